Context: an optimization exercise on an open-source flow, tuned for small area and a short achievable clock period. The choices shown serve that exercise and are no tape-out recipe.
RTL that was checked went through simulation tests only; none was proved equivalent to the original.
Runs are listed by start time; runs that overlapped did not see each other's results, and the first one shown may already differ from the original design.
Not every run is shown, and edits may drop behaviour that the tests do not exercise.
For runs 3 and 4, only the layout was checked, not whether the RTL still works.
No activity file was given, so power comes from the tool's default toggle rates.

==> design/flow/design.v <==
    module fullHashDES(
        input clk,
        input M_valid,
        input rst_n,
        input [63 : 0] C_in, 
        input [7 : 0] M,
        output reg hash_ready,
        output reg [31 : 0] digest_out
    );
    localparam h0_value = 4'h4;
    localparam h1_value = 4'hB;
    localparam h2_value = 4'h7;
    localparam h3_value = 4'h1;
    localparam h4_value = 4'hD;
    localparam h5_value = 4'hF;
    localparam h6_value = 4'h0;
    localparam h7_value = 4'h3;
    reg [15 : 0] counter;
    reg [15 : 0] C;
    reg state;
    reg [7 : 0] M_r;
    wire [7 : 0] [3 : 0] H_main_w_o;
    reg [7 : 0] [3 : 0]  H_main;
    wire [31 : 0] digest;
    reg M_valid_r;
    wire compute_state, init_state, final_state;
    assign compute_state = counter > 0 && state == 1;
    assign init_state = state == 0 && M_valid;
    assign final_state = state == 1 && counter == 0;  
    mainHashIteration main(
        .M(M_r), 
        .h(H_main),
        .h_out(H_main_w_o)
    );
    hashRound_final hashRound_f(
        .C ({48'd0, C}), 
        .h(H_main), 
        .digest(digest)
    );
    always @(posedge clk or negedge rst_n) begin
        if (!rst_n) begin  
            hash_ready <= 0;
            state <= 0;
        end else if(init_state) begin  
            state <= 1;
            hash_ready <= 0;
        end else if(final_state) begin  
            hash_ready <= 1; 
            state <= 0;
        end
    end
    always @(posedge clk) begin
        if (rst_n) begin
            if(init_state) begin  
                counter <= C_in[15 : 0];
                C <= C_in[15 : 0];
                M_r <= M;
                M_valid_r <= M_valid;
                H_main[0] <= h0_value;
                H_main[1] <= h1_value;
                H_main[2] <= h2_value;
                H_main[3] <= h3_value;
                H_main[4] <= h4_value;
                H_main[5] <= h5_value;
                H_main[6] <= h6_value;
                H_main[7] <= h7_value;
            end else if(compute_state) begin 
                if(M_valid_r == 1)begin  
                    counter <= counter - 1; 
                    H_main <= H_main_w_o;
                end
                M_r <= M;  
                M_valid_r <= M_valid;
            end else if(final_state) begin  
                digest_out <= digest;
            end
        end
    end
endmodule
module Sbox (
    input [5 : 0] in,
    output reg [3 : 0] out
);
    reg [1 : 0] row ;
    reg [3 : 0] colum;
    always @(*) begin
        row = {in[5], in[0]};
        colum = in[4 : 1];
        case (colum)
            4'b0000 : case (row)
                        2'b00 :  out = 4'b0010; 
                        2'b01 :  out = 4'b1110;
                        2'b10 :  out = 4'b0100;
                        2'b11 :  out = 4'b1011;
                    endcase
            4'b0001 : case (row)
                        2'b00 :  out = 4'b1100; 
                        2'b01 :  out = 4'b1011;
                        2'b10 :  out = 4'b0010;
                        2'b11 :  out = 4'b1000;
                    endcase
            4'b0010 : case (row)
                        2'b00 :  out = 4'b0100; 
                        2'b01 :  out = 4'b0010;
                        2'b10 :  out = 4'b0001;
                        2'b11 :  out = 4'b1100;
                    endcase
            4'b0011 : case (row)
                        2'b00 :  out = 4'b0001; 
                        2'b01 :  out = 4'b1100;
                        2'b10 :  out = 4'b1011;
                        2'b11 :  out = 4'b0111;
                    endcase
            4'b0100 : case (row)
                        2'b00 :  out = 4'b0111;
                        2'b01 :  out = 4'b0100;
                        2'b10 :  out = 4'b1100;
                        2'b11 :  out = 4'b0001;
                    endcase
            4'b0101 : case (row)
                        2'b00 :  out = 4'b1010; 
                        2'b01 :  out = 4'b0111;
                        2'b10 :  out = 4'b1101;
                        2'b11 :  out = 4'b1110;
                    endcase
            4'b0110 : case (row)
                        2'b00 :  out = 4'b1011;
                        2'b01 :  out = 4'b1101;
                        2'b10 :  out = 4'b0111;
                        2'b11 :  out = 4'b0010;
                    endcase
            4'b0111 : case (row)
                        2'b00 :  out = 4'b0110;
                        2'b01 :  out = 4'b0001;
                        2'b10 :  out = 4'b1000;
                        2'b11 :  out = 4'b1101;
                    endcase
            4'b1000 : case (row)
                        2'b00 :  out = 4'b1000; 
                        2'b01 :  out = 4'b0101;
                        2'b10 :  out = 4'b1111;
                        2'b11 :  out = 4'b0110;
                    endcase
            4'b1001 : case (row)
                        2'b00 :  out = 4'b0101;
                        2'b01 :  out = 4'b0000;
                        2'b10 :  out = 4'b1001;
                        2'b11 :  out = 4'b1111;
                    endcase
            4'b1010 : case (row)
                        2'b00 :  out = 4'b0011;
                        2'b01 :  out = 4'b1111;
                        2'b10 :  out = 4'b1100;
                        2'b11 :  out = 4'b0000;
                    endcase
            4'b1011 : case (row)
                        2'b00 :  out = 4'b1111; 
                        2'b01 :  out = 4'b1100;
                        2'b10 :  out = 4'b0101;
                        2'b11 :  out = 4'b1001;
                    endcase
            4'b1100 :  case (row)
                        2'b00 :  out = 4'b1101;
                        2'b01 :  out = 4'b0011;
                        2'b10 :  out = 4'b0110;
                        2'b11 :  out = 4'b1100;
                    endcase
            4'b1101 :  case (row)
                        2'b00 :  out = 4'b0000; 
                        2'b01 :  out = 4'b1001;
                        2'b10 :  out = 4'b0011;
                        2'b11 :  out = 4'b0100;
                    endcase
            4'b1110 : case (row)
                        2'b00 :  out = 4'b1110; 
                        2'b01 :  out = 4'b1000;
                        2'b10 :  out = 4'b0000;
                        2'b11 :  out = 4'b0101;
                    endcase
            4'b1111 : case (row)
                        2'b00 :  out = 4'b1001;
                        2'b01 :  out = 4'b0110;
                        2'b10 :  out = 4'b1110;
                        2'b11 :  out = 4'b0011;
                    endcase 
        endcase
    end
endmodule
module hashRound (
    input [3 : 0] s_value,  
    input [7 : 0] [3 : 0] h,  
    output reg [7 : 0] [3 : 0]  h_out  
);
reg [3 : 0] tmp; 
    always @(*) begin
        tmp = h[1] ^ s_value;
        h_out[0] = tmp;
        tmp = h[2] ^ s_value;
        h_out[1] = tmp;
        tmp = h[3] ^ s_value;
        h_out[2] = (tmp << 1) | (tmp >> 3);
        tmp = h[4] ^ s_value;
        h_out[3] = (tmp << 1) | (tmp >> 3);
        tmp = h[5] ^ s_value;
        h_out[4] = (tmp << 2) | (tmp >> 2);
        tmp = h[6] ^ s_value;
        h_out[5] = (tmp << 2) | (tmp >> 2);
        tmp = h[7] ^ s_value;
        h_out[6] = (tmp << 3) | (tmp >> 1);
        tmp = h[0] ^ s_value;
        h_out[7] = (tmp << 3) | (tmp >> 1);
    end
endmodule
module hashRound_final (
    input [63 : 0] C,  
    input [7 : 0] [3 : 0] h,  
    output reg [31 : 0] digest  
);
reg [7 : 0] [3 : 0]  s_value;
reg [7 : 0] Ci;
reg [7 : 0] [5 : 0] idx ;
reg [3 : 0] tmp;
reg [7 : 0] [3 : 0] h_out;
Sbox sbox1 (
    .in (idx[0]),
    .out(s_value[0])
);
Sbox sbox2 (
    .in (idx[1]),
    .out(s_value[1])
);
Sbox sbox3 (
    .in (idx[2]),
    .out(s_value[2])
);
Sbox sbox4 (
    .in (idx[3]),
    .out(s_value[3])
);
Sbox sbox5 (
    .in (idx[4]),
    .out(s_value[4])
);
Sbox sbox6 (
    .in (idx[5]),
    .out(s_value[5])
);
Sbox sbox7 (
    .in (idx[6]),
    .out(s_value[6])
);
Sbox sbox8 (
    .in (idx[7]),
    .out(s_value[7])
);
    always @(*) begin
        Ci = C[63 : 56];
        idx[0] = {Ci[7] ^ Ci[1], Ci[3], Ci[2], Ci[5] ^ Ci[0], Ci[4], Ci[6]};
        tmp = h[1] ^ s_value[0];
        h_out[0] = tmp;
        Ci = C[55 : 48];
        idx[1] = {Ci[7] ^ Ci[1], Ci[3], Ci[2], Ci[5] ^ Ci[0], Ci[4], Ci[6]};
        tmp = h[2] ^ s_value[1];
        h_out[1] = tmp;
        Ci = C[47 : 40];
        idx[2] = {Ci[7] ^ Ci[1], Ci[3], Ci[2], Ci[5] ^ Ci[0], Ci[4], Ci[6]};
        tmp = h[3] ^ s_value[2];
        h_out[2] = (tmp << 1) | (tmp >> 3);
        Ci = C[39 : 32];
        idx[3] = {Ci[7] ^ Ci[1], Ci[3], Ci[2], Ci[5] ^ Ci[0], Ci[4], Ci[6]};
        tmp = h[4] ^ s_value[3];
        h_out[3] = (tmp << 1) | (tmp >> 3);
        Ci = C[31 : 24];
        idx[4] = {Ci[7] ^ Ci[1], Ci[3], Ci[2], Ci[5] ^ Ci[0], Ci[4], Ci[6]};
        tmp = h[5] ^ s_value[4];
        h_out[4] = (tmp << 2) | (tmp >> 2);
        Ci = C[23 : 16];
        idx[5] = {Ci[7] ^ Ci[1], Ci[3], Ci[2], Ci[5] ^ Ci[0], Ci[4], Ci[6]};
        tmp = h[6] ^ s_value[5];
        h_out[5] = (tmp << 2) | (tmp >> 2);
        Ci = C[15 : 8];
        idx[6] = {Ci[7] ^ Ci[1], Ci[3], Ci[2], Ci[5] ^ Ci[0], Ci[4], Ci[6]};
        tmp = h[7] ^ s_value[6];
        h_out[6] = (tmp << 3) | (tmp >> 1);
        Ci = C[7 : 0];
        idx[7] = {Ci[7] ^ Ci[1], Ci[3], Ci[2], Ci[5] ^ Ci[0], Ci[4], Ci[6]};     
        tmp = h[0] ^ s_value[7];
        h_out[7] = (tmp << 3) | (tmp >> 1);
        digest = {h_out[0], h_out[1], h_out[2], h_out[3], h_out[4], h_out[5], h_out[6], h_out[7]};
    end
endmodule
module mainHashIteration (
    input [7 : 0] M,
    input [7 : 0] [3 : 0] h,
    output [7 : 0] [3 : 0] h_out
);
reg [3 : 0] s_value;
wire [5 : 0] M6;
assign M6 = {M[3] ^ M[2], M[1], M[0], M[7], M[6], M[5] ^ M[4]};
Sbox sbox(
    .in (M6),
    .out (s_value)
);
wire [7 : 0] [3 : 0] h1_out;
hashRound round1 (
    .s_value(s_value),
    .h(h),
    .h_out(h1_out)
);
wire [7 : 0] [3 : 0] h2_out;
hashRound round2 (
    .s_value(s_value),
    .h(h1_out),
    .h_out(h2_out)
);
wire [7 : 0] [3 : 0] h3_out;
hashRound round3 (
    .s_value(s_value),
    .h(h2_out),
    .h_out(h3_out)
);
hashRound round4 (
    .s_value(s_value),
    .h(h3_out),
    .h_out(h_out)
);
endmodule
==> design/flow/run.sh <==
#!/bin/bash
# synth_recipe.tcl (not shown) runs the flow's synth.tcl, then flattens the netlist and writes it again
# the make line also repeats each setting of config.mk as NAME=value (left out here)
make -C /OpenROAD-flow-scripts/flow DESIGN_CONFIG=/design/flow/config.mk WORK_HOME=/design/flow/orfs CLKGATE_MAP_FILE= SYNTH_SCRIPT=/design/flow/synth_recipe.tcl finish
==> design/flow/config.mk <==
export PLATFORM = sky130hd
export DESIGN_NAME = fullHashDES
export DESIGN_NICKNAME = fullHashDES
export VERILOG_FILES = /design/flow/design.v
export SDC_FILE = /design/flow/constraint.sdc
export NUM_CORES = 4
export LEC_CHECK = 0
export CAP_MARGIN = 20
export CORE_MARGIN = 2
export CORE_UTILIZATION = 40
export SLEW_MARGIN = 20
==> design/flow/constraint.sdc <==
create_clock -name core_clock -period 3.3 [get_ports {clk}]
set_input_delay 0.6600 -clock core_clock [delete_from_list [all_inputs] [get_ports {clk}]]
set_output_delay 0.6600 -clock core_clock [all_outputs]
set_load 0.01 [all_outputs]
==> flow_metrics.env, run 1 <==
export IMPL_max_clock_freq_mhz=324
export IMPL_synthArstFlopShare_pct=1.87
export IMPL_slowest_delay_ns=0.48
export IMPL_seqPwrFrac_pct=48.6
export IMPL_clock_sinks=107
export IMPL_period_minus_slack_ns=3.09
export IMPL_postRouteAntennaNets=0
export IMPL_synth_area_leaders="edfxtp_1 46%, xnor2_1 4.2%, ha_1 4.2%"
export IMPL_cp_start_kind="flop"
export IMPL_core_area_um2=16600
export IMPL_rows=47
export IMPL_worstPathMaxFanout=8
export IMPL_num_antenna_cells=0
export IMPL_dp_slack_ns=0.153
export IMPL_dp_final_hpwl_um=10700
export IMPL_fin_ws_ns=0.212
export IMPL_status="timing/DRC/antenna clean"
export IMPL_synthCells=643
export IMPL_die_area_um2=18100
export IMPL_p_int_uw=2610
export IMPL_start_util_pct=40.9
export IMPL_cts_tree="built"
export IMPL_combPwrFrac_pct=20.2
export IMPL_synth_ff_type="edfxtp_1"
export IMPL_yosys_area_top_type_share_pct=46.3
export IMPL_rsz0062_at_grt="false"
export IMPL_end_kind="flop"
export IMPL_first_pass_iters=5
export IMPL_wl_per_cell_um=16.3
export IMPL_powerDensity_nw_per_um2=429
export IMPL_slew_headroom_pct=33.8
export IMPL_peakVddDrop_uv=304
export IMPL_die_h_um=134
export IMPL_grt_pass1_vias=4892
export IMPL_clk_pin_slew_ns=0.07
export IMPL_grt_max_degree=49
export IMPL_wl_um=15100
export IMPL_avgSynthCellArea_um2=10.6
export IMPL_critPathKind="reg -> reg"
export IMPL_antenna_found_initial=0
export IMPL_drc=0
export IMPL_finalSetupViolCount=0
export IMPL_chipWidth_um=134
export IMPL_cts_buffer_depth=2
export IMPL_drv_cap=0
export IMPL_ys_warn_count=4
export IMPL_fin_skew_ns=0.00939
export IMPL_swShare_pct=24.5
export IMPL_postCtsSetupBuffers=0
export IMPL_viasPerCell=5.48
export IMPL_hold_buffers=0
export IMPL_grt_pass1_wl_um=24500
export IMPL_min_period_over_period_pct=93.6
export IMPL_nNetsFinal=799
export IMPL_gp_congestion=0.889
export IMPL_tns_ns=0
export IMPL_yosysMostFrequentCell="edfxtp_1"
export IMPL_hold_viol_final=0
export IMPL_port_buffers=59
export IMPL_worst_slew_pin_slew_ns=0.993
export IMPL_numCtsBuffers=9
export IMPL_grt_overflow=0
export IMPL_path_cells="xor2_2, ha_1, inv_1, mux4_2, a211oi_2, a31oi_4, xnor2_4, xnor2_1, nand2_1"
export IMPL_synth_cell_type_count=74
export IMPL_final_layout_size_suffix_gt1_share_pct=9.07
export IMPL_root_buffer="clkbuf_16"
export IMPL_synth_edf_count=105
export IMPL_required_ns=3.40
export IMPL_finalMaxSlewViolations=0
export IMPL_layout_area_overhead_vs_synth_pct=18.4
export IMPL_total_leakage_power_uw=0.00293
export IMPL_crit_slowest_cell="mux4_2"
export IMPL_holdPathStages=0
export IMPL_htreeDepth=3
export IMPL_synth_largest_area_cell="edfxtp_1"
export IMPL_drt_initial_drc_count=384
export IMPL_reg2reg_depth=9
export IMPL_pwr_share_clk_pct=31.2
export IMPL_switchingPower_uw=848
export IMPL_synth_common_cells="105 x edfxtp_1, 64 x nand2_1, 50 x nor2_1"
export IMPL_synth_area_um2=6810
export IMPL_ios=108
export IMPL_seq_area_frac_synth_pct=47.0
export IMPL_syn_num_nets=741
export IMPL_insertion_delay_ns=0.35
export IMPL_ys_ff_latch=107
export IMPL_grtUsageTotal_pct=16.9
export IMPL_vias=5074
export IMPL_hold_class="reg -> reg"
export IMPL_cp_arrival_ns=3.19
-- layout make-up --
| type | instances | area [µm²] |
|---|---|---|
| fill | 1513 | 8580 |
| multi-input combinational | 467 | 3310 |
| sequential | 107 | 3200 |
| timing repair buffer | 92 | 888 |
| tap | 220 | 275 |
| clock buffer | 10 | 229 |
| inverter | 24 | 92.6 |
| clock inverter | 6 | 63.8 |
-- placed cells by master (no fill, tap or decap), drive strengths merged, types with 5 or more instances in the layout --
cell           Yosys  layout
o21ai             46      46
nor2              50      50
a21oi             26      26
a31oi             11      11
xnor3              9       9
nor2b             14      14
xnor2             35      35
xor2              20      20
edfxtp           105     105
ha                23      23
a32oi              7       7
a211oi             5       5
and2              10      10
mux2i             20      20
buf               17      33
clkdlybuf4s50      0      59
o22ai              6       6
nor3              17      17
nand2             64      64
clkbuf            28      10
nand3             15      15
nand2b            14      14
inv               24      26
-- kinds of logic after synthesis --
| group | Yosys count | synth area share, % |
|---|---|---|
| buffers and inverters | 69 | 4.65 |
| and+or+nand+nor | 211 | 15.0 |
| xor gates and xnor gates | 64 | 10.6 |
| adders and majority gates | 23 | 4.23 |
| DFF | 107 | 47.0 |
| AOI/OAI and AO/OA | 145 | 14.5 |
| muxes | 24 | 3.99 |
-- critical path: cells and delay by family (launching register included) --
family	cells	cell delay, ns
mux	1	0.48
xor+xnor	3	0.80
flops	1	0.43
fa+ha+maj	1	0.46
buf+inv	1	0.09
compound gates	2	0.50
simple gates	1	0.07
-- power groups by stage --
stage	sequential, µW	clock [µW]	combinational (µW)
after global routing	1690	1150	767
after detailed placement	1710	0	702
after floorplan	1690	0	516
after global placement	1710	0	680
after CTS	1680	1110	706
final	1680	1080	699
-- registers in the layout (all words and copies together), names as in the netlist --
signal,cells
M_r,8
digest_out,32
M_valid_r,1
C,16
state,1
H_main,32
hash_ready,1
counter,16
-- worst paths after layout --
path / from / to / slack, ns
worst max-delay path: M_r[2]$_DFFE_PP_ / H_main[21]$_SDFFCE_PP1P_ / 0.21
worst min-delay path: H_main[10]$_SDFFCE_PP1P_ / digest_out[26]$_DFFE_PP_ / 0.47
worst max register to register: M_r[2]$_DFFE_PP_ / H_main[21]$_SDFFCE_PP1P_ / 0.21
worst min register to register: H_main[10]$_SDFFCE_PP1P_ / digest_out[26]$_DFFE_PP_ / 0.47
max in group asynchronous: rst_n / hash_ready$_DFFE_PN0P_ / 2.62
min in group asynchronous: rst_n / state$_DFFE_PN0P_ / 0.51
-- metrics by stage --
| step | util, % | instances | hold WS [ns] | total power [µW] | cell area [µm²] |
|---|---|---|---|---|---|
| global placement | 46.6 | 910 | 0.436 | 2390 | 7760 |
| floorplan | - | 643 | 0.364 | 2200 | 6810 |
| detailed placement | 46.6 | 910 | 0.445 | 2410 | 7760 |
| CTS | 48.4 | 926 | 0.470 | 3500 | 8050 |
| global route | 48.4 | 926 | 0.480 | 3610 | 8060 |
| finish | 48.4 | 926 | 0.466 | 3460 | 8060 |
-- metal layers --
metal	track usage [%]	up-vias	routed length (µm)
met1	22.7	2433	6920
li1	-	2460	-
met3	2.67	27	736
met2	27.5	154	7090
met4	6.78	0	354
met5	0	-	0
-- what timing repair did --
| action | 4_1_cts | 5_1_grt |
|---|---|---|
| resized for setup | 0 | 1 |
| setup endpoints to repair | 0 | 9 |
| hold endpoints to repair | 0 | 0 |
==> run 2, diff against run 1 <==
==> design/flow/design.v (replaced) <==
module fullHashDES(
    input clk,
    input M_valid,
    input rst_n,
    input [63 : 0] C_in,
    input [7 : 0] M,
    output reg hash_ready,
    output [31 : 0] digest_out
);
    localparam [31:0] H_INIT = {4'h3, 4'h0, 4'hF, 4'hD, 4'h1, 4'h7, 4'hB, 4'h4};
    function automatic [3:0] sbox(input [5:0] i);
        case (i)
            6'd0: sbox = 4'd2;
            6'd1: sbox = 4'd14;
            6'd2: sbox = 4'd12;
            6'd3: sbox = 4'd11;
            6'd4: sbox = 4'd4;
            6'd5: sbox = 4'd2;
            6'd6: sbox = 4'd1;
            6'd7: sbox = 4'd12;
            6'd8: sbox = 4'd7;
            6'd9: sbox = 4'd4;
            6'd10: sbox = 4'd10;
            6'd11: sbox = 4'd7;
            6'd12: sbox = 4'd11;
            6'd13: sbox = 4'd13;
            6'd14: sbox = 4'd6;
            6'd15: sbox = 4'd1;
            6'd16: sbox = 4'd8;
            6'd17: sbox = 4'd5;
            6'd18: sbox = 4'd5;
            6'd19: sbox = 4'd0;
            6'd20: sbox = 4'd3;
            6'd21: sbox = 4'd15;
            6'd22: sbox = 4'd15;
            6'd23: sbox = 4'd12;
            6'd24: sbox = 4'd13;
            6'd25: sbox = 4'd3;
            6'd26: sbox = 4'd0;
            6'd27: sbox = 4'd9;
            6'd28: sbox = 4'd14;
            6'd29: sbox = 4'd8;
            6'd30: sbox = 4'd9;
            6'd31: sbox = 4'd6;
            6'd32: sbox = 4'd4;
            6'd33: sbox = 4'd11;
            6'd34: sbox = 4'd2;
            6'd35: sbox = 4'd8;
            6'd36: sbox = 4'd1;
            6'd37: sbox = 4'd12;
            6'd38: sbox = 4'd11;
            6'd39: sbox = 4'd7;
            6'd40: sbox = 4'd12;
            6'd41: sbox = 4'd1;
            6'd42: sbox = 4'd13;
            6'd43: sbox = 4'd14;
            6'd44: sbox = 4'd7;
            6'd45: sbox = 4'd2;
            6'd46: sbox = 4'd8;
            6'd47: sbox = 4'd13;
            6'd48: sbox = 4'd15;
            6'd49: sbox = 4'd6;
            6'd50: sbox = 4'd9;
            6'd51: sbox = 4'd15;
            6'd52: sbox = 4'd12;
            6'd53: sbox = 4'd0;
            6'd54: sbox = 4'd5;
            6'd55: sbox = 4'd9;
            6'd56: sbox = 4'd6;
            6'd57: sbox = 4'd12;
            6'd58: sbox = 4'd3;
            6'd59: sbox = 4'd4;
            6'd60: sbox = 4'd0;
            6'd61: sbox = 4'd5;
            6'd62: sbox = 4'd14;
            6'd63: sbox = 4'd3;
            default: sbox = 4'd0;
        endcase
    endfunction
    function automatic [3:0] rotl(input [3:0] x, input integer r);
        rotl = (r == 0) ? x : ((x << r) | (x >> (4 - r)));
    endfunction
    function automatic [31:0] perm(input [31:0] h);
        integer i;
        for (i = 0; i < 8; i = i + 1)
            perm[4*i +: 4] = rotl(h[4*((i+1)%8) +: 4], i/2);
    endfunction
    function automatic [31:0] perm2(input [31:0] h);
        perm2 = perm(perm(h));
    endfunction
    function automatic [31:0] perm3(input [31:0] h);
        perm3 = perm(perm2(h));
    endfunction
    function automatic [31:0] perm4(input [31:0] h);
        perm4 = perm2(perm2(h));
    endfunction
    function automatic [31:0] perm7(input [31:0] h);
        perm7 = perm3(perm4(h));
    endfunction
    function automatic [31:0] tmap(input [3:0] u);
        tmap = {rotl(u, 2), rotl(u, 1), u, rotl(u, 2), rotl(u, 2), rotl(u, 3), u, u};
    endfunction
    function automatic [3:0] ubits(input [3:0] s);
        ubits = {s[1]^s[2], s[0]^s[1], s[0]^s[3], s[2]^s[3]};
    endfunction
    function automatic [31:0] absorb(input [31:0] h, input [3:0] u);
        absorb = perm4(h) ^ tmap(u);
    endfunction
    function automatic [31:0] kfin(input [15:0] l);
        reg [3:0] s6, s7;
        begin
            s6 = sbox({l[15]^l[9], l[11], l[10], l[13]^l[8], l[12], l[14]});
            s7 = sbox({l[7]^l[1], l[3], l[2], l[5]^l[0], l[4], l[6]});
            kfin = {rotl(s7, 3), rotl(s6, 3), rotl(4'd2, 2), rotl(4'd2, 2),
                    rotl(4'd2, 1), rotl(4'd2, 1), 4'd2, 4'd2};
        end
    endfunction
    reg busy;
    reg pend;
    reg [15:0] q;
    reg [31:0] g;
    wire [15:0] L = C_in[15:0];
    wire lz = (L == 16'd0);
    wire start = !busy && M_valid;
    wire q_gt1 = |q[15:1];
    wire recv = busy && M_valid && q_gt1;
    wire done = busy && !q_gt1 && !pend;
    wire [3:0] u_m = ubits(sbox({M[3]^M[2], M[1], M[0], M[7], M[6], M[5]^M[4]}));
    wire [31:0] g_base = H_INIT ^ (L[0] ? perm3(kfin(L)) : perm7(kfin(L)));
    wire [31:0] g_start = lz ? (H_INIT ^ perm7(kfin(16'd0))) : absorb(g_base, u_m);
    always @(posedge clk or negedge rst_n) begin
        if (!rst_n) begin
            busy <= 1'b0;
            hash_ready <= 1'b0;
        end else if (start) begin
            busy <= 1'b1;
            hash_ready <= 1'b0;
        end else if (done) begin
            busy <= 1'b0;
            hash_ready <= 1'b1;
        end
    end
    always @(posedge clk) begin
        if (!busy) begin
            q <= L;
            pend <= !lz;
        end else begin
            if (recv) q <= q - 16'd1;
            pend <= recv;
        end
        if (start) g <= g_start;
        else if (recv) g <= absorb(g, u_m);
    end
    wire [31:0] dg = perm(g);
    assign digest_out = {dg[3:0], dg[7:4], dg[11:8], dg[15:12],
                         dg[19:16], dg[23:20], dg[27:24], dg[31:28]};
endmodule
==> run 2 against run 1 <==
  * Still clean on timing, DRC and antenna
  * Global-route usage is 2.1 points higher
  * Critical path depth grew 3
  * Total power fell by 6.8%
  * Sequential power is 34% lower
  * Register-to-register slack improved by 0.62 ns
  * Utilization up 3.2 points
  * First-iteration DRC count decreased by 14%
  * Sequential share of layout area down 15 points
  * Area after synthesis down 27%
  * Clock skew fell by 0.00087 ns
  * Clock power shrank 52%
  * Largest power group is now combinational logic
  * Highest routed layer unchanged
==> flow_metrics.env, run 2 <==
export IMPL_status="timing/DRC/antenna clean"
export IMPL_yosys_area_top_type_share_pct=28.9
export IMPL_largest_reg_flops=32
export IMPL_seq_area_frac_synth_pct=30.3
export IMPL_combPwrFrac_pct=49.5
export IMPL_fin_skew_ns=0.00852
export IMPL_synth_edf_count=48
export IMPL_viasPerCell=5.41
export IMPL_synth_cell_type_count=65
export IMPL_top_register="g"
export IMPL_synthArstFlopShare_pct=3.92
export IMPL_num_antenna_cells=0
export IMPL_hold_buffers=0
export IMPL_total_leakage_power_uw=0.00237
export IMPL_die_h_um=116
export IMPL_layout_area_overhead_vs_synth_pct=25.0
export IMPL_synthCells=552
export IMPL_wl_per_cell_um=15.8
export IMPL_peakVddDrop_uv=241
export IMPL_core_area_um2=12100
export IMPL_clock_sinks=51
export IMPL_period_minus_slack_ns=3.16
export IMPL_finalSetupViolCount=0
export IMPL_insertion_delay_ns=0.30
export IMPL_cp_start_kind="input pin"
export IMPL_max_clock_freq_mhz=317
export IMPL_drc=0
export IMPL_worst_slew_pin_slew_ns=0.747
export IMPL_grt_overflow=0
export IMPL_tns_ns=0
export IMPL_synth_ff_type="edfxtp_1"
export IMPL_synth_area_leaders="edfxtp_1 29%, xor2_1 6.5%, xnor2_1 6.0%"
export IMPL_nNetsFinal=730
export IMPL_hold_viol_final=0
export IMPL_reg_top3="g x32, q x16"
export IMPL_grtUsageTotal_pct=19.0
export IMPL_postCtsSetupBuffers=0
export IMPL_drv_cap=0
export IMPL_grt_pass1_wl_um=20800
export IMPL_syn_num_nets=648
export IMPL_rows=40
export IMPL_final_layout_size_suffix_gt1_share_pct=14.3
export IMPL_ys_warn_count=1
export IMPL_reg2reg_depth=6
export IMPL_drt_initial_drc_count=329
export IMPL_seqPwrFrac_pct=34.4
export IMPL_hold_class="reg -> reg"
export IMPL_hold_start="pend$_DFF_P_"
export IMPL_worstPathMaxFanout=14
export IMPL_numCtsBuffers=5
export IMPL_critPathKind="in -> reg"
export IMPL_swShare_pct=34.3
export IMPL_synth_common_cells="60 x nor2_1, 48 x edfxtp_1, 42 x a21oi_1"
export IMPL_r2r_start="q[2]$_DFFE_PP_"
export IMPL_p_int_uw=2120
export IMPL_whs_ns=0.485
export IMPL_p_total_uw=3220
export IMPL_dp_slack_ns=-0.409
export IMPL_rr_endpoint="q[14]$_DFFE_PP_"
export IMPL_required_ns=3.34
export IMPL_powerDensity_nw_per_um2=518
export IMPL_ys_ff_latch=51
export IMPL_cts_tree="built"
export IMPL_end_kind="flop"
export IMPL_root_buffer="clkbuf_16"
export IMPL_clk_pin_slew_ns=0.07
export IMPL_grt_pass1_vias=4202
export IMPL_yosysMostFrequentCell="nor2_1"
export IMPL_finalMaxSlewViolations=0
export IMPL_vias=4345
export IMPL_min_to="busy$_DFFE_PN0P_"
export IMPL_switchingPower_uw=1100
export IMPL_fin_ws_ns=0.145
export IMPL_dp_final_hpwl_um=9440
export IMPL_slew_headroom_pct=50.1
export IMPL_postRouteAntennaNets=0
export IMPL_rrSetupSlack_ns=0.83
export IMPL_cts_buffer_depth=2
export IMPL_first_pass_iters=5
export IMPL_fill_cells=1144
export IMPL_holdPathStages=2
export IMPL_crit_start="M[4]"
export IMPL_htreeDepth=2
export IMPL_port_buffers=59
export IMPL_mostFrequentLayoutCells="60 x nor2_1, 56 x clkdlybuf4s50_1, 48 x edfxtp_1"
export IMPL_avgSynthCellArea_um2=9.02
export IMPL_gp_congestion=0.901
export IMPL_wl_um=12700
export IMPL_chipWidth_um=116
export IMPL_final_common_cell="nor2_1"
export IMPL_pwr_share_clk_pct=16.1
export IMPL_synth_largest_area_cell="edfxtp_1"
export IMPL_rsz0062_at_grt="false"
export IMPL_utilization_pct=51.6
export IMPL_grt_max_degree=33
export IMPL_cp_arrival_ns=3.19
export IMPL_ios=108
export IMPL_min_period_over_period_pct=95.6
export IMPL_antenna_found_initial=0
export IMPL_synth_area_um2=4980
export IMPL_die_area_um2=13400
export IMPL_start_util_pct=41.3
run 2: cell count changes in the layout (fill, tap and decap cells not counted), moves of 16 or more:
cell | before | now
a21oi_1 | 26 | 42
buf_4 | 29 | 47
edfxtp_1 | 105 | 48
nand2_1 | 64 | 41
o21ai_0 | 46 | 25
xor2_1 | 19 | 37
run 2: cell families (layout without fill, tap and decap cells):
logic type / count (synthesis) / in the layout / share of synthesized area [%]
flops: 51 / 51 / 30.3
xor+xnor: 72 / 72 / 12.8
mux: 34 / 34 / 11.0
fa+ha+maj: 21 / 21 / 5.28
simple gates: 176 / 176 / 16.7
buf+inv: 59 / 142 / 5.98
compound gates: 139 / 139 / 17.9
run 2: per-layer routing:
metal | GRT usage (%) | routed length (µm)
met2 | 31.3 | 5940
met1 | 26.7 | 6130
met3 | 1.73 | 417
met5 | 0 | 0
met4 | 5.54 | 187
run 2: area by class of cell:
cell class                 instances  area (µm²)  area share, %
clock inverter                     3        20.0          0.321
tap                              168         210           3.38
inverter                          21        81.3           1.31
sequential                        51        1510           24.3
clock buffer                       5         125           2.01
multi-input combinational        442        3200           51.3
timing repair buffer             113        1080           17.4
run 2: worst max path at each step:
stage | end | slack (ns) | cells past startpoint
floorplan | g[0]$_DFFE_PP_ | 0.03 | 11
global placement | g[11]$_DFFE_PP_ | -0.31 | 12
detailed placement | g[1]$_DFFE_PP_ | -0.41 | 12
CTS | g[30]$_DFFE_PP_ | 0.07 | 12
global route | g[30]$_DFFE_PP_ | 0.01 | 12
finish | g[1]$_DFFE_PP_ | 0.14 | 12
run 2: what timing repair did:
item / 4_1_cts / 5_1_grt
setup endpoints to repair: 21 / 22
gates resized for setup: 2 / 4
cloned: 0 / 0
run 2: power groups by stage:
stage / clock (µW) / combinational (µW) / sequential, µW
finish: 518 / 1600 / 1110
global route: 544 / 1750 / 1130
CTS: 525 / 1600 / 1110
detailed placement: 0 / 1590 / 1120
global placement: 0 / 1560 / 1120
floorplan: 0 / 906 / 1170
run 2: worst max-delay path, stage by stage:
cell and delay [ns]:
dlygate4sd2_1 0.28, xnor2_4 0.17, inv_1 0.09, ha_1 0.31
inv_1 0.06, mux2_4 0.26, mux4_2 0.52, xor2_1 0.19
mux2i_4 0.17, buf_12 0.17, xor2_1 0.19, a22oi_1 0.11
run 2: metrics by stage:
stage          std cells  cell area, µm²
6_report             803            6230
5_1_grt              803            6230
4_1_cts              803            6210
3_5_place_dp         795            6070
3_3_place_gp         795            6070
2_1_floorplan        552            4990
==> run 3, diff against run 2 <==
--- a/design/flow/design.v
+++ b/design/flow/design.v
@@ -128,4 +128,7 @@
     wire [3:0] u_m = ubits(sbox({M[3]^M[2], M[1], M[0], M[7], M[6], M[5]^M[4]}));
-    wire [31:0] g_base = H_INIT ^ (L[0] ? perm3(kfin(L)) : perm7(kfin(L)));
-    wire [31:0] g_start = lz ? (H_INIT ^ perm7(kfin(16'd0))) : absorb(g_base, u_m);
+    wire [31:0] g_base = lz ? perm4(H_INIT ^ perm7(kfin(16'd0)))
+                            : (H_INIT ^ (L[0] ? perm3(kfin(L)) : perm7(kfin(L))));
+    wire [31:0] g_src = start ? g_base : g;
+    wire [3:0] u_g = (start && lz) ? 4'd0 : u_m;
+    wire [31:0] g_next = absorb(g_src, u_g);
     always @(posedge clk or negedge rst_n) begin
@@ -150,4 +153,3 @@
         end
-        if (start) g <= g_start;
-        else if (recv) g <= absorb(g, u_m);
+        if (start || recv) g <= g_next;
     end
==> run 3 against run 2 <==
  * Critical endpoint is now g[7]$_DFFE_PP_
  * Largest power group unchanged
  * Sequential share of layout area grew 0.12 points
  * Combinational power shrank 4%
  * Final cell count shrank 1.6%
  * Largest cell class unchanged
  * Critical path type unchanged
==> flow_metrics.env, run 3 <==
export IMPL_status="timing/DRC/antenna clean"
export IMPL_cts_tree="built"
export IMPL_slowest_delay_ns=0.54
export IMPL_clock_sinks=51
export IMPL_route_met3_wl_um=597
export IMPL_yosys_area_top_type_share_pct=30.0
export IMPL_holdPathStages=1
export IMPL_root_buffer="clkbuf_16"
export IMPL_numCtsBuffers=5
export IMPL_chipWidth_um=114
export IMPL_antenna_found_initial=0
export IMPL_synth_common_cells="59 x nor2_1, 50 x nand2_1, 49 x a21oi_1"
export IMPL_grt_pass1_wl_um=22100
export IMPL_rows=40
export IMPL_nNetsFinal=742
export IMPL_drt_initial_drc_count=387
export IMPL_dp_final_hpwl_um=10100
export IMPL_grt_max_degree=38
export IMPL_ios=108
export IMPL_rsz0062_at_grt="false"
export IMPL_synth_edf_count=48
export IMPL_p_int_uw=2120
export IMPL_yosysMostFrequentCell="nor2_1"
export IMPL_fin_skew_ns=0.00865
export IMPL_path_depth=10
export IMPL_finalMaxSlewViolations=0
export IMPL_start_util_pct=40.5
export IMPL_swShare_pct=33.7
export IMPL_whs_ns=0.490
export IMPL_crit_slowest_cell="mux4_2"
export IMPL_postRouteAntennaNets=0
export IMPL_hold_viol_final=0
export IMPL_seqPwrFrac_pct=34.5
export IMPL_design_area_um2=6200
export IMPL_synth_area_leaders="edfxtp_1 30%, ha_1 6.5%, xnor2_1 5.7%"
export IMPL_syn_num_nets=640
export IMPL_utilization_pct=52.2
export IMPL_seq_area_frac_synth_pct=31.5
export IMPL_vias=4507
export IMPL_cts_buffer_depth=2
export IMPL_mostFrequentLayoutCells="73 x buf_4, 59 x nor2_1, 57 x clkdlybuf4s50_1"
export IMPL_hold_class="reg -> reg"
export IMPL_viasPerCell=5.71
export IMPL_required_ns=3.34
export IMPL_htreeDepth=2
export IMPL_reg2reg_depth=7
export IMPL_synthArstFlopShare_pct=3.92
export IMPL_min_period_over_period_pct=96.9
export IMPL_grtUsageTotal_pct=21.1
export IMPL_switchingPower_uw=1080
export IMPL_drv_cap=0
export IMPL_crit_start="M[6]"
export IMPL_combPwrFrac_pct=48.4
export IMPL_fill_cells=1126
export IMPL_synthCells=540
export IMPL_grt_pass1_vias=4476
export IMPL_worstPathMaxFanout=6
export IMPL_period_minus_slack_ns=3.20
export IMPL_cp_top_family="multiplexers"
export IMPL_powerDensity_nw_per_um2=515
export IMPL_grt_overflow=0
export IMPL_clk_pin_slew_ns=0.08
export IMPL_end_kind="flop"
export IMPL_drc=0
export IMPL_insertion_delay_ns=0.29
export IMPL_peakVddDrop_uv=353
export IMPL_ys_ff_latch=51
export IMPL_worst_slew_pin_slew_ns=0.738
export IMPL_postCtsSetupBuffers=0
export IMPL_r2r_start="busy$_DFFE_PN0P_"
export IMPL_layout_area_overhead_vs_synth_pct=29.1
export IMPL_met2_length_um=6510
export IMPL_synth_ff_type="edfxtp_1"
export IMPL_wl_met1_um=6110
export IMPL_total_leakage_power_uw=0.00244
export IMPL_synth_largest_area_cell="edfxtp_1"
export IMPL_critPathKind="in -> reg"
export IMPL_highest_layer="met4"
export IMPL_final_common_cell="buf_4"
export IMPL_wl_um=13400
export IMPL_cp_arrival_ns=3.24
export IMPL_port_buffers=59
export IMPL_avgSynthCellArea_um2=8.89
export IMPL_reg_top3="g x32, q x16"
export IMPL_final_layout_size_suffix_gt1_share_pct=17.9
export IMPL_first_pass_iters=5
export IMPL_critPathBufInv=2
export IMPL_max_clock_freq_mhz=313
export IMPL_path_cells="clkdlybuf4s50_1, inv_2, ha_4, nor2b_1, o21bai_1, mux4_2, xnor2_2, nor2_1, a211o_2, mux2_2"
export IMPL_pwr_share_clk_pct=17.2
export IMPL_die_h_um=114
export IMPL_dp_slack_ns=-0.530
export IMPL_synth_area_um2=4800
export IMPL_gp_congestion=0.914
export IMPL_synth_cell_type_count=71
export IMPL_cp_start_kind="input pin"
export IMPL_core_area_um2=11900
export IMPL_die_area_um2=12900
export IMPL_largest_reg_flops=32
export IMPL_wl_per_cell_um=16.9
export IMPL_finalSetupViolCount=0
export IMPL_slew_headroom_pct=50.7
export IMPL_hold_start="hash_ready$_DFFE_PN0P_"
export IMPL_num_antenna_cells=0
export IMPL_fin_ws_ns=0.102
export IMPL_top_register="g"
export IMPL_ys_warn_count=1
export IMPL_post_dp_cell_area_um2=6000
run 3: final cells by class:
class	count	area, µm²	share of cell area [%]
clock inverters	2	16.3	0.263
multi-input cells	430	3110	50.2
inverters	21	78.8	1.27
clock buffers	6	139	2.24
well taps	147	184	2.97
flip-flops and latches	51	1510	24.4
repair buffers	133	1160	18.7
run 3: routing by layer:
metal,up-vias,GRT usage (%)
li1,2190,-
met1,2184,28.7
met2,121,35.8
met3,12,3.40
met4,0,4.39
met5,-,0
run 3: cells by family after synthesis:
family                     after synthesis  synth area share, %
and+or+nand+nor                        180                 17.3
adders and majority gates               25                 6.52
buffers and inverters                   59                 5.19
xor gates and xnor gates                54                 10.6
muxes                                   29                 9.12
DFF                                     51                 31.5
AOI/OAI and AO/OA                      142                 19.8
run 3: worst paths after layout:
| kind | end | slack [ns] |
|---|---|---|
| max in group asynchronous | busy$_DFFE_PN0P_ | 2.66 |
| min reg2reg | hash_ready$_DFFE_PN0P_ | 0.49 |
| min in group asynchronous | hash_ready$_DFFE_PN0P_ | 0.52 |
| max reg2reg | g[7]$_DFFE_PP_ | 1.10 |
| min | hash_ready$_DFFE_PN0P_ | 0.49 |
| max | g[7]$_DFFE_PP_ | 0.10 |
run 3: through the flow:
stage          total power (µW)  setup TNS [ns]  instances
3_5_place_dp               2630          -13.60        782
3_3_place_gp               2610          -13.59        782
5_1_grt                    3390               0        790
4_1_cts                    3210               0        790
6_report                   3190               0        790
2_1_floorplan              1970               0        540
run 3: power by group through the flow:
| stage | Clock [µW] | Sequential (µW) | Combinational, µW |
|---|---|---|---|
| floorplan | 0 | 1160 | 809 |
| global placement | 0 | 1110 | 1500 |
| detailed placement | 0 | 1110 | 1520 |
| CTS | 564 | 1100 | 1540 |
| global route | 583 | 1120 | 1690 |
| finish | 548 | 1100 | 1540 |
run 3: timing repair:
action                     4_1_cts  5_1_grt
pin swaps                        1        1
setup endpoints to repair       29        9
hold buffers                     0        0
gates resized for setup          7        4
==> run 4, diff against run 3 <==
--- a/design/flow/config.mk
+++ b/design/flow/config.mk
@@ -10,2 +10,3 @@
 export CORE_UTILIZATION = 40
+export SETUP_SLACK_MARGIN = 1.5
 export SLEW_MARGIN = 20
==> run 4 against run 3 <==
  * Synthesized cell count unchanged
  * Critical path depth unchanged
  * Area after synthesis unchanged
  * Hold slack got worse by 0.0035 ns
  * First-iteration DRC count increased by 1.8%
  * Via count increased by 4.7%
  * Sequential power about the same
  * Global-route usage increased by 1.1 points
  * Sequential share of layout area decreased by 2.3 points
  * Final cell count increased by 3.9%
  * Clock power increased by 8.9%
==> flow_metrics.env, run 4 <==
export IMPL_status="timing/DRC/antenna clean"
export IMPL_die_h_um=114
export IMPL_rows=40
export IMPL_holdPathStages=1
export IMPL_p_total_uw=3390
export IMPL_synth_ff_type="edfxtp_1"
export IMPL_peakVddDrop_uv=358
export IMPL_die_area_um2=12900
export IMPL_path_cells="buf_8, xnor2_4, inv_2, ha_4, inv_2, mux4_2, mux4_2, xnor2_2, or2_4, xor2_1"
export IMPL_worstPathMaxFanout=6
export IMPL_fin_ws_ns=0.341
export IMPL_clock_sinks=51
export IMPL_syn_num_nets=640
export IMPL_hold_start="hash_ready$_DFFE_PN0P_"
export IMPL_largest_reg_flops=32
export IMPL_vias=4720
export IMPL_nNetsFinal=773
export IMPL_hold_class="reg -> reg"
export IMPL_wl_um=15200
export IMPL_dp_final_hpwl_um=10500
export IMPL_critPathBufInv=3
export IMPL_insertion_delay_ns=0.30
export IMPL_top_register="g"
export IMPL_hold_buffers=0
export IMPL_viasPerCell=5.75
export IMPL_min_to="hash_ready$_DFFE_PN0P_"
export IMPL_fin_skew_ns=0.00608
export IMPL_grt_overflow=0
export IMPL_synth_edf_count=48
export IMPL_synth_cell_type_count=71
export IMPL_avgSynthCellArea_um2=8.89
export IMPL_clk_pin_slew_ns=0.07
export IMPL_antenna_found_initial=0
export IMPL_postRouteAntennaNets=0
export IMPL_worst_slew_pin_slew_ns=0.612
export IMPL_port_buffers=59
export IMPL_required_ns=3.34
export IMPL_grt_max_degree=38
export IMPL_synthArstFlopShare_pct=3.92
export IMPL_num_antenna_cells=0
export IMPL_mostFrequentLayoutCells="83 x buf_4, 55 x nor2_1, 48 x edfxtp_1"
export IMPL_finalMaxSlewViolations=0
export IMPL_core_area_um2=11900
export IMPL_dp_slack_ns=-0.620
export IMPL_reg2reg_depth=8
export IMPL_ys_warn_count=1
export IMPL_rsz0062_at_grt="true"
export IMPL_slew_headroom_pct=59.1
export IMPL_tns_ns=0
export IMPL_final_common_cell="buf_4"
export IMPL_grtUsageTotal_pct=22.2
export IMPL_synth_common_cells="59 x nor2_1, 50 x nand2_1, 49 x a21oi_1"
export IMPL_root_buffer="clkbuf_16"
export IMPL_ys_ff_latch=51
export IMPL_finalSetupViolCount=0
export IMPL_drt_initial_drc_count=394
export IMPL_hold_viol_final=0
export IMPL_synth_area_um2=4800
export IMPL_end_kind="flop"
export IMPL_gp_congestion=0.896
export IMPL_yosysMostFrequentCell="nor2_1"
export IMPL_rrSetupSlack_ns=1.23
export IMPL_min_period_over_period_pct=89.7
export IMPL_whs_ns=0.486
export IMPL_final_layout_size_suffix_gt1_share_pct=29.8
export IMPL_cp_arrival_ns=3.00
export IMPL_cp_start_kind="input pin"
export IMPL_period_minus_slack_ns=2.96
export IMPL_synthCells=540
export IMPL_rr_endpoint="g[29]$_DFFE_PP_"
export IMPL_cts_tree="built"
export IMPL_critPathKind="in -> reg"
export IMPL_first_pass_iters=5
export IMPL_powerDensity_nw_per_um2=495
export IMPL_drc=0
export IMPL_synth_area_leaders="edfxtp_1 30%, ha_1 6.5%, xnor2_1 5.7%"
export IMPL_grt_pass1_wl_um=23200
export IMPL_cp_top_family="multiplexers"
export IMPL_max_clock_freq_mhz=338
export IMPL_ios=108
export IMPL_chipWidth_um=114
export IMPL_synth_largest_area_cell="edfxtp_1"
export IMPL_grt_pass1_vias=4606
export IMPL_total_leakage_power_uw=0.00280
export IMPL_slowest_delay_ns=0.53
export IMPL_layout_area_overhead_vs_synth_pct=42.8
export IMPL_crit_slowest_cell="mux4_2"
export IMPL_yosys_area_top_type_share_pct=30.0
export IMPL_start_util_pct=40.5
export IMPL_htreeDepth=2
export IMPL_drv_cap=0
export IMPL_cts_buffer_depth=2
export IMPL_reg_top3="g x32, q x16"
export IMPL_numCtsBuffers=5
export IMPL_r2r_start="busy$_DFFE_PN0P_"
export IMPL_seq_area_frac_synth_pct=31.5
export IMPL_wl_per_cell_um=18.5
## run 4: cell counts after synthesis
Identical to the previous run, type by type.
## run 4: kinds of logic (layout without fill, tap and decap cells)
kind of cell | Yosys count | in the layout | share of synthesized area [%]
xor+xnor | 54 | 54 | 10.6
buf+inv | 59 | 190 | 5.19
fa+ha+maj | 25 | 25 | 6.52
flops | 51 | 51 | 31.5
mux | 29 | 29 | 9.12
compound gates | 142 | 142 | 19.8
simple gates | 180 | 183 | 17.3
## run 4: cell type report
cell class	instances	area, µm²
tap	147	184
inverter	21	78.8
timing repair buffer	161	1440
clock buffer	6	129
sequential	51	1510
multi-input combinational	433	3470
clock inverter	2	37.5
fill	1060	5010
## run 4: power by group
group          switching [µW]  total (µW)  internal [µW]  leakage, µW
Sequential                125        1100            980     0.000501
Combinational             813        1690            877      0.00222
Clock                     238         597            359    0.0000771
Total                    1180        3390           2220      0.00280
## run 4: worst register-to-register path: cells and delay by family (launching register included)
family | cells | cell delay (ns)
flip-flops | 1 | 0.32
AND/OR/NAND/NOR | 3 | 0.55
XOR/XNOR | 1 | 0.14
buffers and inverters | 2 | 0.43
AO/OA/AOI/OAI | 2 | 0.37
## run 4: per-stage QoR
stage                     std cells  area, µm²  utilization [%]
after floorplan                 540       4860                -
after global placement          787       6090             51.3
after detailed placement        787       6090             51.3
after CTS                       807       6600             55.7
after global routing            821       6850             57.8
final                           821       6850             57.8
## run 4: repair_timing
item                                    4_1_cts  5_1_grt
resized for setup                           105       42
endpoints found under the setup margin      123       88
pin swaps                                    20       15
setup buffers                                11       11
cloned                                        1        3
## run 4: worst max-delay path by stage
stage	start	end	slack, ns	cells after the start
floorplan	M[5]	g[0]$_DFFE_PP_	0.08	10
global placement	M[5]	g[16]$_DFFE_PP_	-0.57	11
detailed placement	M[5]	g[2]$_DFFE_PP_	-0.62	11
CTS	M[4]	g[0]$_DFFE_PP_	0.36	10
global route	M[4]	g[26]$_DFFE_PP_	0.29	13
finish	M[4]	g[25]$_DFFE_PP_	0.34	10
## run 4: layer usage
| metal | up-vias | track usage, % | part of all wire [%] |
|---|---|---|---|
| met5 | - | 0 | 0 |
| met4 | 0 | 4.31 | 1.5 |
| met3 | 20 | 4.14 | 5.7 |
| met2 | 147 | 38.4 | 50 |
| met1 | 2305 | 29.3 | 43 |
| li1 | 2248 | - | - |
==> run 5, diff against run 4 <==
--- a/design/flow/design.v
+++ b/design/flow/design.v
@@ -105,2 +105,71 @@
     endfunction
+    function automatic [3:0] ubox(input [5:0] i);
+        case (i)
+            6'd0: ubox = 4'd12;
+            6'd1: ubox = 4'd6;
+            6'd2: ubox = 4'd10;
+            6'd3: ubox = 4'd9;
+            6'd4: ubox = 4'd9;
+            6'd5: ubox = 4'd12;
+            6'd6: ubox = 4'd6;
+            6'd7: ubox = 4'd10;
+            6'd8: ubox = 4'd3;
+            6'd9: ubox = 4'd9;
+            6'd10: ubox = 4'd15;
+            6'd11: ubox = 4'd3;
+            6'd12: ubox = 4'd9;
+            6'd13: ubox = 4'd12;
+            6'd14: ubox = 4'd5;
+            6'd15: ubox = 4'd6;
+            6'd16: ubox = 4'd3;
+            6'd17: ubox = 4'd15;
+            6'd18: ubox = 4'd15;
+            6'd19: ubox = 4'd0;
+            6'd20: ubox = 4'd10;
+            6'd21: ubox = 4'd0;
+            6'd22: ubox = 4'd0;
+            6'd23: ubox = 4'd10;
+            6'd24: ubox = 4'd12;
+            6'd25: ubox = 4'd10;
+            6'd26: ubox = 4'd0;
+            6'd27: ubox = 4'd5;
+            6'd28: ubox = 4'd6;
+            6'd29: ubox = 4'd3;
+            6'd30: ubox = 4'd5;
+            6'd31: ubox = 4'd5;
+            6'd32: ubox = 4'd9;
+            6'd33: ubox = 4'd9;
+            6'd34: ubox = 4'd12;
+            6'd35: ubox = 4'd3;
+            6'd36: ubox = 4'd6;
+            6'd37: ubox = 4'd10;
+            6'd38: ubox = 4'd9;
+            6'd39: ubox = 4'd3;
+            6'd40: ubox = 4'd10;
+            6'd41: ubox = 4'd6;
+            6'd42: ubox = 4'd12;
+            6'd43: ubox = 4'd6;
+            6'd44: ubox = 4'd3;
+            6'd45: ubox = 4'd12;
+            6'd46: ubox = 4'd3;
+            6'd47: ubox = 4'd12;
+            6'd48: ubox = 4'd0;
+            6'd49: ubox = 4'd5;
+            6'd50: ubox = 4'd5;
+            6'd51: ubox = 4'd0;
+            6'd52: ubox = 4'd10;
+            6'd53: ubox = 4'd0;
+            6'd54: ubox = 4'd15;
+            6'd55: ubox = 4'd5;
+            6'd56: ubox = 4'd5;
+            6'd57: ubox = 4'd10;
+            6'd58: ubox = 4'd10;
+            6'd59: ubox = 4'd9;
+            6'd60: ubox = 4'd0;
+            6'd61: ubox = 4'd15;
+            6'd62: ubox = 4'd6;
+            6'd63: ubox = 4'd10;
+            default: ubox = 4'd0;
+        endcase
+    endfunction
     function automatic [31:0] absorb(input [31:0] h, input [3:0] u);
@@ -119,2 +188,3 @@
     reg pend;
+    reg [3:0] u_r;
     reg [15:0] q;
@@ -122,3 +192,2 @@
     wire [15:0] L = C_in[15:0];
-    wire lz = (L == 16'd0);
     wire start = !busy && M_valid;
@@ -127,8 +196,3 @@
     wire done = busy && !q_gt1 && !pend;
-    wire [3:0] u_m = ubits(sbox({M[3]^M[2], M[1], M[0], M[7], M[6], M[5]^M[4]}));
-    wire [31:0] g_base = lz ? perm4(H_INIT ^ perm7(kfin(16'd0)))
-                            : (H_INIT ^ (L[0] ? perm3(kfin(L)) : perm7(kfin(L))));
-    wire [31:0] g_src = start ? g_base : g;
-    wire [3:0] u_g = (start && lz) ? 4'd0 : u_m;
-    wire [31:0] g_next = absorb(g_src, u_g);
+    wire [31:0] g_base = H_INIT ^ (L[0] ? perm3(kfin(L)) : perm7(kfin(L)));
     always @(posedge clk or negedge rst_n) begin
@@ -146,5 +210,6 @@
     always @(posedge clk) begin
+        u_r <= ubox({M[3]^M[2], M[1], M[0], M[7], M[6], M[5]^M[4]});
         if (!busy) begin
             q <= L;
-            pend <= !lz;
+            pend <= M_valid && (L != 16'd0);
         end else begin
@@ -153,3 +218,4 @@
         end
-        if (start || recv) g <= g_next;
+        if (start) g <= g_base;
+        else if (pend) g <= absorb(g, u_r);
     end
--- a/design/flow/config.mk
+++ b/design/flow/config.mk
@@ -10,3 +10,2 @@
 export CORE_UTILIZATION = 40
-export SETUP_SLACK_MARGIN = 1.5
 export SLEW_MARGIN = 20
==> run 5 against run 4 <==
  * Worst setup slack gained 0.13 ns
  * Via count down 17%
  * Synthesized cell count down 8.7%
  * Critical path depth is 1 lower
  * Total power fell by 24%
  * Clock-buffer cell count fell by 1
  * Combinational power down 43%
  * Area after synthesis is 6.2% lower
  * Largest power group is now sequential cells
  * Still clean
  * Global-route usage shrank 3.1 points
  * First-iteration DRC count is 12% higher
  * Fmax rose by 4.7%
  * Sequential share of layout area up 6.8 points
==> flow_metrics.env, run 5 <==
export IMPL_ys_warn_count=1
export IMPL_hold_viol_final=0
export IMPL_num_antenna_cells=0
export IMPL_cp_start_kind="input pin"
export IMPL_seq_area_frac_synth_pct=35.3
export IMPL_die_h_um=110
export IMPL_largest_reg_flops=32
export IMPL_period_minus_slack_ns=2.83
export IMPL_required_ns=3.42
export IMPL_pwr_share_clk_pct=21.5
export IMPL_clk_pin_slew_ns=0.08
export IMPL_hold_class="in -> async"
export IMPL_dp_final_hpwl_um=8440
export IMPL_vias=3918
export IMPL_r2r_start="q[5]$_DFFE_PP_"
export IMPL_status="timing/DRC/antenna clean"
export IMPL_wl_um=11400
export IMPL_final_layout_size_suffix_gt1_share_pct=10.3
export IMPL_placed_cells=688
export IMPL_core_area_um2=10900
export IMPL_rsz0062_at_grt="false"
export IMPL_cts_tree="built"
export IMPL_slew_headroom_pct=43.3
export IMPL_p_total_uw=2590
export IMPL_top_register="g"
export IMPL_synth_ff_type="edfxtp_1"
export IMPL_yosys_area_top_type_share_pct=32.0
export IMPL_worstPathMaxFanout=5
export IMPL_final_common_cell="clkdlybuf4s50_1"
export IMPL_grt_max_degree=33
export IMPL_hold_buffers=0
export IMPL_peakVddDrop_uv=252
export IMPL_drv_cap=0
export IMPL_drc=0
export IMPL_reg2reg_depth=5
export IMPL_seqPwrFrac_pct=41.4
export IMPL_ios=108
export IMPL_grt_pass1_wl_um=18400
export IMPL_end_kind="flop"
export IMPL_numCtsBuffers=5
export IMPL_synth_largest_area_cell="edfxtp_1"
export IMPL_clock_sinks=55
export IMPL_combPwrFrac_pct=37.1
export IMPL_switchingPower_uw=829
export IMPL_die_area_um2=12100
export IMPL_htreeDepth=2
export IMPL_swShare_pct=32.1
export IMPL_ys_ff_latch=55
export IMPL_viasPerCell=5.63
export IMPL_finalSetupViolCount=0
export IMPL_avgSynthCellArea_um2=9.14
export IMPL_synth_cell_type_count=61
export IMPL_start_util_pct=41.2
export IMPL_postCtsSetupBuffers=0
export IMPL_finalMaxSlewViolations=0
export IMPL_grtUsageTotal_pct=19.1
export IMPL_synth_area_leaders="edfxtp_1 32%, xnor2_1 7.4%, ha_1 7.2%"
export IMPL_dp_slack_ns=0.185
export IMPL_post_cts_resized=0
export IMPL_reg_top3="g x32, q x16, u_r x4"
export IMPL_synthArstFlopShare_pct=3.64
export IMPL_critPathKind="in -> reg"
export IMPL_powerDensity_nw_per_um2=469
export IMPL_mostFrequentLayoutCells="59 x clkdlybuf4s50_1, 52 x nand2_1, 48 x nor2_1, 48 x edfxtp_1, 38 x xnor2_1"
export IMPL_fin_skew_ns=0.00938
export IMPL_drt_initial_drc_count=440
export IMPL_rows=38
export IMPL_worst_slew_pin_slew_ns=0.845
export IMPL_gp_congestion=0.913
export IMPL_p_int_uw=1760
export IMPL_root_buffer="clkbuf_16"
export IMPL_rrSetupSlack_ns=0.94
export IMPL_layout_area_overhead_vs_synth_pct=22.3
export IMPL_grt_overflow=0
export IMPL_grt_pass1_vias=3736
export IMPL_cts_buffer_depth=2
export IMPL_chipWidth_um=110
export IMPL_max_clock_freq_mhz=354
export IMPL_rr_endpoint="q[15]$_DFFE_PP_"
export IMPL_postRouteAntennaNets=0
export IMPL_synth_common_cells="52 x nand2_1, 48 x edfxtp_1, 48 x nor2_1"
export IMPL_antenna_found_initial=0
export IMPL_first_pass_iters=5
export IMPL_cp_arrival_ns=2.94
export IMPL_tns_ns=0
export IMPL_syn_num_nets=594
export IMPL_fill_cells=1036
export IMPL_port_buffers=59
export IMPL_total_leakage_power_uw=0.00210
export IMPL_synth_edf_count=48
export IMPL_min_period_over_period_pct=85.7
export IMPL_fin_ws_ns=0.473
export IMPL_nNetsFinal=656
export IMPL_insertion_delay_ns=0.30
export IMPL_synth_area_um2=4500
export IMPL_yosysMostFrequentCell="nand2_1"
export IMPL_fin_cells=696
export IMPL_synthCells=493
export IMPL_wl_per_cell_um=16.4
==> run 5: cell type report <==
class | instances | area, µm² | area share, %
sequential | 55 | 1590 | 28.9
multi-input combinational | 388 | 2720 | 49.3
timing repair buffer | 88 | 808 | 14.7
clock buffer | 5 | 125 | 2.27
clock inverter | 3 | 27.5 | 0.500
inverter | 17 | 63.8 | 1.16
tap | 140 | 175 | 3.18
==> run 5: kinds of logic (layout without fill, tap and decap cells) <==
kind of cell | count (synthesis) | count (layout) | share of synthesized area [%]
flops | 55 | 55 | 35.3
mux | 19 | 19 | 6.25
buf+inv | 50 | 113 | 4.31
xor+xnor | 56 | 56 | 11.7
compound gates | 125 | 125 | 18.5
fa+ha+maj | 26 | 26 | 7.22
simple gates | 162 | 162 | 16.6
==> run 5: power groups by stage <==
stage          sequential, µW  clock, µW  combinational (µW)
6_report                 1070        557                 958
4_1_cts                  1070        564                 961
3_5_place_dp             1090          0                 954
2_1_floorplan            1080          0                 557
3_3_place_gp             1080          0                 941
5_1_grt                  1090        594                1050
==> run 5: critical path: stages <==
cell	delay, ns
clkdlybuf4s50_1	0.47
inv_1	0.11
ha_1	0.38
xor3_1	0.45
nor2_1	0.05
a311oi_1	0.22
o21ai_1	0.10
o21a_1	0.24
o31ai_1	0.24
==> run 5: metal layers <==
layer / up-vias / wire length [µm] / global-route usage (%)
met5: - / 0 / 0
met4: 0 / 127 / 5.00
met3: 9 / 443 / 1.88
met2: 112 / 5580 / 33.3
met1: 1874 / 5230 / 25.3
li1: 1923 / - / -
==> run 5: worst max path at each step <==
stage / startpoint / end / slack [ns] / cells past startpoint
floorplan: M[4] / u_r[2]$_DFF_P_ / 0.85 / 6
global placement: C_in[5] / g[3]$_DFFE_PP_ / 0.18 / 7
detailed placement: C_in[12] / g[30]$_DFFE_PP_ / 0.18 / 9
CTS: C_in[12] / g[30]$_DFFE_PP_ / 0.49 / 9
global route: C_in[5] / g[3]$_DFFE_PP_ / 0.28 / 7
finish: C_in[12] / g[30]$_DFFE_PP_ / 0.47 / 9
==> run 5: stage by stage <==
| stage | utilization (%) | hold WS [ns] | cell area (µm²) |
|---|---|---|---|
| finish | 50.4 | 0.541 | 5510 |
| global placement | 49.0 | 0.537 | 5360 |
| detailed placement | 49.0 | 0.538 | 5360 |
| CTS | 50.4 | 0.532 | 5510 |
| floorplan | - | 0.364 | 4500 |
| global route | 50.4 | 0.533 | 5510 |
==> run 6, diff against run 5 <==
--- a/design/flow/design.v
+++ b/design/flow/design.v
@@ -187,2 +187,3 @@
     reg busy;
+    reg take;        
     reg pend;
@@ -193,5 +194,4 @@
     wire start = !busy && M_valid;
-    wire q_gt1 = |q[15:1];
-    wire recv = busy && M_valid && q_gt1;
-    wire done = busy && !q_gt1 && !pend;
+    wire recv = take && M_valid;
+    wire done = busy && !take && !pend;
     wire [31:0] g_base = H_INIT ^ (L[0] ? perm3(kfin(L)) : perm7(kfin(L)));
@@ -208,2 +208,6 @@
         end
+    end
+    always @(posedge clk) begin
+        if (!busy) take <= M_valid && (|L[15:1]);
+        else if (recv) take <= (|q[15:2]) || (q[1] && q[0]);
     end
==> design/flow/flow/run.sh (new file) <==
#!/bin/bash
# Own layout flow: the standard ORFS flow (standard.sh), with two changes:
#  - synthesis: ORFS's synth.tcl with the extract_fa step skipped and
#    flow/abc.script as ABC's mapping script (registers are mapped exactly as
#    in the standard synthesis: same dfflibmap, names and cell types);
#  - port buffers: buf_1 cells (BUFFER_PORTS_ARGS) in place of ORFS's default.
# Every tool's output goes to a log file in this folder (and ORFS's own logs).
set -euo pipefail
W=$PWD
F=$W/flow

# synthesis script: a patched copy of ORFS's synth.tcl
python3 - "$FLOW_HOME/scripts/synth.tcl" "$W/own_synth.tcl" "$F/abc.script" > "$W/own_synth_patch.log" 2>&1 <<'PY'
import sys
src, dst, abc = sys.argv[1:4]
s = open(src).read()
pre = "source $::env(SCRIPTS_DIR)/synth_preamble.tcl"
fa = "  extract_fa {*}[dont_use_extract_fa_args]"
assert s.count(pre) == 1 and s.count(fa) == 1
s = s.replace(pre, pre + "\nset abc_args [lreplace $abc_args 1 1 {%s}]" % abc)
s = s.replace(fa, "  # extract_fa skipped")
open(dst, "w").write(s)
print("patched", src, "->", dst)
PY
sed "s#source \$::env(SCRIPTS_DIR)/synth.tcl#source $W/own_synth.tcl#" synth_recipe.tcl > "$W/own_synth_recipe.tcl"
grep -q "source $W/own_synth.tcl" "$W/own_synth_recipe.tcl"

bash standard.sh SYNTH_SCRIPT="$W/own_synth_recipe.tcl" \
  "BUFFER_PORTS_ARGS=-buffer_cell sky130_fd_sc_hd__buf_1" finish > "$W/own_flow_make.log" 2>&1
test -s out/final.def
==> design/flow/flow/abc.script (new file) <==
strash
&get -n
&fraig -x
&put
scorr
dc2
strash
&get -n
&dch -f
&nf -R 1000
&put
==> design/flow/standard.sh (new file) <==
#!/bin/bash
# synth_recipe.tcl (not shown) runs the flow's synth.tcl, then flattens the netlist and writes it again
# the make line also repeats each setting of config.mk as NAME=value (left out here)
make -C /OpenROAD-flow-scripts/flow DESIGN_CONFIG=/design/flow/config.mk WORK_HOME=/design/flow/orfs CLKGATE_MAP_FILE= SYNTH_SCRIPT=/design/flow/synth_recipe.tcl "${@:-finish}"
--- a/design/flow/config.mk
+++ b/design/flow/config.mk
@@ -10,2 +10,3 @@
 export CORE_UTILIZATION = 40
+export SETUP_SLACK_MARGIN = 1.0
 export SLEW_MARGIN = 20
removed: design/flow/run.sh
==> run 6 against run 5 <==
  * Still clean
  * Combinational power grew 39%
  * Worst setup slack gained 0.68 ns
  * Die area shrank 17%
  * Via count shrank 8.0%
  * Clock power shrank 27%
  * Final cell count shrank 10%
  * Largest cell class unchanged
==> flow_metrics.env, run 6 <==
export IMPL_cp_arrival_ns=2.19
export IMPL_worstPathMaxFanout=10
export IMPL_rsz0062_at_grt="true"
export IMPL_wl_per_cell_um=15.7
export IMPL_placed_cells=618
export IMPL_numCtsBuffers=5
export IMPL_first_pass_iters=5
export IMPL_start_util_pct=40.7
export IMPL_drc=0
export IMPL_cts_tree="built"
export IMPL_min_period_over_period_pct=65.2
export IMPL_die_h_um=100
export IMPL_port_buffers=59
export IMPL_path_cells="buf_2, xor2_1, buf_4, nor2_2, nor2_1, nor3_1, a31oi_1, a21oi_1, a22oi_1"
export IMPL_drt_initial_drc_count=286
export IMPL_synth_area_um2=3720
export IMPL_critPathKind="in -> reg"
export IMPL_htreeDepth=2
export IMPL_vias=3605
export IMPL_num_antenna_cells=0
export IMPL_synth_ff_type="edfxtp_1"
export IMPL_fin_ws_ns=1.15
export IMPL_finalMaxSlewViolations=0
export IMPL_dp_final_hpwl_um=7170
export IMPL_synth_edf_count=49
export IMPL_dp_slack_ns=0.612
export IMPL_hold_class="in -> async"
export IMPL_slew_headroom_pct=45.8
export IMPL_insertion_delay_ns=0.32
export IMPL_largest_reg_flops=32
export IMPL_ios=108
export IMPL_reg2reg_depth=6
export IMPL_slowest_delay_ns=0.27
export IMPL_grt_pass1_wl_um=16400
export IMPL_reg_top3="g x32, q x16, u_r x4"
export IMPL_final_layout_size_suffix_gt1_share_pct=6.60
export IMPL_synth_cell_type_count=41
export IMPL_wl_um=9810
export IMPL_yosys_area_top_type_share_pct=39.5
export IMPL_hold_viol_final=0
export IMPL_layout_area_overhead_vs_synth_pct=15.8
export IMPL_synthArstFlopShare_pct=3.57
export IMPL_powerDensity_nw_per_um2=787
export IMPL_peakVddDrop_uv=320
export IMPL_syn_num_nets=513
export IMPL_status="timing/DRC/antenna clean"
export IMPL_rrSetupSlack_ns=1.15
export IMPL_required_ns=3.34
export IMPL_clock_sinks=56
export IMPL_rows=35
export IMPL_synth_area_leaders="edfxtp_1 40%, a21oi_1 7.4%, nand2_1 6.7%"
export IMPL_drv_cap=0
export IMPL_rr_endpoint="q[15]$_DFFE_PP_"
export IMPL_cts_buffer_depth=2
export IMPL_antenna_found_initial=0
export IMPL_cp_start_kind="input pin"
export IMPL_end_kind="flop"
export IMPL_fin_skew_ns=0.0137
export IMPL_finalSetupViolCount=0
export IMPL_core_area_um2=9150
export IMPL_tns_ns=0
export IMPL_seq_area_frac_synth_pct=43.6
export IMPL_chipWidth_um=100
export IMPL_worst_slew_pin_slew_ns=0.814
export IMPL_clk_pin_slew_ns=0.10
export IMPL_viasPerCell=5.76
export IMPL_hold_buffers=0
export IMPL_total_leakage_power_uw=0.00150
export IMPL_yosysMostFrequentCell="nand2_1"
export IMPL_max_clock_freq_mhz=465
export IMPL_period_minus_slack_ns=2.15
export IMPL_whs_ns=0.109
export IMPL_root_buffer="clkbuf_8"
export IMPL_grtUsageTotal_pct=19.9
export IMPL_ys_warn_count=1
export IMPL_r2r_start="q[5]$_DFFE_PP_"
export IMPL_top_register="g"
export IMPL_grt_pass1_vias=3277
export IMPL_postRouteAntennaNets=0
export IMPL_p_total_uw=3390
export IMPL_fin_cells=626
export IMPL_final_common_cell="nand2_1"
export IMPL_die_area_um2=10100
export IMPL_avgSynthCellArea_um2=8.50
export IMPL_synthCells=438
export IMPL_grt_overflow=0
export IMPL_ys_ff_latch=56
export IMPL_synth_largest_area_cell="edfxtp_1"
export IMPL_nNetsFinal=589
export IMPL_synth_common_cells="66 x nand2_1, 58 x nor2_1, 55 x a21oi_1"
export IMPL_gp_congestion=0.931
export IMPL_postCtsSetupBuffers=0
export IMPL_crit_slowest_cell="a21oi_1"
export IMPL_grt_max_degree=40
export IMPL_mostFrequentLayoutCells="66 x nand2_1, 57 x nor2_1, 55 x a21oi_1"
-- run 6: cell types whose count changed after synthesis, moves of 11 or more --
cell	previous run	this run
a31oi_1	5	16
o21ai_0	19	43
a21oi_1	37	55
inv_1	17	0
ha_1	26	0
clkbuf_1	25	0
nand2_1	52	66
-- run 6: stage by stage --
| step | util (%) | instance area (µm²) |
|---|---|---|
| after floorplan | - | 3730 |
| after global placement | 45.5 | 4160 |
| after detailed placement | 45.5 | 4160 |
| after CTS | 46.7 | 4280 |
| after global routing | 47.1 | 4310 |
| final | 47.1 | 4310 |
-- run 6: worst max-delay path, delay by kind of cell --
kind / cells / cell delay, ns
AO/OA/AOI/OAI: 3 / 0.48
XOR/XNOR: 1 / 0.18
buffers and inverters: 2 / 0.36
AND/OR/NAND/NOR: 3 / 0.50
-- run 6: layout make-up --
type / instances / area, µm²
clock buffer: 5 / 68.8
clock inverter: 3 / 27.5
fill: 918 / 4840
inverter: 2 / 7.51
multi-input combinational: 380 / 2140
sequential: 56 / 1620
tap: 111 / 139
timing repair buffer: 69 / 305
-- run 6: worst max path at each step --
stage | startpoint | endpoint | slack [ns] | cells after the start
global route | C_in[4] | g[2]$_DFFE_PP_ | 0.98 | 10
finish | C_in[0] | g[2]$_DFFE_PP_ | 1.15 | 9
floorplan | C_in[8] | g[14]$_DFFE_PP_ | 1.02 | 7
global placement | C_in[0] | g[19]$_DFFE_PP_ | 0.59 | 9
detailed placement | C_in[0] | g[2]$_DFFE_PP_ | 0.61 | 8
CTS | C_in[8] | g[30]$_DFFE_PP_ | 1.02 | 9
-- run 6: repair_timing --
action | CTS | global route
gates resized for setup | 4 | 13
setup endpoints to repair | 6 | 16
endpoints found under the hold margin | 0 | 0
-- run 6: cells by family after synthesis --
group | count (synthesis) | share of synthesized area (%)
and+or+nand+nor | 179 | 21.0
muxes | 1 | 0.269
DFF | 56 | 43.6
xor gates and xnor gates | 36 | 8.47
AOI/OAI and AO/OA | 164 | 26.5
buffers and inverters | 2 | 0.202
-- run 6: per-layer routing --
layer | vias to the layer above | routed length (µm) | share of wire (%) | global-route usage [%]
met1 | 1656 | 4540 | 46 | 28.6
li1 | 1814 | - | - | -
met5 | - | 0 | 0 | 0
met2 | 124 | 4650 | 47 | 32.7
met4 | 0 | 147 | 1.5 | 4.32
met3 | 11 | 479 | 4.9 | 2.08
-- run 6: power by group --
part | total, µW | switching (µW) | internal (µW)
combinational | 1330 | 798 | 535
clock | 405 | 248 | 157
sequential | 1650 | 320 | 1340
==> run 7, diff against run 6 <==
==> design/flow/flow/abc.script (replaced) <==
strash
dch
map
topo
buffer
upsize
dnsize
--- a/design/flow/config.mk
+++ b/design/flow/config.mk
@@ -10,3 +10,3 @@
 export CORE_UTILIZATION = 40
-export SETUP_SLACK_MARGIN = 1.0
+export SETUP_SLACK_MARGIN = 1.6
 export SLEW_MARGIN = 20
==> run 7 against run 6 <==
  * Clock-buffer cell count unchanged
  * Critical path depth unchanged
  * Area after synthesis increased by 11%
==> flow_metrics.env, run 7 <==
export IMPL_worst_slew_pin_slew_ns=0.600
export IMPL_cts_tree="built"
export IMPL_mostFrequentLayoutCells="75 x nand3_1, 70 x nand2_1, 59 x nor2_1"
export IMPL_antenna_found_initial=0
export IMPL_hold_viol_final=0
export IMPL_die_h_um=106
export IMPL_whs_ns=0.0879
export IMPL_finalSetupViolCount=0
export IMPL_ios=108
export IMPL_final_common_cell="nand3_1"
export IMPL_slew_headroom_pct=59.8
export IMPL_synth_largest_area_cell="edfxtp_1"
export IMPL_ys_warn_count=1
export IMPL_postRouteAntennaNets=0
export IMPL_fin_skew_ns=0.0111
export IMPL_yosysMostFrequentCell="nand2_1"
export IMPL_clock_sinks=56
export IMPL_avgSynthCellArea_um2=7.51
export IMPL_synthArstFlopShare_pct=3.57
export IMPL_syn_num_nets=627
export IMPL_grtUsageTotal_pct=20.6
export IMPL_htreeDepth=2
export IMPL_grt_pass1_wl_um=18800
export IMPL_tns_ns=0
export IMPL_synth_area_um2=4150
export IMPL_wl_per_cell_um=15.6
export IMPL_largest_reg_flops=32
export IMPL_final_layout_size_suffix_gt1_share_pct=19.9
export IMPL_dp_final_hpwl_um=8130
export IMPL_grt_max_degree=34
export IMPL_nNetsFinal=697
export IMPL_reg_top3="g x32, q x16, u_r x4"
export IMPL_critPathKind="in -> reg"
export IMPL_yosys_area_top_type_share_pct=35.5
export IMPL_cts_buffer_depth=2
export IMPL_grt_overflow=0
export IMPL_worstPathMaxFanout=16
export IMPL_gp_congestion=0.895
export IMPL_wl_um=11800
export IMPL_status="timing/DRC/antenna clean"
export IMPL_drc=0
export IMPL_core_area_um2=10200
export IMPL_top_register="g"
export IMPL_max_clock_freq_mhz=599
export IMPL_ys_ff_latch=56
export IMPL_drt_initial_drc_count=366
export IMPL_end_kind="flop"
export IMPL_start_util_pct=40.7
export IMPL_crit_start="C_in[10]"
export IMPL_powerDensity_nw_per_um2=418
export IMPL_numCtsBuffers=5
export IMPL_fill_cells=1005
export IMPL_drv_cap=0
export IMPL_rows=37
export IMPL_layout_area_overhead_vs_synth_pct=23.8
export IMPL_rsz0062_at_grt="true"
export IMPL_required_ns=3.40
export IMPL_synth_area_leaders="edfxtp_1 35%, nand3_1 9.7%, nand2_1 8.2%"
export IMPL_synth_ff_type="edfxtp_1"
export IMPL_seq_area_frac_synth_pct=39.1
export IMPL_port_buffers=59
export IMPL_cp_start_kind="input pin"
export IMPL_clk_pin_slew_ns=0.12
export IMPL_period_minus_slack_ns=1.67
export IMPL_reg2reg_depth=8
export IMPL_total_leakage_power_uw=0.00201
export IMPL_synthCells=552
export IMPL_hold_class="in -> async"
export IMPL_synth_edf_count=49
export IMPL_hold_buffers=0
export IMPL_num_antenna_cells=0
export IMPL_chipWidth_um=106
export IMPL_r2r_start="q[2]$_DFFE_PP_"
export IMPL_insertion_delay_ns=0.33
export IMPL_synth_common_cells="91 x nand2_1, 80 x nand3_1, 72 x nor2_1"
export IMPL_first_pass_iters=5
export IMPL_grt_pass1_vias=3873
export IMPL_finalMaxSlewViolations=0
export IMPL_vias=4369
export IMPL_viasPerCell=5.76
export IMPL_synth_cell_type_count=49
export IMPL_min_period_over_period_pct=50.6
export IMPL_root_buffer="clkbuf_8"
export IMPL_cp_arrival_ns=1.77
export IMPL_die_area_um2=11200
export IMPL_peakVddDrop_uv=193
==> run 7: cell types whose count changed after synthesis, moves of 13 or more <==
cell / previous run / this run
a21oi_1: 55 / 32
clkbuf_1: 0 / 14
inv_1: 0 / 34
nand2_1: 66 / 91
nand3_1: 13 / 80
nor2_1: 58 / 72
o21ai_0: 43 / 28
xnor2_1: 28 / 15
==> run 7: final cells by class <==
cell class	count	area [µm²]	share of cell area (%)
multi-input combinational	435	2590	50.4
sequential	56	1620	31.6
timing repair buffer	83	478	9.32
inverter	41	176	3.44
tap	136	170	3.32
clock buffer	5	68.8	1.34
clock inverter	3	27.5	0.537
==> run 7: power breakdown <==
part	internal, µW	switching [µW]
combinational	283	414
clock	157	259
sequential	925	108
==> run 7: critical path, cell delays in order <==
cell and delay (ns):
buf_4 0.18, clkinvlp_4 0.16, buf_6 0.14, nand3_1 0.07
o2bb2ai_1 0.14, nand2_1 0.08, nand4_1 0.08, o21ai_1 0.10
o2bb2ai_1 0.14
==> run 7: metal layers <==
metal / track usage, % / up-vias / wire length (µm)
met5: 0 / - / 0
met4: 5.45 / 0 / 247
met3: 1.98 / 25 / 759
met2: 34.3 / 206 / 5740
li1: - / 2127 / -
met1: 28.6 / 2011 / 5080
==> run 7: per-stage QoR <==
stage,setup slack [ns],total power (µW),cell area (µm²),std cells,utilization [%]
after floorplan,1.52,1470,4210,552,-
after global placement,0.788,1650,4500,727,44.2
after detailed placement,0.770,1660,4500,727,44.2
after CTS,1.50,2100,4800,749,47.1
after global routing,1.56,2260,5130,759,50.4
final,1.63,2150,5130,759,50.4
==> run 7: cells by family after synthesis <==
family	synth area share, %
xor gates and xnor gates	4.86
AOI/OAI and AO/OA	20.4
buffers and inverters	6.28
DFF	39.1
and+or+nand+nor	29.3
==> run 7: final timing paths <==
check	end	slack, ns
min in group core_clock	hash_ready$_DFFE_PN0P_	0.54
max	g[30]$_DFFE_PP_	1.63
max in group asynchronous	hash_ready$_DFFE_PN0P_	3.07
max reg2reg	q[14]$_DFFE_PP_	1.65
min	busy$_DFFE_PN0P_	0.09
min reg2reg	hash_ready$_DFFE_PN0P_	0.54
==> run 7: repair_timing <==
item	in CTS	in global routing
endpoints found under the hold margin	0	0
pin swaps	7	16
resized for setup	37	74
buffers inserted	11	10
gates cloned	3	0
endpoints found under the setup margin	63	88
==> run 8, diff against run 7 <==
--- a/design/flow/design.v
+++ b/design/flow/design.v
@@ -105,69 +105,69 @@
     endfunction
-    function automatic [3:0] ubox(input [5:0] i);
+    function automatic [2:0] ubox3(input [5:0] i);
         case (i)
-            6'd0: ubox = 4'd12;
-            6'd1: ubox = 4'd6;
-            6'd2: ubox = 4'd10;
-            6'd3: ubox = 4'd9;
-            6'd4: ubox = 4'd9;
-            6'd5: ubox = 4'd12;
-            6'd6: ubox = 4'd6;
-            6'd7: ubox = 4'd10;
-            6'd8: ubox = 4'd3;
-            6'd9: ubox = 4'd9;
-            6'd10: ubox = 4'd15;
-            6'd11: ubox = 4'd3;
-            6'd12: ubox = 4'd9;
-            6'd13: ubox = 4'd12;
-            6'd14: ubox = 4'd5;
-            6'd15: ubox = 4'd6;
-            6'd16: ubox = 4'd3;
-            6'd17: ubox = 4'd15;
-            6'd18: ubox = 4'd15;
-            6'd19: ubox = 4'd0;
-            6'd20: ubox = 4'd10;
-            6'd21: ubox = 4'd0;
-            6'd22: ubox = 4'd0;
-            6'd23: ubox = 4'd10;
-            6'd24: ubox = 4'd12;
-            6'd25: ubox = 4'd10;
-            6'd26: ubox = 4'd0;
-            6'd27: ubox = 4'd5;
-            6'd28: ubox = 4'd6;
-            6'd29: ubox = 4'd3;
-            6'd30: ubox = 4'd5;
-            6'd31: ubox = 4'd5;
-            6'd32: ubox = 4'd9;
-            6'd33: ubox = 4'd9;
-            6'd34: ubox = 4'd12;
-            6'd35: ubox = 4'd3;
-            6'd36: ubox = 4'd6;
-            6'd37: ubox = 4'd10;
-            6'd38: ubox = 4'd9;
-            6'd39: ubox = 4'd3;
-            6'd40: ubox = 4'd10;
-            6'd41: ubox = 4'd6;
-            6'd42: ubox = 4'd12;
-            6'd43: ubox = 4'd6;
-            6'd44: ubox = 4'd3;
-            6'd45: ubox = 4'd12;
-            6'd46: ubox = 4'd3;
-            6'd47: ubox = 4'd12;
-            6'd48: ubox = 4'd0;
-            6'd49: ubox = 4'd5;
-            6'd50: ubox = 4'd5;
-            6'd51: ubox = 4'd0;
-            6'd52: ubox = 4'd10;
-            6'd53: ubox = 4'd0;
-            6'd54: ubox = 4'd15;
-            6'd55: ubox = 4'd5;
-            6'd56: ubox = 4'd5;
-            6'd57: ubox = 4'd10;
-            6'd58: ubox = 4'd10;
-            6'd59: ubox = 4'd9;
-            6'd60: ubox = 4'd0;
-            6'd61: ubox = 4'd15;
-            6'd62: ubox = 4'd6;
-            6'd63: ubox = 4'd10;
-            default: ubox = 4'd0;
+            6'd0: ubox3 = 3'd4;
+            6'd1: ubox3 = 3'd6;
+            6'd2: ubox3 = 3'd2;
+            6'd3: ubox3 = 3'd1;
+            6'd4: ubox3 = 3'd1;
+            6'd5: ubox3 = 3'd4;
+            6'd6: ubox3 = 3'd6;
+            6'd7: ubox3 = 3'd2;
+            6'd8: ubox3 = 3'd3;
+            6'd9: ubox3 = 3'd1;
+            6'd10: ubox3 = 3'd7;
+            6'd11: ubox3 = 3'd3;
+            6'd12: ubox3 = 3'd1;
+            6'd13: ubox3 = 3'd4;
+            6'd14: ubox3 = 3'd5;
+            6'd15: ubox3 = 3'd6;
+            6'd16: ubox3 = 3'd3;
+            6'd17: ubox3 = 3'd7;
+            6'd18: ubox3 = 3'd7;
+            6'd19: ubox3 = 3'd0;
+            6'd20: ubox3 = 3'd2;
+            6'd21: ubox3 = 3'd0;
+            6'd22: ubox3 = 3'd0;
+            6'd23: ubox3 = 3'd2;
+            6'd24: ubox3 = 3'd4;
+            6'd25: ubox3 = 3'd2;
+            6'd26: ubox3 = 3'd0;
+            6'd27: ubox3 = 3'd5;
+            6'd28: ubox3 = 3'd6;
+            6'd29: ubox3 = 3'd3;
+            6'd30: ubox3 = 3'd5;
+            6'd31: ubox3 = 3'd5;
+            6'd32: ubox3 = 3'd1;
+            6'd33: ubox3 = 3'd1;
+            6'd34: ubox3 = 3'd4;
+            6'd35: ubox3 = 3'd3;
+            6'd36: ubox3 = 3'd6;
+            6'd37: ubox3 = 3'd2;
+            6'd38: ubox3 = 3'd1;
+            6'd39: ubox3 = 3'd3;
+            6'd40: ubox3 = 3'd2;
+            6'd41: ubox3 = 3'd6;
+            6'd42: ubox3 = 3'd4;
+            6'd43: ubox3 = 3'd6;
+            6'd44: ubox3 = 3'd3;
+            6'd45: ubox3 = 3'd4;
+            6'd46: ubox3 = 3'd3;
+            6'd47: ubox3 = 3'd4;
+            6'd48: ubox3 = 3'd0;
+            6'd49: ubox3 = 3'd5;
+            6'd50: ubox3 = 3'd5;
+            6'd51: ubox3 = 3'd0;
+            6'd52: ubox3 = 3'd2;
+            6'd53: ubox3 = 3'd0;
+            6'd54: ubox3 = 3'd7;
+            6'd55: ubox3 = 3'd5;
+            6'd56: ubox3 = 3'd5;
+            6'd57: ubox3 = 3'd2;
+            6'd58: ubox3 = 3'd2;
+            6'd59: ubox3 = 3'd1;
+            6'd60: ubox3 = 3'd0;
+            6'd61: ubox3 = 3'd7;
+            6'd62: ubox3 = 3'd6;
+            6'd63: ubox3 = 3'd2;
+            default: ubox3 = 3'd0;
         endcase
@@ -189,3 +189,3 @@
     reg pend;
-    reg [3:0] u_r;
+    reg [2:0] u_r;
     reg [15:0] q;
@@ -214,3 +214,3 @@
     always @(posedge clk) begin
-        u_r <= ubox({M[3]^M[2], M[1], M[0], M[7], M[6], M[5]^M[4]});
+        u_r <= ubox3({M[3]^M[2], M[1], M[0], M[7], M[6], M[5]^M[4]});
         if (!busy) begin
@@ -219,3 +219,3 @@
         end else begin
-            if (recv) q <= q - 16'd1;
+            q <= q - {15'd0, recv};
             pend <= recv;
@@ -223,3 +223,3 @@
         if (start) g <= g_base;
-        else if (pend) g <= absorb(g, u_r);
+        else if (pend) g <= absorb(g, {^u_r, u_r});
     end
==> run 8 against run 7 <==
  * Design area is 6.6% lower
  * Final cell count is 1.3% lower
  * Clock skew is 0.0053 ns lower
  * First-iteration DRC count is 11% lower
  * Clock power is 13% higher
  * Still clean
  * Largest cell class unchanged
  * Die area is 4.5% lower
==> flow_metrics.env, run 8 <==
export IMPL_drt_initial_drc_count=327
export IMPL_synth_cell_type_count=44
export IMPL_synth_area_leaders="edfxtp_1 25%, nand3_1 13%, dfxtp_1 10%"
export IMPL_max_clock_freq_mhz=591
export IMPL_drv_cap=0
export IMPL_design_area_um2=4790
export IMPL_synthArstFlopShare_pct=3.64
export IMPL_grt_max_degree=31
export IMPL_die_h_um=103
export IMPL_clock_sinks=55
export IMPL_vias=4320
export IMPL_first_pass_iters=5
export IMPL_cts_tree="built"
export IMPL_multi_input_area_um2=2490
export IMPL_dp_final_hpwl_um=8040
export IMPL_ios=108
export IMPL_crit_slowest_cell="or2_4"
export IMPL_cp_top_family="simple AND/OR/NAND/NOR gates"
export IMPL_synth_common_cells="99 x nand3_1, 88 x nand2_1, 55 x nor2_1"
export IMPL_gp_congestion=0.925
export IMPL_seq_area_frac_synth_pct=36.5
export IMPL_viasPerCell=5.77
export IMPL_insertion_delay_ns=0.32
export IMPL_grt_overflow=0
export IMPL_mostFrequentLayoutCells="93 x nand3_1, 79 x nand2_1, 49 x nor2_1"
export IMPL_synth_edf_count=33
export IMPL_largest_reg_flops=32
export IMPL_num_antenna_cells=0
export IMPL_ff_latch_area_um2=1450
export IMPL_rr_endpoint="g[6]$_SDFFCE_PP0P_"
export IMPL_slew_headroom_pct=70.9
export IMPL_hold_viol_final=0
export IMPL_worst_slew_pin_slew_ns=0.436
export IMPL_end_kind="flop"
export IMPL_critPathKind="in -> reg"
export IMPL_synth_area_um2=3950
export IMPL_yosys_area_top_type_share_pct=25.1
export IMPL_rrSetupSlack_ns=1.66
export IMPL_peakVddDrop_uv=327
export IMPL_antenna_found_initial=0
export IMPL_avgSynthCellArea_um2=7.12
export IMPL_r2r_start="busy$_DFFE_PN0P_"
export IMPL_root_buffer="clkbuf_8"
export IMPL_ys_warn_count=1
export IMPL_synth_ff_type="edfxtp_1"
export IMPL_rsz0062_at_grt="true"
export IMPL_syn_num_nets=630
export IMPL_fill_cells=989
export IMPL_status="timing/DRC/antenna clean"
export IMPL_grt_pass1_wl_um=18800
export IMPL_top_register="g"
export IMPL_final_common_cell="nand3_1"
export IMPL_min_period_over_period_pct=51.3
export IMPL_chipWidth_um=103
export IMPL_die_area_um2=10700
export IMPL_grt_pass1_vias=3838
export IMPL_cp_start_kind="input pin"
export IMPL_grtUsageTotal_pct=22.0
export IMPL_cts_buffer_depth=2
export IMPL_required_ns=3.38
export IMPL_reg2reg_depth=3
export IMPL_post_dp_cell_area_um2=4320
export IMPL_start_util_pct=40.8
export IMPL_yosysMostFrequentCell="nand3_1"
export IMPL_crit_start="C_in[13]"
export IMPL_numCtsBuffers=5
export IMPL_tns_ns=0
export IMPL_reg_top3="g x32, q x16, u_r x3"
export IMPL_core_area_um2=9680
export IMPL_layout_area_overhead_vs_synth_pct=21.3
export IMPL_rows=36
export IMPL_wl_um=11600
export IMPL_slowest_delay_ns=0.27
export IMPL_postRouteAntennaNets=0
export IMPL_final_layout_size_suffix_gt1_share_pct=15.1
export IMPL_path_cells="buf_12, or2_4, nand4_1, nand2_1, o211ai_1, nand3_1, nand3_1, nand2_1"
export IMPL_ys_ff_latch=55
export IMPL_fin_skew_ns=0.00580
export IMPL_hold_class="in -> async"
export IMPL_finalMaxSlewViolations=0
export IMPL_wl_per_cell_um=15.5
export IMPL_worstPathMaxFanout=6
export IMPL_period_minus_slack_ns=1.69
export IMPL_finalSetupViolCount=0
export IMPL_p_total_uw=3440
export IMPL_powerDensity_nw_per_um2=718
export IMPL_nNetsFinal=690
export IMPL_drc=0
export IMPL_synth_largest_area_cell="edfxtp_1"
export IMPL_clk_pin_slew_ns=0.11
export IMPL_cp_arrival_ns=1.77
export IMPL_port_buffers=59
export IMPL_synthCells=555
export IMPL_critPathBufInv=1
export IMPL_htreeDepth=2
export IMPL_total_leakage_power_uw=0.00194
-- run 8: repair_timing --
action	in CTS	in global routing
setup endpoints to repair	68	52
pin swaps	9	15
endpoints found under the hold margin	0	0
gates cloned	3	1
hold buffers	0	0
setup buffers	5	7
gates resized for setup	40	46
-- run 8: through the flow --
step	utilization [%]	worst slack [ns]	std cells	hold WS (ns)
5_1_grt	49.5	1.52	749	0.121
3_3_place_gp	44.6	0.974	725	0.470
2_1_floorplan	-	1.50	555	0.364
6_report	49.5	1.61	749	0.125
4_1_cts	47.4	1.58	741	0.116
3_5_place_dp	44.6	0.956	725	0.465
-- run 8: worst max-delay path by stage --
stage                                 end  slack [ns]  depth (start not counted)
after CTS                 g[16]$_DFFE_PP_        1.58                          3
after floorplan           g[14]$_DFFE_PP_        1.50                          8
after global placement     g[1]$_DFFE_PP_        0.97                          9
after detailed placement  g[17]$_DFFE_PP_        0.96                          8
final                     g[14]$_DFFE_PP_        1.61                          8
after global routing      g[14]$_DFFE_PP_        1.52                          8
-- run 8: area by class of cell --
class | instances | share of cell area (%)
Clock buffer | 6 | 1.51
Inverter | 42 | 3.50
Timing Repair Buffer | 75 | 8.48
Sequential cell | 55 | 30.3
Tap cell | 133 | 3.47
Multi-Input combinational cell | 436 | 51.9
Clock inverter | 2 | 0.809
-- run 8: logic make-up after synthesis --
group,Yosys count,share of synthesized area (%)
and+or+nand+nor,290,34.1
xor gates and xnor gates,17,3.77
DFF,55,36.5
buffers and inverters,68,7.09
AOI/OAI and AO/OA,125,18.6
-- run 8: worst reg2reg max path: cells and delay by family (launching register included) --
kind / cells / cell delay, ns
flip-flops: 1 / 0.59
AND/OR/NAND/NOR: 2 / 0.45
buffers and inverters: 1 / 0.30
-- run 8: metal layers --
layer / part of all wire [%] / vias to the layer above / global-route usage, %
met5: 0 / - / 0
met4: 1.7 / 0 / 8.40
met3: 6.0 / 16 / 2.15
met2: 48 / 175 / 35.9
met1: 44 / 2029 / 30.1
li1: - / 2100 / -
-- run 8: power by group --
| group | internal [µW] | total [µW] | switching (µW) | leakage [µW] |
|---|---|---|---|---|
| logic | 558 | 1430 | 876 | 0.00138 |
| clock network | 230 | 469 | 239 | 0.0000558 |
| registers | 1220 | 1540 | 321 | 0.000511 |
==> run 9, diff against run 8 <==
--- a/design/flow/config.mk
+++ b/design/flow/config.mk
@@ -10,3 +10,3 @@
 export CORE_UTILIZATION = 40
-export SETUP_SLACK_MARGIN = 1.6
+export SETUP_SLACK_MARGIN = 1.65
 export SLEW_MARGIN = 20
==> run 9 against run 8 <==
  * Still clean on timing, DRC and antenna
  * Non-clock buffer count increased by 3
  * Register-to-register slack improved by 0.06 ns
  * Via count decreased by 2.0%
  * Largest cell class unchanged
  * Fmax increased by 5.0%
  * Worst setup slack improved by 0.081 ns
  * Final cell count increased by 0.40%
  * Design area increased by 2.3%
  * Clock skew increased by 0.0054 ns
  * Critical path type unchanged
  * Sequential share of layout area decreased by 0.71 points
==> flow_metrics.env, run 9 <==
export IMPL_status="timing/DRC/antenna clean"
export IMPL_cp_start_kind="input pin"
export IMPL_hold_class="in -> async"
export IMPL_ys_warn_count=1
export IMPL_grt_max_degree=31
export IMPL_grt_pass1_wl_um=18300
export IMPL_synth_largest_area_cell="edfxtp_1"
export IMPL_top_register="g"
export IMPL_synth_edf_count=33
export IMPL_insertion_delay_ns=0.32
export IMPL_wl_um=11000
export IMPL_fin_skew_ns=0.0112
export IMPL_grt_overflow=0
export IMPL_yosys_area_top_type_share_pct=25.1
export IMPL_path_common_cell="nand3_1"
export IMPL_final_layout_size_suffix_gt1_share_pct=17.0
export IMPL_min_period_over_period_pct=48.8
export IMPL_end_kind="flop"
export IMPL_synthCells=555
export IMPL_worstPathMaxFanout=6
export IMPL_cp_top_family="simple AND/OR/NAND/NOR gates"
export IMPL_max_clock_freq_mhz=621
export IMPL_slew_headroom_pct=64.2
export IMPL_postRouteAntennaNets=0
export IMPL_yosysMostFrequentCell="nand3_1"
export IMPL_syn_num_nets=630
export IMPL_numCtsBuffers=5
export IMPL_die_area_um2=10700
export IMPL_cts_tree="built"
export IMPL_ys_ff_latch=55
export IMPL_rsz0062_at_grt="true"
export IMPL_layout_area_overhead_vs_synth_pct=24.1
export IMPL_viasPerCell=5.63
export IMPL_num_antenna_cells=0
export IMPL_mostFrequentLayoutCells="92 x nand3_1, 76 x nand2_1, 50 x nor2_1"
export IMPL_root_buffer="clkbuf_8"
export IMPL_peakVddDrop_uv=275
export IMPL_first_pass_iters=5
export IMPL_htreeDepth=2
export IMPL_wl_per_cell_um=14.7
export IMPL_vias=4232
export IMPL_ios=108
export IMPL_drc=0
export IMPL_drv_cap=0
export IMPL_drt_initial_drc_count=199
export IMPL_powerDensity_nw_per_um2=689
export IMPL_antenna_found_initial=0
export IMPL_hold_viol_final=0
export IMPL_seq_area_frac_synth_pct=36.5
export IMPL_r2r_start="busy$_DFFE_PN0P_"
export IMPL_worst_slew_pin_slew_ns=0.532
export IMPL_tns_ns=0
export IMPL_grt_pass1_vias=3778
export IMPL_synth_area_um2=3950
export IMPL_port_buffers=59
export IMPL_rows=36
export IMPL_fill_cells=983
export IMPL_chipWidth_um=103
export IMPL_required_ns=3.39
export IMPL_largest_reg_flops=32
export IMPL_p_total_uw=3380
export IMPL_critPathBufInv=1
export IMPL_synth_area_leaders="edfxtp_1 25%, nand3_1 13%, dfxtp_1 10%"
export IMPL_total_leakage_power_uw=0.00196
export IMPL_clock_sinks=55
export IMPL_start_util_pct=40.8
export IMPL_nNetsFinal=693
export IMPL_final_common_cell="nand3_1"
export IMPL_path_cells="buf_12, or2_4, nand3_1, o211ai_1, nand3_1, nand3_1, nand3_1, nand2_1"
export IMPL_die_h_um=103
export IMPL_critPathKind="in -> reg"
export IMPL_synth_ff_type="edfxtp_1"
export IMPL_dp_final_hpwl_um=7810
export IMPL_period_minus_slack_ns=1.61
export IMPL_finalMaxSlewViolations=0
export IMPL_clk_pin_slew_ns=0.10
export IMPL_slowest_delay_ns=0.27
export IMPL_crit_start="C_in[8]"
export IMPL_reg_top3="g x32, q x16, u_r x3"
export IMPL_finalSetupViolCount=0
export IMPL_avgSynthCellArea_um2=7.12
export IMPL_core_area_um2=9680
export IMPL_grtUsageTotal_pct=21.0
export IMPL_synthArstFlopShare_pct=3.64
export IMPL_crit_slowest_cell="or2_4"
export IMPL_gp_congestion=0.886
export IMPL_cp_arrival_ns=1.70
export IMPL_cts_buffer_depth=2
export IMPL_synth_common_cells="99 x nand3_1, 88 x nand2_1, 55 x nor2_1"
export IMPL_synth_cell_type_count=44
==> run 9: power by group <==
part | total, µW | internal [µW] | switching, µW
Combinational | 1480 | 576 | 899
Clock | 396 | 154 | 242
Sequential | 1510 | 1220 | 290
Total | 3380 | 1950 | 1430
==> run 9: final timing paths <==
path | endpoint | slack [ns] | depth (start not counted)
max in group asynchronous | busy$_DFFE_PN0P_ | 3.01 | 1
worst max register to register | g[28]$_DFFE_PP_ | 1.72 | 4
worst min register to register | q[5]$_DFF_P_ | 0.50 | 2
worst min-delay path | hash_ready$_DFFE_PN0P_ | 0.13 | 1
min in group core_clock | q[5]$_DFF_P_ | 0.50 | 2
worst max-delay path | g[29]$_DFFE_PP_ | 1.69 | 8
==> run 9: final cells by class <==
cell class | instances | area (µm²) | area share [%]
multi-input cells | 436 | 2540 | 51.9
flip-flops and latches | 55 | 1450 | 29.6
clock inverters | 3 | 22.5 | 0.459
well taps | 133 | 166 | 3.39
inverters | 42 | 204 | 4.16
clock buffers | 5 | 68.8 | 1.40
repair buffers | 78 | 448 | 9.13
==> run 9: metal layers <==
layer  global-route usage [%]  vias up  routed length, µm
li1                         -     2125                  -
met1                     29.5     1951               5000
met2                     34.3      140               5320
met3                     1.88       16                518
met4                     6.58        0                208
met5                        0        -                  0
==> run 9: worst register-to-register path, cell delays in order, from the launching register on <==
cell,delay (ns)
dfrtp_1,0.37
buf_4,0.22
nor2_4,0.16
buf_6,0.24
or2_2,0.30
==> run 9: logic make-up after synthesis <==
family / Yosys count / share of synthesized area [%]
xor+xnor: 17 / 3.77
buf+inv: 68 / 7.09
compound gates: 125 / 18.6
simple gates: 290 / 34.1
flops: 55 / 36.5
==> run 9: stage by stage <==
stage / instance area (µm²) / cells / setup WS [ns] / hold WS (ns) / util [%]
after floorplan: 4140 / 555 / 1.50 / 0.364 / -
after global placement: 4390 / 727 / 0.811 / 0.477 / 45.3
after detailed placement: 4390 / 727 / 0.813 / 0.478 / 45.3
after CTS: 4740 / 748 / 1.65 / 0.129 / 49.0
after global routing: 4900 / 752 / 1.58 / 0.123 / 50.6
final: 4900 / 752 / 1.69 / 0.131 / 50.6
==> run 9: timing repair <==
item / CTS / global route
pin swaps: 17 / 12
hold buffers: 0 / 0
gates cloned: 4 / 0
buffers inserted: 9 / 4
endpoints found under the setup margin: 68 / 62
gates resized for setup: 61 / 38

separate check: timing with driven ports:
No port has a modelled driver above. Below, the same layouts with a new extraction and two added sets of constraints.
Step 1 sets driving cells, clkbuf_16 on the clock port and buf_2 on the other inputs (assumed; they add their load-dependent delay and slew).
Step 2 also shifts input and output timing later by t, the mid clock arrival at the registers, as if the neighbouring blocks saw the same clock.
Slacks: no drivers / after step 1 / after step 2; pairs: no drivers / after step 1.
run | t (ns) | setup slack, ns | worst register clock-pin slew, ns | worst slew at a driven data input, ns | pins driven straight from the clock port
run 1 | 0.391 | 0.212 / 0.212 / 0.212 | 0.07 / 0.07 | 0.04 | 1
run 2 | 0.328 | 0.145 / 0.161 / -0.166 | 0.07 / 0.07 | 0.04 | 1
run 3 | 0.326 | 0.102 / 0.118 / -0.208 | 0.08 / 0.08 | 0.04 | 1
run 4 | 0.330 | 0.341 / 0.341 / 0.011 | 0.07 / 0.07 | 0.05 | 1
run 5 | 0.326 | 0.473 / 0.484 / 0.158 | 0.08 / 0.08 | 0.03 | 1
run 6 | 0.344 | 1.148 / 1.154 / 0.816 | 0.12 / 0.12 | 0.04 | 1
run 7 | 0.350 | 1.630 / 1.635 / 1.285 | 0.12 / 0.12 | 0.05 | 1
run 8 | 0.343 | 1.609 / 1.586 / 1.243 | 0.11 / 0.11 | 0.06 | 1
run 9 | 0.346 | 1.689 / 1.669 / 1.324 | 0.11 / 0.11 | 0.06 | 1
Met with ideal ports but missed after step 2: setup timing in run 2 and run 3. For run 8, which loses most, drivers alone change the setup slack by -0.023 ns; drivers and shift together by -0.366 ns.
